From an optimization exercise on the open Yosys and OpenROAD flow, aimed at small area; shortcuts taken in it are not production practice.
In this exercise RTL edits were held to simulation tests only and were not proved equivalent to the original.
Order is by start time. A run may have started before the one above it ended, and the first run may already hold edits.
The series may have gaps, and a smaller design here may also do less where the tests do not look.

==> design.v <==
module rfile #(
    parameter REG_W = -1,
    parameter REG_S = -1,
    parameter DATA_W = -1
)(
    input wire  clk,
    input wire [REG_W-1:0] a1,a2,a3,
    output wire [DATA_W-1:0] rd1,rd2,
    input wire [DATA_W-1:0] wd,
    input wire              we
);
    reg [DATA_W-1:0] rf [0:REG_S-1];
    wire [DATA_W-1:0] x1;
    assign x1 = rf[1];
    assign rd1 = (a1 == 0) ? {DATA_W{1'b0}} : rf[a1];
    assign rd2 = (a2 == 0) ? {DATA_W{1'b0}} : rf[a2];
    always @(posedge clk) begin
        if (we && (a3 != 0)) begin
            rf[a3] <= wd;
        end
    end
endmodule
module alu #(
    parameter DATA_W =32,
    parameter SHAMT_W = 5,
    parameter OP =3
)(
    input wire [DATA_W-1:0] a,
    input wire [DATA_W-1:0] b,
    input wire [OP-1:0]     s,
    input wire              ext,
    output reg [DATA_W-1:0] y
);
    wire [SHAMT_W-1:0] shamt = b[SHAMT_W-1:0];  
    always @(*) begin
        case (s)
        3'b000: y= ext ? (a-b) : (a+b);  
        3'b111: y= a & b;                
        3'b110: y= a | b;                
        3'b100: y= a ^ b;                
        3'b001: y= a << shamt;           
        3'b101:  begin
            if (ext)
                y = $signed(a) >>> shamt;  
            else
                y = a >> shamt;          
        end
        default: y=0;
     endcase
    end
endmodule
module rv32i #(
    parameter   MEMORY_S    =   2**8,
    parameter   OPCODE_W    =   7,
    parameter   SHAMT_W     =   5,
    parameter   OP          =   3,
    parameter   PC_W        =   8,
    parameter   REG_W       =   5,
    parameter   DATA_W      =   32,
    parameter   REG_S       =   32,
    parameter   FUNCT3      =   3,
    parameter   FUNCT7      =   7,
    parameter   IMM         =   32,
    parameter   BYTE        =   8,
    parameter   HALF        =   2*BYTE,
    parameter   WORD        =   4*BYTE,
    parameter   STORE_M     =   2
)(
    input wire                  clk,
    input wire                  n_rst,
    input wire  [DATA_W-1:0]    instruction,
    output wire [PC_W-1:0]      pc,
    input wire  [DATA_W-1:0]    d_in,
    output wire                 wr_en,
    output wire [STORE_M-1:0]   mode,
    output wire [PC_W-1:0]      wr_addr,
    output wire [PC_W-1:0]      rd_addr,
    output wire [DATA_W-1:0]    d_out
);
    reg [PC_W - 1:0]        pc_reg;     
    reg [DATA_W - 1:0]      inst;       
    wire                    r_we;       
    wire [PC_W-1:0]         pc_next;    
    assign pc    = pc_reg;
    always @(posedge clk or negedge n_rst) begin
        if (!n_rst) begin
            pc_reg <= 0;
        end else begin
            pc_reg <= pc_next;   
        end
    end
    always @(posedge clk or negedge n_rst) begin
        if (!n_rst) begin
            inst <= 0;
        end else begin
            inst <= instruction;
        end
    end
    wire    [REG_W-1:0]     rs1,rs2,rd;
    wire    [DATA_W-1:0]    rdata1,rdata2;
    wire                    aluop;
    wire    [OPCODE_W-1:0]  opcode;
    wire    [FUNCT3-1:0]    funct3;
    wire    [FUNCT7-1:0]    funct7;
    wire    [DATA_W-1:0]    imm_i, imm_s, imm_b, imm_j, imm_u;
    wire    [DATA_W-1:0]    imm_sel;
    reg     [REG_W-1:0]     rd_E;
    reg     [DATA_W-1:0]    rdata_E1,rdata_E2;
    reg                     aluop_E;
    reg     [OP-1:0]        funct3_E;
    reg     [IMM-1:0]       imm_E;
    reg     [OPCODE_W-1:0]  opcode_E;
    reg     [PC_W-1:0]      pc_E;
    assign funct7   = inst[31:25];
    assign rs2      = inst[24:20];
    assign rs1      = inst[19:15];
    assign funct3   = inst[14:12];
    assign rd       = inst[11:7];
    assign opcode   = inst[6:0];
    assign aluop    = inst[30];
    assign imm_i = {{20{inst[31]}}, inst[31:20]};
    assign imm_s = {{20{inst[31]}}, inst[31:25], inst[11:7]};
    assign imm_b = {{19{inst[31]}}, inst[31], inst[7], inst[30:25], inst[11:8], 1'b0};
    assign imm_j = {{11{inst[31]}}, inst[31], inst[19:12], inst[20], inst[30:21], 1'b0};
    assign imm_u = {inst[31:12], 12'b0};
    assign imm_sel = (opcode == 7'b0000011   || opcode == 7'b0010011   || opcode == 7'b1100111) ? imm_i :
                     (opcode == 7'b0100011)   ? imm_s :
                     (opcode == 7'b1100011)  ? imm_b :
                     (opcode == 7'b1101111)     ? imm_j :
                     (opcode == 7'b0110111 || opcode == 7'b0010111) ? imm_u :
                     imm_i;
    wire                    is_jal_D;        
    wire                    is_jalr_D;       
    wire    [PC_W-1:0]      jal_target_D;    
    wire    [PC_W-1:0]      jalr_target_D;   
    wire    [DATA_W-1:0]    jal_sum_D;       
    wire    [DATA_W-1:0]    jalr_sum_D;      
    assign is_jal_D       = (opcode == 7'b1101111);
    assign is_jalr_D      = (opcode == 7'b1100111);
    assign jal_sum_D      = pc_reg + imm_sel;
    assign jalr_sum_D     = rdata1 + imm_sel;
    assign jal_target_D   = jal_sum_D[PC_W-1:0];
    assign jalr_target_D  = jalr_sum_D[PC_W-1:0];
    rfile #(
        .REG_W(REG_W),
        .DATA_W(DATA_W),
        .REG_S(REG_S)
    )rfile(
        .clk(clk),
        .a1(rs1),        
        .a2(rs2),        
        .a3(rd_W),       
        .rd1(rdata1),    
        .rd2(rdata2),    
        .wd(wd),         
        .we(r_we)        
    );
    always @(posedge clk) begin
        rdata_E1    <= rdata1;
        rdata_E2    <= rdata2;
        rd_E        <= rd;
        funct3_E    <= funct3;
        aluop_E     <= aluop;
        opcode_E    <= opcode;
        imm_E       <= imm_sel;
        pc_E        <= pc_reg;
    end
    reg     [DATA_W-1:0]    alu_res_M;
    reg     [REG_W-1:0]     rd_M;
    reg     [FUNCT3-1:0]    funct3_M;
    reg     [DATA_W-1:0]    rdata_M1,rdata_M2;
    reg     [OPCODE_W-1:0]  opcode_M;
    reg     [PC_W-1:0]      pc_M;
    wire    [DATA_W-1:0]    alu_res;
    wire    [DATA_W-1:0]    in_a, in_b;
    wire    [FUNCT3-1:0]    s;
    wire                    branch_taken_E;
    wire    [PC_W-1:0]      pc_plus4;
    wire    [PC_W-1:0]      branch_target;
    wire    [PC_W-1:0]      jal_target;
    wire    [PC_W-1:0]      jalr_target;
    wire                    use_imm_E;
    reg     [PC_W-1:0]      pc_next_r;
    wire    [DATA_W-1:0]    branch_sum;
    wire    [DATA_W-1:0]    jal_sum;
    wire    [DATA_W-1:0]    jalr_sum;
    assign s        = (opcode_E == 7'b0110011 || opcode_E == 7'b0010011) ? funct3_E : 0;
    assign use_imm_E= (opcode_E == 7'b0000011)  || (opcode_E == 7'b0100011) ||
                      (opcode_E == 7'b0010011)   || (opcode_E == 7'b1101111)   ||
                      (opcode_E == 7'b1100111)  || (opcode_E == 7'b0110111)   ||
                      (opcode_E == 7'b0010111);
    assign in_a     = (opcode_E == 7'b0010111) ? pc_E : (opcode_E == 7'b0110111 ? {DATA_W{1'b0}} : rdata_E1);
    assign in_b     = use_imm_E ? imm_E : rdata_E2;
    assign branch_taken_E = (opcode_E == 7'b1100011) && (funct3_E == 3'b000) && (rdata_E1 == rdata_E2);
    assign pc_plus4       = pc_reg + 8'd4;       
    assign branch_sum     = pc_E + imm_E;        
    assign branch_target  = branch_sum[7:0];     
    always @(*) begin
        pc_next_r = pc_plus4;                    
        if (branch_taken_E)  pc_next_r = branch_target;   
        if (is_jal_D)        pc_next_r = jal_target_D;    
        if (is_jalr_D)       pc_next_r = jalr_target_D;   
    end
    assign pc_next = pc_next_r;
    alu #(
        .DATA_W(DATA_W),
        .SHAMT_W(SHAMT_W),
        .OP(OP)
    )alu(
        .a(in_a),
        .b(in_b),
        .s(s),  
        .ext(aluop_E),
        .y(alu_res)
    );
    always @(posedge clk)begin
        alu_res_M   <= alu_res;
        rd_M        <= rd_E;
        funct3_M    <= funct3_E;
        opcode_M    <= opcode_E;
        rdata_M1    <= rdata_E1;
        rdata_M2    <= rdata_E2;
        pc_M        <= pc_E;
    end
    wire    [DATA_W-1:0]    rd_data;
    reg     [OPCODE_W-1:0]  opcode_W;
    reg     [DATA_W-1:0]    rd_data_W;
    reg     [DATA_W-1:0]    alu_res_W;
    reg     [REG_W-1:0]     rd_W;
    reg     [PC_W-1:0]      pc_W;
    assign rd_addr  = alu_res_M;
    assign rd_data  = rd_data_sel(funct3_M,d_in);
    function [DATA_W-1:0] rd_data_sel(
        input [FUNCT3-1:0] funct,
        input [DATA_W-1:0] data
    );
        case(funct)
            3'b000 : rd_data_sel = (data[7]) ? {24'hFFFFFF,data[7:0]}:{24'h0,data[7:0]};
            3'b001 : rd_data_sel = (data[15]) ? {16'hFFFF,data[15:0]}:{16'h0,data[15:0]};
            3'b010 : rd_data_sel = data;
            3'b100 : rd_data_sel = {24'h0,data[7:0]};
            3'b101 : rd_data_sel = {16'h0,data[15:0]};
            default: rd_data_sel = 32'h0;
        endcase
    endfunction
    always @(posedge clk) begin
        opcode_W    <= opcode_M;
        rd_data_W   <= rd_data;
        rd_W        <= rd_M;
        alu_res_W   <= alu_res_M;
        pc_W        <= pc_M;
    end
    wire [DATA_W-1:0]   wd;
    wire [DATA_W-1:0]   jal_link;
    assign jal_link  = pc_W + 32'd4;   
    assign wd        = (opcode_W == 7'b0000011)                         ? rd_data_W :
                       (opcode_W == 7'b0110011   || opcode_W == 7'b0010011 ||
                        opcode_W == 7'b0010111 || opcode_W == 7'b0110111) ? alu_res_W :
                       (opcode_W == 7'b1101111  || opcode_W == 7'b1100111) ? jal_link :
                       rd_data_W;
    assign r_we     = (opcode_W == 7'b0000011)  || (opcode_W == 7'b0110011)   ||
                      (opcode_W == 7'b0010011)   || (opcode_W == 7'b1101111)  ||
                      (opcode_W == 7'b1100111)  || (opcode_W == 7'b0110111)  ||
                      (opcode_W == 7'b0010111);
    assign wr_en    = (opcode_M == 7'b0100011);
    assign mode     = funct3_M[1:0];
    assign wr_addr  = alu_res_M;
    assign d_out    = rdata_M2;
endmodule
==> run.sh <==
#!/bin/bash
# synth_recipe.tcl (not shown) runs the flow's synth.tcl, then flattens the netlist and writes it again
# the make line also repeats each setting of config.mk as NAME=value (left out here)
make -C /OpenROAD-flow-scripts/flow DESIGN_CONFIG=/design/flow/config.mk WORK_HOME=/design/flow/orfs CLKGATE_MAP_FILE= SYNTH_SCRIPT=/design/flow/synth_recipe.tcl finish
==> config.mk <==
export PLATFORM = sky130hd
export DESIGN_NAME = rv32i
export DESIGN_NICKNAME = rv32i
export VERILOG_FILES = /design/flow/design.v
export SDC_FILE = /design/flow/constraint.sdc
export NUM_CORES = 4
export LEC_CHECK = 0
export CAP_MARGIN = 20
export CORE_MARGIN = 2
export CORE_UTILIZATION = 40
export SLEW_MARGIN = 20
==> constraint.sdc <==
create_clock -name core_clock -period 7.0 [get_ports {clk}]
set_input_delay 1.4000 -clock core_clock [delete_from_list [all_inputs] [get_ports {clk}]]
set_output_delay 1.4000 -clock core_clock [all_outputs]
set_load 0.01 [all_outputs]
==> results of run 1 <==
==> per-stage QoR <==
stage                     hold WS (ns)  instances  cell area (um^2)
after global placement          0.3107       6375             70120
after CTS                       0.3120       6642             74960
after global routing            0.3250       6643             74980
after detailed placement        0.3121       6378             70200
after floorplan                 0.3096       4240             66190
final                           0.3145       6645             74990
==> worst reg2reg max path, cell delays in order (launching register included) <==
cell	delay, ns
dfxtp_1	0.38
and4bb_4	0.27
o2bb2ai_1	0.31
o21ai_0	0.32
nand4_1	0.37
a2111oi_4	0.48
a21oi_1	0.15
xnor2_1	0.19
ha_1	0.53
nand4_1	0.26
nor4_1	0.23
o21ai_0	0.46
or3b_1	0.35
nand4_1	0.16
o31ai_1	0.54
a41oi_1	0.22
xor2_1	0.17
o2111ai_1	0.21
==> path summary, 6_finish.rpt <==
path / endpoint / slack (ns) / cells after the start
max: alu_res_M[29]$_DFF_P_ / 1.29 / 17
min: rd_M[4]$_DFF_P_ / 0.31 / 0
max reg2reg: alu_res_M[29]$_DFF_P_ / 1.29 / 17
min reg2reg: rd_M[4]$_DFF_P_ / 0.31 / 0
min in group asynchronous: inst[16]$_DFF_PN0_ / 0.73 / 2
max in group asynchronous: inst[23]$_DFF_PN0_ / 5.71 / 2
==> synth_stat cells (11+ instances only) <==
cell / count / area (um^2)
o21ai_1: 11 / 55.05
nor4_1: 17 / 106.4
nor2b_1: 20 / 125.1
nand2b_1: 17 / 106.4
dfxtp_1: 291 / 5826
a21oi_1: 200 / 1001
mux2i_1: 140 / 1401
clkbuf_1: 155 / 581.8
o211ai_1: 44 / 330.3
edfxtp_1: 1024 / 30750
buf_1: 55 / 206.5
xnor2_1: 79 / 691.9
ha_1: 120 / 1501
nand3_1: 68 / 340.3
a31oi_1: 23 / 143.9
and3_1: 14 / 87.58
nand4_1: 18 / 112.6
buf_6: 12 / 135.1
inv_1: 92 / 345.3
o22ai_1: 32 / 200.2
buf_4: 23 / 172.7
nand2_1: 185 / 694.4
o21ai_0: 128 / 640.6
mux4_2: 647 / 14570
a22o_1: 26 / 227.7
nor3_1: 56 / 280.3
a211oi_1: 41 / 307.8
nor2_1: 231 / 867.1
or3_1: 12 / 75.07
dfrtp_1: 40 / 1001
a221oi_1: 11 / 96.34
buf_2: 62 / 310.3
xor2_1: 38 / 332.8
and2_1: 16 / 100.1
or4_1: 12 / 90.09
a21o_1: 41 / 307.8
==> metal layers <==
layer	track usage	vias up	part of all wire
li1	-	17251	-
met1	0.3631	22328	0.38
met2	0.4603	2242	0.48
met3	0.04387	500	0.075
met4	0.1472	2	0.060
met5	0	-	0.000071
==> cell families after synthesis <==
| logic type | count (synthesis) |
|---|---|
| simple gates | 714 |
| mux | 797 |
| flops | 1355 |
| compound gates | 696 |
| buf+inv | 405 |
| other cells | 1 |
| fa+ha+maj | 124 |
| xor+xnor | 117 |
==> final cells by class <==
| cell class | instances | area [um^2] | area share |
|---|---|---|---|
| inverters | 98 | 372.9 | 0.004972 |
| clock buffers | 200 | 4028 | 0.05371 |
| clock inverters | 64 | 735.7 | 0.009811 |
| flip-flops and latches | 1355 | 37620 | 0.5016 |
| repair buffers | 256 | 2362 | 0.03150 |
| diodes | 3 | 7.507 | 0.0001001 |
| multi-input cells | 2480 | 27130 | 0.3617 |
| well taps | 2189 | 2739 | 0.03652 |
==> out/summary.txt, run 1 <==
Most flops, register -> rfile.rf
GPL Wtd Cong -> 1.042
port bufs -> 124
simple logic cell fraction of the synthesized area -> 0.05183
worst clock skew -> 0.03845 ns
# IOs -> 125
crit path time final -> 5.714 ns
Worst EP arrival -> 6.40 ns
CTS hold repair buffers -> 0
mux cell area share after synthesis -> 0.2434
CP required -> 7.68 ns
Place WS -> 1.459 ns
CP Launch Point -> opcode_E[2]$_DFF_P_
cell count after synthesis -> 4209
die area -> 168400 um^2
Post-synth EDFFs -> 1024
area of the core -> 164400 um^2
final core occ -> 0.4560
cell area after synthesis -> 66070 um^2
most common cell after layout, fill and taps aside -> edfxtp_1
post-synthesis sequential element count -> 1355
Setup Buffers After CTS -> 0
Compound-Gate Fraction of Synth Area -> 0.06959
average wire per standard cell -> 35.85 um
achievable clock frequency -> 0.1750 GHz
first-pass GRT wire length -> 332.0 mm
CP max FO -> 8
WL final -> 238.2 mm
number of global-route vias before repair -> 41993
unrepaired setup endpoints after global routing -> no
Slew @ Worst Pin -> 1.284 ns
Final Setup Violations -> 0
Worst path slowest cell -> o31ai_1
P&R area growth vs syn -> 13.49%
number of H-tree levels -> 4
clock sink count -> 1355
clk slew on worst S/H paths -> 0.06 ns
CTS Buffer Depth -> 3
ys async rst share -> 0.02952
aggregate global routing overflow -> 0
drt initial violations -> 5492
cts bufs inserted -> 144
Syn Area/Cell -> 15.70 um^2
final worst slack -> 1.286 ns
XOR/XNOR share of the synthesized area -> 0.01551
CP Class -> reg -> reg
Die W -> 410.4 um
DRC Markers -> 0
Max Slew Vio Count -> 0
DRT Pass-1 Iters -> 6
most frequent cells in the layout -> edfxtp_1 (1024), mux4_2 (647), dfxtp_1 (289)
MaxCap Viol Count -> 0
vias -> 42323
Final TNS setup -> 0 ns
Critical Path Source Type -> register
CP peak stage delay -> 0.54 ns
Initial Utilization -> 0.4018
Buf/Inv on CP -> 0
CTS-repair resized insts -> 0
Setup crit end kind -> register
Die Y-Extent -> 410.4 um
Post-Synth Adder-Cell Area -> 0.02394
Slew HR -> 0.1439
Clock Root Buffer -> clkbuf_16
Fillers -> 14287
main combinational cell family by area after synthesis -> multiplexers
status -> timing/DRC/antenna clean
fin crit share -> 0.8163
Worst R2R Start -> opcode_E[2]$_DFF_P_
estimated wirelength of the detail-placed design -> 159.3 mm
CP top delay family -> compound AO/OA/AOI/OAI gates
hold_sp -> rd_E[4]$_DFF_P_
Yosys cell types -> 102
final net count -> 4525
layout cells sized above 1 -> 0.2520
cells along the critical path -> and4bb_4 > o2bb2ai_1 > o21ai_0 > nand4_1 > a2111oi_4 > a21oi_1 > xnor2_1 > ha_1 > nand4_1 > nor4_1 > o21ai_0 > or3b_1 > nand4_1 > o31ai_1 > a41oi_1 > xor2_1 > o2111ai_1
Fin. Hold Viols -> 0
most frequent CP cell -> nand4_1
Site Rows -> 149
Largest register FFs -> 1024
Min-Delay Path Class -> reg -> reg
aggregate global-route resource usage -> 0.2816
TritonCTS clock tree -> done
Main synth FF type -> edfxtp_1
Avg Vias per Cell -> 6.369
largest net degree at the start of global routing -> 94
synth warn -> 3
clk latency of the worst-skew pair -> 0.80 ns
post-synthesis sequential area ratio -> 0.5687
antenna violations before repair -> 8
Final ANT Viol Nets -> 0
Power of run 1 is not shown: the default activity estimate is doubtful for this run.
==> run 2: changes to the inputs <==
==> design.v (replaced) <==
module dec31 (
    input  wire [4:0]  a,
    output wire [31:1] y
);
    genvar i;
    generate
        for (i = 1; i < 32; i = i + 1) begin : g_d
            assign y[i] = (a == i);
        end
    endgenerate
endmodule
module wdec31 (
    input  wire [4:0]  a,
    output wire [31:1] we,
    output wire [31:1] nwe
);
    genvar i;
    generate
        for (i = 1; i < 32; i = i + 1) begin : g_d
            assign we[i]  = (a == i);
            assign nwe[i] = (a != i);
        end
    endgenerate
endmodule
module rnext (
    input  wire [31:0] q,
    input  wire [31:0] wd,
    input  wire        we,
    input  wire        nwe,
    output wire [31:0] y
);
    assign y = (q & {32{nwe}}) | (wd & {32{we}});
endmodule
module aoi222 (
    input  wire a1, a2, b1, b2, c1, c2,
    output wire y
);
    assign y = ~((a1 & a2) | (b1 & b2) | (c1 & c2));
endmodule
module rmux (
    input  wire [31:1]       s,
    input  wire [32*31-1:0]  q,
    output wire [31:0]       y
);
    genvar i, j;
    generate
        for (j = 0; j < 32; j = j + 1) begin : g_b
            wire [10:0] t;
            for (i = 0; i < 10; i = i + 1) begin : g_t
                aoi222 u (
                    .a1(s[3*i+1]), .a2(q[32*(3*i)+j]),
                    .b1(s[3*i+2]), .b2(q[32*(3*i+1)+j]),
                    .c1(s[3*i+3]), .c2(q[32*(3*i+2)+j]),
                    .y(t[i]));
            end
            assign t[10] = ~(s[31] & q[32*30+j]);
            assign y[j] = ~&t;
        end
    endgenerate
endmodule
module alu (
    input  wire [31:0] a,
    input  wire [31:0] b,
    input  wire [2:0]  s,
    input  wire        ext,
    output reg  [31:0] y,
    output wire        eq
);
    wire [31:0] x   = a ^ b;
    wire [31:0] sum = a + (b ^ {32{ext}}) + {31'b0, ext};
    assign eq = ~|x;
    wire        left = ~s[2];
    wire [31:0] ar;
    genvar i;
    generate
        for (i = 0; i < 32; i = i + 1) begin : g_rev
            assign ar[i] = a[31-i];
        end
    endgenerate
    wire [31:0] sin  = left ? ar : a;
    wire        fill = ext & a[31] & ~left;
    wire [31:0] sr   = $signed({fill, sin}) >>> b[4:0];
    wire [31:0] srr;
    generate
        for (i = 0; i < 32; i = i + 1) begin : g_rev2
            assign srr[i] = sr[31-i];
        end
    endgenerate
    always @(*) begin
        case (s)
        3'b000: y = sum;
        3'b111: y = a & b;
        3'b110: y = a | b;
        3'b100: y = x;
        3'b001: y = srr;
        3'b101: y = sr;
        default: y = 32'b0;
        endcase
    end
endmodule
module rv32i (
    input  wire        clk,
    input  wire        n_rst,
    input  wire [31:0] instruction,
    output wire [7:0]  pc,
    input  wire [31:0] d_in,
    output wire        wr_en,
    output wire [1:0]  mode,
    output wire [7:0]  wr_addr,
    output wire [7:0]  rd_addr,
    output wire [31:0] d_out
);
    reg  [7:0]  pc_reg;
    reg  [31:0] inst;
    wire [7:0]  pc_next;
    assign pc = pc_reg;
    always @(posedge clk or negedge n_rst)
        if (!n_rst) pc_reg <= 8'd0;
        else        pc_reg <= pc_next;
    always @(posedge clk or negedge n_rst)
        if (!n_rst) inst[0] <= 1'b0;
        else        inst[0] <= instruction[0];
    always @(posedge clk)
        inst[31:1] <= instruction[31:1];
    wire [6:0] op = inst[6:0];
    wire [2:0] f3 = inst[14:12];
    wire is_load  = (op == 7'b0000011);
    wire is_store = (op == 7'b0100011);
    wire is_br    = (op == 7'b1100011);
    wire is_imm   = (op == 7'b0010011);
    wire is_op    = (op == 7'b0110011);
    wire is_jal   = (op == 7'b1101111);
    wire is_jalr  = (op == 7'b1100111);
    wire is_lui   = (op == 7'b0110111);
    wire is_auipc = (op == 7'b0010111);
    wire writes   = is_load | is_op | is_imm | is_jal | is_jalr | is_lui | is_auipc;
    wire [31:0] r1, r2;
    wire [4:0]  rd_W;
    reg  [31:0] wd_W;
    wire [32*31-1:0] rq;
    wire [31:1]      s1, s2, we, nwe;
    genvar gi;
    generate
        for (gi = 1; gi < 32; gi = gi + 1) begin : g_rf
            reg  [31:0] r;
            wire [31:0] rn;
            rnext u_n (.q(r), .wd(wd_W), .we(we[gi]), .nwe(nwe[gi]), .y(rn));
            always @(posedge clk)
                r <= rn;
            assign rq[32*(gi-1) +: 32] = r;
        end
    endgenerate
    wdec31 u_wdec (.a(rd_W), .we(we), .nwe(nwe));
    dec31  u_dec1 (.a(inst[19:15]), .y(s1));
    dec31  u_dec2 (.a(inst[24:20]), .y(s2));
    rmux   u_rd1  (.s(s1), .q(rq), .y(r1));
    rmux   u_rd2  (.s(s2), .q(rq), .y(r2));
    wire [8:0] link = {1'b0, pc_reg} + 9'd4;
    wire [7:0] imm_p = {inst[27:25], inst[3] ? inst[24:21] : inst[11:8], 1'b0};
    wire [7:0] add_p = pc_reg + imm_p;
    wire       st_fmt = inst[5] & ~inst[6];
    wire       sub_a  = inst[30] & ~inst[6];
    wire [7:0] imm_a  = st_fmt ? {inst[27:25], inst[11:7]} : inst[27:20];
    wire [7:0] add_a  = r1[7:0] + (imm_a ^ {8{sub_a}}) + {7'b0, sub_a};
    wire        a_r1 = is_op | is_imm | is_br;
    wire        a_j  = is_jal | is_jalr;
    wire [31:0] in_a = a_r1     ? r1 :
                       is_auipc ? {24'b0, pc_reg} :
                       a_j      ? {23'b0, link} : 32'b0;
    wire        b_r2 = is_op | is_br | is_store;
    wire        b_u  = is_lui | is_auipc;
    wire [31:0] in_b = b_r2   ? r2 :
                       is_imm ? {{20{inst[31]}}, inst[31:20]} :
                       b_u    ? {inst[31:12], 12'b0} : 32'b0;
    reg [31:0] a_E, b_E;
    reg [7:0]  t_E;
    reg        alu_E, ext_E, beq_E;
    reg [4:0]  rd_E;
    reg [2:0]  f3_E;
    reg        ld_E, st_E;
    always @(posedge clk) begin
        a_E   <= in_a;
        b_E   <= in_b;
        t_E   <= inst[6] ? add_p : add_a;
        alu_E <= is_op | is_imm;
        ext_E <= inst[30] & (is_op | is_imm | b_u);
        beq_E <= is_br & (f3 == 3'b000);
        rd_E  <= writes ? inst[11:7] : 5'd0;
        f3_E  <= f3;
        ld_E  <= is_load;
        st_E  <= is_store;
    end
    wire [31:0] y;
    wire        eq;
    alu alu (.a(a_E), .b(b_E), .s(alu_E ? f3_E : 3'b000), .ext(ext_E), .y(y), .eq(eq));
    wire taken_E = beq_E & eq;
    assign pc_next = is_jalr ? add_a :
                     is_jal  ? add_p :
                     taken_E ? t_E   : link[7:0];
    reg [31:0] x_M;
    reg [7:0]  a_M;
    reg [4:0]  rd_M;
    reg [2:0]  f3_M;
    reg        ld_M, st_M;
    always @(posedge clk) begin
        x_M  <= y;
        a_M  <= t_E;
        rd_M <= rd_E;
        f3_M <= f3_E;
        ld_M <= ld_E;
        st_M <= st_E;
    end
    assign wr_en   = st_M;
    assign mode    = f3_M[1:0];
    assign wr_addr = a_M;
    assign rd_addr = a_M;
    assign d_out   = x_M;
    function [31:0] rd_data_sel(input [2:0] funct, input [31:0] data);
        case (funct)
            3'b000 : rd_data_sel = {{24{data[7]}}, data[7:0]};
            3'b001 : rd_data_sel = {{16{data[15]}}, data[15:0]};
            3'b010 : rd_data_sel = data;
            3'b100 : rd_data_sel = {24'h0, data[7:0]};
            3'b101 : rd_data_sel = {16'h0, data[15:0]};
            default: rd_data_sel = 32'h0;
        endcase
    endfunction
    reg [4:0] rd_Wr;
    assign rd_W = rd_Wr;
    always @(posedge clk) begin
        wd_W  <= ld_M ? rd_data_sel(f3_M, d_in) : x_M;
        rd_Wr <= rd_M;
    end
endmodule
--- a/config.mk
+++ b/config.mk
@@ -8,4 +8,9 @@
 export CAP_MARGIN = 20
 export CORE_MARGIN = 2
 export CORE_UTILIZATION = 40
+export CTS_BUF_LIST = sky130_fd_sc_hd__clkbuf_16
+export CTS_CLUSTER_DIAMETER = 100
+export CTS_CLUSTER_SIZE = 20
 export SLEW_MARGIN = 20
+export SYNTH_HIERARCHICAL = 1
+export SYNTH_MINIMUM_KEEP_SIZE = 0
==> out/summary.txt, run 2 <==
status -> timing/DRC/antenna clean
Main synth FF type -> dfxtp_1
CP max FO -> 19 (+11)
Hold Path End -> rd_Wr[4]$_DFF_P_
DRC Markers -> 0 (unchanged)
aggregate global routing overflow -> 0 (unchanged)
synth warn -> 8 (+5)
post-synthesis sequential area ratio -> 0.4485 (-0.1202)
WL final -> 235.6 mm (-1.1%)
Setup crit end kind -> register
DRT Pass-1 Iters -> 14 (+8)
cts bufs inserted -> 73 (-49%)
Die W -> 370.9 um (-9.6%)
Worst EP arrival -> 5.49 ns (-0.91 ns)
Syn Area/Cell -> 11.09 um^2 (-29%)
Final ANT Viol Nets -> 0 (unchanged)
achievable clock frequency -> 0.2040 GHz (+17%)
cell area after synthesis -> 53850 um^2 (-19%)
clk slew on worst S/H paths -> 0.09 ns (+0.03 ns)
Slew HR -> 0.1382 (-0.005680)
most frequent cells in the layout -> dfxtp_1 (1192), a22o_1 (948), a222oi_1 (643)
P&R area growth vs syn -> 8.746%
largest net degree at the start of global routing -> 52 (-45%)
Worst R2R Start -> inst[18]$_DFF_P_
antenna violations before repair -> 11 (+3)
# IOs -> 125 (unchanged)
Min-Delay Path Class -> reg -> reg
final non-filler cell area -> 58550 um^2 (-22%)
top post-synthesis cells by area -> dfxtp_1 (44%), a22o_1 (15%), a222oi_1 (12%)
number of diodes -> 0 (-3)
CP required -> 7.59 ns (-0.09 ns)
average wire per standard cell -> 35.30 um (-1.5%)
Initial Utilization -> 0.4035 (+0.001631)
area of the core -> 133500 um^2 (-19%)
final net count -> 5077 (+12%)
Placement Cell Area -> 56340 um^2 (-20%)
port bufs -> 124 (unchanged)
Largest register FFs -> 992 (-3.1%)
drt initial violations -> 11010 (+100%)
Most flops, register -> g_rf.r
ys async rst share -> 0.007475 (-0.02205)
Post-synth EDFFs -> 0 (-100%)
clk latency of the worst-skew pair -> 0.71 ns (-0.09 ns)
first-pass GRT wire length -> 331.0 mm (-0.29%)
layout cells sized above 1 -> 0.1005 (-0.1515)
estimated wirelength of the detail-placed design -> 148.0 mm (-7.1%)
reg2reg path depth -> 12 (-5)
clock sink count -> 1204 (-11%)
Final Setup Violations -> 0 (unchanged)
r2r setup slk -> 2.10 ns (+0.81 ns)
CTS Buffer Depth -> 3 (unchanged)
number of H-tree levels -> 3 (-1)
Die Y-Extent -> 370.9 um (-9.6%)
GPL Wtd Cong -> 1.032 (-0.95%)
Critical Path Source Type -> register
vias -> 48994 (+16%)
most common cell after layout, fill and taps aside -> dfxtp_1
Synth top area share -> 0.4443 (-0.02109)
Final TNS setup -> 0 ns (unchanged)
number of global-route vias before repair -> 44502 (+6.0%)
CTS-repair resized insts -> 0 (unchanged)
worst hold path depth -> 0 (unchanged)
CP Class -> reg -> reg
MaxCap Viol Count -> 0 (unchanged)
fin crit share -> 0.7002 (-0.1162)
Site Rows -> 134 (-10%)
CTS hold repair buffers -> 0 (unchanged)
top cells by count, synth -> dfxtp_1 (1195), a22o_1 (948), a222oi_1 (643)
worst clock skew -> 0.04700 ns (+0.008554 ns)
Slew @ Worst Pin -> 1.293 ns (+0.008521 ns)
Setup Buffers After CTS -> 0 (unchanged)
aggregate global-route resource usage -> 0.3263 (+0.04471)
die area -> 137600 um^2 (-18%)
cell count after synthesis -> 4857 (+15%)
TritonCTS clock tree -> done
hold_sp -> rd_M[4]$_DFF_P_
Fin. Hold Viols -> 0 (unchanged)
top-count cell post-synth -> dfxtp_1
post-synthesis sequential element count -> 1204 (-11%)
Crit Reg-Reg Endpoint -> pc_reg[7]$_DFF_PN0_
Clock Root Buffer -> clkbuf_16
unrepaired setup endpoints after global routing -> no
Avg Vias per Cell -> 7.340 (+15%)
Max Slew Vio Count -> 0 (unchanged)
Yosys cell types -> 88 (-14%)
area leader, netlist -> dfxtp_1
crit path time final -> 4.901 ns (-0.8131 ns)
run 2: modules after synthesis (local to each module, per instance):
module / flip-flops and latches / cells inside
alu: 0 / 950
aoi222: 0 / 1
dec31: 0 / 46
rmux: 0 / 131
rnext: 0 / 38
rv32i: 1204 / 1640
wdec31: 0 / 95
run 2: how the worst max path moves through the flow:
| stage | start | endpoint | slack, ns | cells past startpoint |
|---|---|---|---|---|
| after floorplan | b_E[2]$_DFF_P_ | x_M[30]$_DFF_P_ | 3.10 | 16 |
| after global placement | inst[18]$_DFF_P_ | pc_reg[6]$_DFF_PN0_ | 2.39 | 13 |
| after detailed placement | inst[18]$_DFF_P_ | pc_reg[6]$_DFF_PN0_ | 2.30 | 13 |
| after CTS | inst[18]$_DFF_P_ | pc_reg[6]$_DFF_PN0_ | 2.28 | 13 |
| after global routing | inst[18]$_DFF_P_ | pc_reg[6]$_DFF_PN0_ | 2.01 | 13 |
| final | inst[18]$_DFF_P_ | pc_reg[7]$_DFF_PN0_ | 2.10 | 12 |
run 2: kinds of logic (layout without fill, tap and decap cells):
family | after synthesis | count (layout) | synth area share
fa+ha+maj | 118 | 118 | 0.02784
buf+inv | 443 | 493 | 0.05990
simple gates | 744 | 744 | 0.06825
xor+xnor | 78 | 78 | 0.01283
compound gates | 2166 | 2166 | 0.3518
flops | 1204 | 1204 | 0.4485
mux | 104 | 104 | 0.03088
run 2: metal layers:
layer  global-route usage  share of wire  vias up
met1               0.4362           0.39    24225
met5                    0        0.00041        -
met3               0.1013           0.14      578
met4               0.1619          0.056       12
met2               0.4732           0.42     3666
li1                     -              -    20513
run 2: critical path, cell delays in order, from the launching register on:
cell      delay [ns]
dfxtp_1         0.42
nand2b_1        0.74
nor2_4          0.29
buf_16          0.27
a222oi_1        0.38
nand4_1         0.65
a2111o_1        0.65
ha_1            0.31
a21oi_1         0.21
o22ai_1         0.13
a211oi_2        0.33
nor2_1          0.08
a311o_1         0.27
run 2: metrics by stage:
step	hold WS [ns]	worst slack, ns	util	std cells
after global routing	0.3324	2.006	0.4388	6675
after detailed placement	0.3132	2.304	0.4221	6580
after global placement	0.3106	2.388	0.4216	6577
after CTS	0.3223	2.278	0.4376	6669
after floorplan	0.3096	3.098	-	4857
final	0.3174	2.099	0.4388	6675
run 2: layout make-up:
cell class	instances	area, um^2
clock buffers	76	1902
clock inverters	13	155.1
fillers	12673	74900
inverters	130	488.0
multi-input cells	3210	27110
flip-flops and latches	1204	24150
well taps	1768	2212
repair buffers	274	2532
Power of run 2 is not shown: the default activity estimate is doubtful for this run.
==> run 3: changes to the inputs <==
--- a/design.v
+++ b/design.v
@@ -58,45 +58,170 @@
         end
     endgenerate
 endmodule
+module c_xor2 (input wire a, b, output wire y);
+    assign y = a ^ b;
+endmodule
+module c_ha (input wire a, b, output wire s, c);
+    assign s = a ^ b;
+    assign c = a & b;
+endmodule
+module c_and2 (input wire a, b, output wire y);
+    assign y = a & b;
+endmodule
+module c_ao21 (input wire a1, a2, b1, output wire y);
+    assign y = (a1 & a2) | b1;
+endmodule
+module c_mx2i (input wire a0, a1, s, output wire y);
+    assign y = ~(s ? a1 : a0);
+endmodule
+module c_aoi22 (input wire a1, a2, b1, b2, output wire y);
+    assign y = ~((a1 & a2) | (b1 & b2));
+endmodule
+module c_nand2 (input wire a, b, output wire y);
+    assign y = ~(a & b);
+endmodule
 module alu (
     input  wire [31:0] a,
     input  wire [31:0] b,
     input  wire [2:0]  s,
     input  wire        ext,
-    output reg  [31:0] y,
+    output wire [31:0] y,
     output wire        eq
 );
-    wire [31:0] x   = a ^ b;
-    wire [31:0] sum = a + (b ^ {32{ext}}) + {31'b0, ext};
-    assign eq = ~|x;
+    genvar i;
+    wire [31:0] bx, p, g;
+    generate
+        for (i = 0; i < 32; i = i + 1) begin : g_pg
+            c_xor2 u_bx (.a(b[i]), .b(ext), .y(bx[i]));
+            c_ha   u_pg (.a(a[i]), .b(bx[i]), .s(p[i]), .c(g[i]));
+        end
+    endgenerate
+    assign eq = ~|p;
+    wire [31:0] G0, P0;
+    c_ao21 u_g00 (.a1(p[0]), .a2(ext), .b1(g[0]), .y(G0[0]));
+    assign P0[0] = 1'b0;
+    assign G0[31:1] = g[31:1];
+    assign P0[31:1] = p[31:1];
+    wire [31:0] G1, P1, G2, P2, G3, P3, G4, P4, H;
+    generate
+        for (i = 0; i < 32; i = i + 1) begin : g_l1
+            if (i % 2 == 1) begin : g_m
+                c_ao21 u_g (.a1(P0[i]), .a2(G0[i-1]), .b1(G0[i]), .y(G1[i]));
+                if (i > 1) begin : g_p
+                    c_and2 u_p (.a(P0[i]), .b(P0[i-1]), .y(P1[i]));
+                end else begin : g_z
+                    assign P1[i] = 1'b0;
+                end
+            end else begin : g_t
+                assign G1[i] = G0[i];
+                assign P1[i] = P0[i];
+            end
+        end
+        for (i = 0; i < 32; i = i + 1) begin : g_l2
+            if (i % 4 == 3) begin : g_m
+                c_ao21 u_g (.a1(P1[i]), .a2(G1[i-2]), .b1(G1[i]), .y(G2[i]));
+                if (i > 3) begin : g_p
+                    c_and2 u_p (.a(P1[i]), .b(P1[i-2]), .y(P2[i]));
+                end else begin : g_z
+                    assign P2[i] = 1'b0;
+                end
+            end else begin : g_t
+                assign G2[i] = G1[i];
+                assign P2[i] = P1[i];
+            end
+        end
+        for (i = 0; i < 32; i = i + 1) begin : g_l3
+            if (i % 8 == 7) begin : g_m
+                c_ao21 u_g (.a1(P2[i]), .a2(G2[i-4]), .b1(G2[i]), .y(G3[i]));
+                if (i > 7) begin : g_p
+                    c_and2 u_p (.a(P2[i]), .b(P2[i-4]), .y(P3[i]));
+                end else begin : g_z
+                    assign P3[i] = 1'b0;
+                end
+            end else begin : g_t
+                assign G3[i] = G2[i];
+                assign P3[i] = P2[i];
+            end
+        end
+        for (i = 0; i < 32; i = i + 1) begin : g_l4
+            if (i % 16 == 15) begin : g_m
+                c_ao21 u_g (.a1(P3[i]), .a2(G3[i-8]), .b1(G3[i]), .y(G4[i]));
+                assign P4[i] = 1'b0;
+            end else begin : g_t
+                assign G4[i] = G3[i];
+                assign P4[i] = P3[i];
+            end
+        end
+        for (i = 0; i < 31; i = i + 1) begin : g_h
+            if (i == 15 || i == 7 || i == 3 || i == 1 || i == 0) begin : g_d
+                assign H[i] = (i == 15) ? G4[i] : (i == 7) ? G3[i] : (i == 3) ? G2[i] :
+                              (i == 1) ? G1[i] : G0[i];
+            end else if (i == 23) begin : g_23
+                c_ao21 u_h (.a1(P3[i]), .a2(H[15]), .b1(G3[i]), .y(H[i]));
+            end else if (i % 8 == 3 || i % 8 == 7) begin : g_4
+                c_ao21 u_h (.a1(P2[i]), .a2(H[i-4]), .b1(G2[i]), .y(H[i]));
+            end else if (i % 2 == 1) begin : g_2
+                c_ao21 u_h (.a1(P1[i]), .a2(H[i-2]), .b1(G1[i]), .y(H[i]));
+            end else begin : g_1
+                c_ao21 u_h (.a1(P0[i]), .a2(H[i-1]), .b1(G0[i]), .y(H[i]));
+            end
+        end
+    endgenerate
+    wire [31:0] c = {H[30:0], ext};
+    wire [31:0] sum;
+    generate
+        for (i = 0; i < 32; i = i + 1) begin : g_sum
+            c_xor2 u_s (.a(p[i]), .b(c[i]), .y(sum[i]));
+        end
+    endgenerate
     wire        left = ~s[2];
-    wire [31:0] ar;
-    genvar i;
-    generate
-        for (i = 0; i < 32; i = i + 1) begin : g_rev
-            assign ar[i] = a[31-i];
-        end
-    endgenerate
-    wire [31:0] sin  = left ? ar : a;
-    wire        fill = ext & a[31] & ~left;
-    wire [31:0] sr   = $signed({fill, sin}) >>> b[4:0];
-    wire [31:0] srr;
-    generate
-        for (i = 0; i < 32; i = i + 1) begin : g_rev2
-            assign srr[i] = sr[31-i];
-        end
-    endgenerate
-    always @(*) begin
-        case (s)
-        3'b000: y = sum;
-        3'b111: y = a & b;
-        3'b110: y = a | b;
-        3'b100: y = x;
-        3'b001: y = srr;
-        3'b101: y = sr;
-        default: y = 32'b0;
-        endcase
-    end
+    wire        fill = ext & a[31];
+    wire [31:0] st0, st1, st2, st3, st4, st5;
+    generate
+        for (i = 0; i < 32; i = i + 1) begin : g_sh
+            c_mx2i u0 (.a0(a[i]), .a1(a[31-i]), .s(left), .y(st0[i]));    
+            if (i + 1 < 32) begin : g1a
+                c_mx2i u1 (.a0(st0[i]), .a1(st0[i+1]), .s(b[0]), .y(st1[i]));
+            end else begin : g1b
+                c_mx2i u1 (.a0(st0[i]), .a1(~fill), .s(b[0]), .y(st1[i]));
+            end
+            if (i + 2 < 32) begin : g2a
+                c_mx2i u2 (.a0(st1[i]), .a1(st1[i+2]), .s(b[1]), .y(st2[i]));  
+            end else begin : g2b
+                c_mx2i u2 (.a0(st1[i]), .a1(fill), .s(b[1]), .y(st2[i]));
+            end
+            if (i + 4 < 32) begin : g3a
+                c_mx2i u3 (.a0(st2[i]), .a1(st2[i+4]), .s(b[2]), .y(st3[i]));
+            end else begin : g3b
+                c_mx2i u3 (.a0(st2[i]), .a1(~fill), .s(b[2]), .y(st3[i]));
+            end
+            if (i + 8 < 32) begin : g4a
+                c_mx2i u4 (.a0(st3[i]), .a1(st3[i+8]), .s(b[3]), .y(st4[i]));  
+            end else begin : g4b
+                c_mx2i u4 (.a0(st3[i]), .a1(fill), .s(b[3]), .y(st4[i]));
+            end
+            if (i + 16 < 32) begin : g5a
+                c_mx2i u5 (.a0(st4[i]), .a1(st4[i+16]), .s(b[4]), .y(st5[i]));
+            end else begin : g5b
+                c_mx2i u5 (.a0(st4[i]), .a1(~fill), .s(b[4]), .y(st5[i]));
+            end
+        end
+    endgenerate
+    wire [31:0] sr = st5;
+    wire s_sum = (s == 3'b000);
+    wire s_sll = (s == 3'b001);
+    wire s_srl = (s == 3'b101);
+    wire s_p   = (s == 3'b100) | (s == 3'b110);
+    wire s_g   = (s == 3'b111) | (s == 3'b110);
+    generate
+        for (i = 0; i < 32; i = i + 1) begin : g_out
+            wire t0, t1, t2;
+            c_aoi22 u0 (.a1(s_sum), .a2(sum[i]), .b1(s_sll), .b2(sr[31-i]), .y(t0));
+            c_aoi22 u1 (.a1(s_srl), .a2(sr[i]),  .b1(s_p),   .b2(p[i]),     .y(t1));
+            c_nand2 u2 (.a(s_g), .b(g[i]), .y(t2));
+            assign y[i] = ~(t0 & t1 & t2);
+        end
+    endgenerate
 endmodule
 module rv32i (
     input  wire        clk,
@@ -183,7 +308,8 @@
         b_E   <= in_b;
         t_E   <= inst[6] ? add_p : add_a;
         alu_E <= is_op | is_imm;
-        ext_E <= inst[30] & (is_op | is_imm | b_u);
+        ext_E <= inst[30] & (((is_op | is_imm) & (f3 == 3'b000)) |
+                             ((is_op | is_imm) & (f3 == 3'b101)) | b_u);
         beq_E <= is_br & (f3 == 3'b000);
         rd_E  <= writes ? inst[11:7] : 5'd0;
         f3_E  <= f3;
==> out/summary.txt, run 3 <==
die area -> 131700 um^2 (-4.3%)
Slew HR -> 0.1041 (-0.03413)
Placed Cells -> 6093 (-7.4%)
clock sink count -> 1204 (unchanged)
Crit. path cell count -> 13 (+1)
Main synth FF type -> dfxtp_1
MaxCap Viol Count -> 0 (unchanged)
reg2reg path depth -> 13 (+1)
CTS Buffer Depth -> 3 (unchanged)
Buf/Inv on CP -> 1 (unchanged)
unrepaired setup endpoints after global routing -> no
Max Slew Vio Count -> 0 (unchanged)
status -> timing/DRC/antenna clean
final non-filler cell area -> 56320 um^2 (-3.8%)
top layer reached by signal wires -> met5
aggregate global-route resource usage -> 0.3237 (-0.002584)
Yosys cell types -> 64 (-27%)
Die Y-Extent -> 362.9 um (-2.2%)
CP required -> 7.59 ns (about the same)
Worst path slowest cell -> nand2b_1
Fillers -> 11872 (-6.3%)
number of H-tree levels -> 3 (unchanged)
post-synthesis sequential area ratio -> 0.4687 (+0.02022)
CP max FO -> 17 (-2)
met3 WL post-DR -> 30.45 mm (-5.0%)
achievable clock frequency -> 0.1975 GHz (-3.2%)
CP Class -> reg -> reg
area leader, netlist -> dfxtp_1
Slew @ Worst Pin -> 1.341 ns (+0.04801 ns)
cts bufs inserted -> 72 (-1.4%)
layout cells sized above 1 -> 0.1109 (+0.01045)
Setup crit end kind -> register
P&R area growth vs syn -> 9.316%
vias -> 46543 (-5.0%)
synth warn -> 7 (-1)
number of global-route vias before repair -> 42639 (-4.2%)
Avg Vias per Cell -> 7.519 (+2.4%)
Setup Buffers After CTS -> 0 (unchanged)
WL final -> 224.3 mm (-4.8%)
post-synthesis sequential element count -> 1204 (unchanged)
CTS-repair resized insts -> 0 (unchanged)
Final ANT Viol Nets -> 0 (unchanged)
DRC Markers -> 0 (unchanged)
Most flops, register -> g_rf.r
cells along the critical path -> nand2b_1 > nor2_4 > buf_4 > a222oi_1 > nand4_1 > a2111o_1 > ha_1 > and2_1 > and3_1 > and2_1 > a211oi_1 > nand3_1 > o211ai_1
Min-Delay Path Class -> reg -> reg
Fin. Hold Viols -> 0 (unchanged)
Worst EP arrival -> 5.65 ns (+0.16 ns)
WL met1 -> 85.85 mm (-6.9%)
most common cell after layout, fill and taps aside -> dfxtp_1
Critical Path Source Type -> register
Post-synth EDFFs -> 0 (unchanged)
Clock Root Buffer -> clkbuf_16
top cells by count, synth -> dfxtp_1 (1195), a22o_1 (943), a222oi_1 (641)
Placement Cell Area -> 54160 um^2 (-3.9%)
DRT Pass-1 Iters -> 14 (unchanged)
final net count -> 4626 (-8.9%)
top post-synthesis cells by area -> dfxtp_1 (46%), a22o_1 (16%), a222oi_1 (12%)
CTS hold repair buffers -> 0 (unchanged)
port bufs -> 124 (unchanged)
Post-Layout Cell Count -> 6190 (-7.3%)
cell count after synthesis -> 4409 (-9.2%)
worst hold path depth -> 0 (unchanged)
area of the core -> 127700 um^2 (-4.3%)
first-pass GRT wire length -> 315.2 mm (-4.8%)
crit path time final -> 5.063 ns (+0.1614 ns)
Final Setup Violations -> 0 (unchanged)
GPL Wtd Cong -> 0.9609 (-6.9%)
most frequent cells in the layout -> dfxtp_1 (1189), a22o_1 (943), a222oi_1 (641)
CP peak stage delay -> 0.73 ns (about the same)
CP top delay family -> simple AND/OR/NAND/NOR gates
Site Rows -> 131 (-2.2%)
worst clock skew -> 0.05012 ns (+0.003114 ns)
cell area after synthesis -> 51520 um^2 (-4.3%)
Initial Utilization -> 0.4035 (about the same)
Routed met2 length -> 93.91 mm (-4.1%)
Synth top area share -> 0.4643 (+0.02004)
# IOs -> 125 (unchanged)
top-count cell post-synth -> dfxtp_1
fin crit share -> 0.7232 (+0.02305)
Fin Hold WS -> 0.3256 ns (+0.008151 ns)
largest net degree at the start of global routing -> 35 (-33%)
estimated wirelength of the detail-placed design -> 139.9 mm (-5.5%)
Die W -> 362.9 um (-2.2%)
TritonCTS clock tree -> done
clk slew on worst S/H paths -> 0.09 ns (about the same)
clk latency of the worst-skew pair -> 0.70 ns (about the same)
Syn Area/Cell -> 11.69 um^2 (+5.4%)
Final TNS setup -> 0 ns (unchanged)
ys async rst share -> 0.007475 (unchanged)
antenna violations before repair -> 17 (+6)
aggregate global routing overflow -> 0 (unchanged)
average wire per standard cell -> 36.23 um (+2.7%)
drt initial violations -> 10385 (-5.7%)
most frequent CP cell -> and2_1
Largest register FFs -> 992 (unchanged)
==> run 3: changes by cell type after synthesis, sizes merged, moves of 35 or more <==
cell	previous run	this run
mux2i	42	199
inv	130	42
o21ai	111	25
nor2	202	117
a21oi	129	46
ha	115	46
nand2	225	169
clkbuf	79	25
a22oi	16	65
mux4	46	0
a21o	23	58
==> run 3: kinds of logic after synthesis <==
group / after synthesis / share of synthesized area
AOI/OAI and AO/OA: 1977 / 0.3535
DFF: 1204 / 0.4687
muxes: 209 / 0.04092
and+or+nand+nor: 597 / 0.05984
adders and majority gates: 48 / 0.01195
xor gates and xnor gates: 86 / 0.01477
buffers and inverters: 288 / 0.05037
==> run 3: final timing paths <==
check	startpoint	to	slack [ns]
worst max-delay path	inst[19]$_DFF_P_	pc_reg[7]$_DFF_PN0_	1.94
worst min-delay path	rd_E[0]$_SDFF_PN0_	rd_M[0]$_DFF_P_	0.33
worst max register to register	inst[19]$_DFF_P_	pc_reg[7]$_DFF_PN0_	1.94
worst min register to register	rd_E[0]$_SDFF_PN0_	rd_M[0]$_DFF_P_	0.33
max in group asynchronous	n_rst	pc_reg[7]$_DFF_PN0_	5.59
min in group asynchronous	n_rst	pc_reg[4]$_DFF_PN0_	1.05
==> run 3: cell type report <==
class                      instances  area [um^2]  area share
multi-input combinational       2917        25440      0.4517
clock inverter                    13        113.9    0.002022
inverter                          42        157.7    0.002799
tap                             1662         2079     0.03692
antenna                            2        5.005  0.00008886
clock buffer                      75         1877     0.03332
timing repair buffer             275         2495     0.04430
sequential                      1204        24160      0.4289
==> run 3: modules after synthesis (local to each module, per instance), excerpt <==
module   cells inside  flops+latches  area [um^2]
aoi222              1              0        10.01
c_ao21              1              0        7.507
c_and2              1              0        6.256
dec31              46              0        217.7
rmux              131              0        914.6
c_aoi22             1              0        12.51
wdec31             95              0        452.9
c_ha                1              0        12.51
c_xor2              1              0        8.758
c_nand2             1              0        3.754
alu                52              0        274.0
==> run 3: metrics by stage <==
step | worst slack (ns) | util
floorplan | 2.915 | -
global placement | 2.356 | 0.4240
detailed placement | 2.295 | 0.4241
CTS | 2.229 | 0.4397
global route | 1.917 | 0.4411
finish | 1.937 | 0.4411
==> run 3: routing by layer <==
metal | global-route usage | up-vias
met4 | 0.1617 | 8
met1 | 0.4234 | 22973
met5 | 0.007029 | -
met3 | 0.09744 | 777
met2 | 0.4815 | 3647
li1 | - | 19138
Power of run 3 is not shown: the default activity estimate is doubtful for this run.
==> run 4: changes to the inputs <==
--- a/design.v
+++ b/design.v
@@ -74,11 +74,8 @@
 module c_mx2i (input wire a0, a1, s, output wire y);
     assign y = ~(s ? a1 : a0);
 endmodule
-module c_aoi22 (input wire a1, a2, b1, b2, output wire y);
-    assign y = ~((a1 & a2) | (b1 & b2));
-endmodule
-module c_nand2 (input wire a, b, output wire y);
-    assign y = ~(a & b);
+module c_sel5 (input wire s0, v0, s1, v1, s2, v2, s3, v3, s4, v4, output wire y);
+    assign y = (s0 & v0) | (s1 & v1) | (s2 & v2) | (s3 & v3) | (s4 & v4);
 endmodule
 module alu (
     input  wire [31:0] a,
@@ -215,11 +212,9 @@
     wire s_g   = (s == 3'b111) | (s == 3'b110);
     generate
         for (i = 0; i < 32; i = i + 1) begin : g_out
-            wire t0, t1, t2;
-            c_aoi22 u0 (.a1(s_sum), .a2(sum[i]), .b1(s_sll), .b2(sr[31-i]), .y(t0));
-            c_aoi22 u1 (.a1(s_srl), .a2(sr[i]),  .b1(s_p),   .b2(p[i]),     .y(t1));
-            c_nand2 u2 (.a(s_g), .b(g[i]), .y(t2));
-            assign y[i] = ~(t0 & t1 & t2);
+            c_sel5 u (.s0(s_sum), .v0(sum[i]), .s1(s_sll), .v1(sr[31-i]),
+                      .s2(s_srl), .v2(sr[i]),  .s3(s_p),   .v3(p[i]),
+                      .s4(s_g),   .v4(g[i]),   .y(y[i]));
         end
     endgenerate
 endmodule
==> flow/run.sh (new file) <==
#!/bin/bash
# The standard layout (standard.sh: standard synthesis, floorplan, place,
# CTS, route), with the port buffers made from the smallest buffer cell.
# ORFS writes each step's log under orfs/logs; make's own output goes to
# make_finish.log here.
set -euo pipefail
bash standard.sh "BUFFER_PORTS_ARGS=-buffer_cell sky130_fd_sc_hd__buf_1" finish > make_finish.log 2>&1
==> standard.sh (new file) <==
#!/bin/bash
# synth_recipe.tcl (not shown) runs the flow's synth.tcl, then flattens the netlist and writes it again
# the make line also repeats each setting of config.mk as NAME=value (left out here)
make -C /OpenROAD-flow-scripts/flow DESIGN_CONFIG=/design/flow/config.mk WORK_HOME=/design/flow/orfs CLKGATE_MAP_FILE= SYNTH_SCRIPT=/design/flow/synth_recipe.tcl "${@:-finish}"
--- a/config.mk
+++ b/config.mk
@@ -7,10 +7,10 @@
 export LEC_CHECK = 0
 export CAP_MARGIN = 20
 export CORE_MARGIN = 2
-export CORE_UTILIZATION = 40
+export CORE_UTILIZATION = 60
 export CTS_BUF_LIST = sky130_fd_sc_hd__clkbuf_16
 export CTS_CLUSTER_DIAMETER = 100
-export CTS_CLUSTER_SIZE = 20
+export CTS_CLUSTER_SIZE = 22
 export SLEW_MARGIN = 20
 export SYNTH_HIERARCHICAL = 1
 export SYNTH_MINIMUM_KEEP_SIZE = 0
removed: run.sh
==> out/summary.txt, run 4 <==
Min-Delay Path Class -> reg -> reg
hold_sp -> rd_E[2]$_SDFF_PN0_
CP max FO -> 20 (+3)
Setup crit end kind -> register
achievable clock frequency -> 0.2026 GHz (+2.6%)
CTS-repair resized insts -> 0 (unchanged)
Avg Vias per Cell -> 8.329 (+11%)
Post-Layout Cell Count -> 5625 (-9.1%)
final non-filler cell area -> 54020 um^2 (-4.1%)
TritonCTS clock tree -> done
area leader, netlist -> dfxtp_1
Slew @ Worst Pin -> 1.265 ns (-0.07539 ns)
DRT Pass-1 Iters -> 12 (-2)
Fin. Hold Viols -> 0 (unchanged)
cts bufs inserted -> 60 (-17%)
Main synth FF type -> dfxtp_1
antenna violations before repair -> 33 (+16)
unrepaired setup endpoints after global routing -> no
post-synthesis sequential element count -> 1204 (unchanged)
Post-synth EDFFs -> 0 (unchanged)
top-count cell post-synth -> dfxtp_1
Initial Utilization -> 0.6032 (+0.1997)
Synth top area share -> 0.4680 (+0.003637)
most frequent cells in the layout -> dfxtp_1 (1189), a22o_1 (943), a222oi_1 (673)
first-pass GRT wire length -> 304.0 mm (-3.5%)
Max Slew Vio Count -> 0 (unchanged)
Largest register FFs -> 992 (unchanged)
top cells by count, synth -> dfxtp_1 (1195), a22o_1 (943), a222oi_1 (673)
clock sink count -> 1204 (unchanged)
top post-synthesis cells by area -> dfxtp_1 (47%), a22o_1 (16%), a222oi_1 (13%)
cell area after synthesis -> 51120 um^2 (-0.78%)
Final Setup Violations -> 0 (unchanged)
Worst EP arrival -> 5.51 ns (-0.14 ns)
aggregate global routing overflow -> 0 (unchanged)
crit path time final -> 4.936 ns (-0.1268 ns)
most common cell after layout, fill and taps aside -> dfxtp_1
number of global-route vias before repair -> 41171 (-3.4%)
DRC Markers -> 0 (unchanged)
clk slew on worst S/H paths -> 0.09 ns (about the same)
Setup Buffers After CTS -> 0 (unchanged)
fin crit share -> 0.7051 (-0.01811)
Final TNS setup -> 0 ns (unchanged)
Most flops, register -> g_rf.r
final net count -> 4568 (-1.3%)
Final ANT Viol Nets -> 0 (unchanged)
largest net degree at the start of global routing -> 36 (+2.9%)
MaxCap Viol Count -> 0 (unchanged)
aggregate global-route resource usage -> 0.4770 (+0.1532)
average wire per standard cell -> 38.78 um (+7.0%)
WL final -> 218.2 mm (-2.7%)
drt initial violations -> 10939 (+5.3%)
post-synthesis sequential area ratio -> 0.4724 (+0.003671)
port bufs -> 124 (unchanged)
GPL Wtd Cong -> 1.041 (+8.3%)
CP Class -> reg -> reg
Worst R2R Start -> inst[18]$_DFF_P_
area of the core -> 84750 um^2 (-34%)
Site Rows -> 107 (-18%)
CP required -> 7.57 ns (-0.02 ns)
CP Launch Point -> inst[18]$_DFF_P_
Die Y-Extent -> 295.9 um (-18%)
ys async rst share -> 0.007475 (unchanged)
Placed Cells -> 5528 (-9.3%)
estimated wirelength of the detail-placed design -> 133.4 mm (-4.7%)
Placement Cell Area -> 52190 um^2 (-3.6%)
CTS hold repair buffers -> 0 (unchanged)
Syn Area/Cell -> 11.68 um^2 (about the same)
Clock Root Buffer -> clkbuf_16
die area -> 87550 um^2 (-34%)
Slew HR -> 0.1544 (+0.05038)
status -> timing/DRC/antenna clean
number of H-tree levels -> 2 (-1)
# IOs -> 125 (unchanged)
clk latency of the worst-skew pair -> 0.70 ns (about the same)
Critical Path Source Type -> register
layout cells sized above 1 -> 0.09060 (-0.02031)
P&R area growth vs syn -> 5.671%
vias -> 46849 (+0.66%)
Die W -> 295.9 um (-18%)
worst clock skew -> 0.04050 ns (-0.009619 ns)
cell count after synthesis -> 4377 (-0.73%)
Yosys cell types -> 63 (-1.6%)
synth warn -> 7 (unchanged)
CTS Buffer Depth -> 3 (unchanged)
[run 4: final timing paths]
| check | depth (start not counted) | slack [ns] | to |
|---|---|---|---|
| setup / recovery | 12 | 2.06 | pc_reg[6]$_DFF_PN0_ |
| hold / removal | 0 | 0.33 | rd_M[2]$_DFF_P_ |
| setup reg to reg | 12 | 2.06 | pc_reg[6]$_DFF_PN0_ |
| hold reg to reg | 0 | 0.33 | rd_M[2]$_DFF_P_ |
| max in group asynchronous | 1 | 5.90 | inst[0]$_DFF_PN0_ |
| min in group asynchronous | 1 | 0.69 | pc_reg[4]$_DFF_PN0_ |
[run 4: layer usage]
| metal | wire, um | vias to the layer above | share of wire | GRT usage |
|---|---|---|---|---|
| li1 | - | 19028 | - | - |
| met1 | 80180 | 22863 | 0.37 | 0.6279 |
| met2 | 84790 | 4078 | 0.39 | 0.6419 |
| met3 | 36370 | 858 | 0.17 | 0.2046 |
| met4 | 16580 | 22 | 0.076 | 0.2827 |
| met5 | 229 | - | 0.0010 | 0.01330 |
[run 4: cells by family (layout without fill, tap and decap cells)]
logic type      after synthesis  count (layout)  synth area share
mux                         209             209           0.04124
other cells                   0              22                 0
compound gates             1977            1977            0.3515
buf+inv                     288             370           0.05076
xor+xnor                     86              86           0.01488
flops                      1204            1204            0.4724
simple gates                565             565           0.05717
fa+ha+maj                    48              48           0.01204
[run 4: cell type report]
| cell class | instances | area [um^2] |
|---|---|---|
| flip-flops and latches | 1204 | 24160 |
| diodes | 22 | 55.05 |
| repair buffers | 261 | 1617 |
| clock buffers | 61 | 1526 |
| multi-input cells | 2885 | 25040 |
| well taps | 1144 | 1431 |
| fillers | 6903 | 30720 |
| clock inverters | 6 | 42.54 |
| inverters | 42 | 157.7 |
[run 4: worst max-delay path: stages, from the launching register on]
cell and delay [ns]:
dfxtp_1 0.39, nand2b_1 0.74, nor2_4 0.28, buf_4 0.34, a222oi_1 0.30, nand4_1 0.43
a2111o_1 0.67, fa_1 0.52, a21o_1 0.20, a221o_1 0.30, a21oi_1 0.18, xnor2_1 0.11
a221o_1 0.32
[run 4: Yosys stat by module (local to each module, per instance)]
module  times used  cell area, um^2  flops+latches  cells inside
rv32i            1            26920           1204          1631
wdec31           1            452.9              0            95
alu              1            113.9              0            20
c_xor2          64            8.758              0             1
c_sel5          32            21.27              0             3
c_ao21          53            7.507              0             1
rmux             2            914.6              0           131
c_and2          22            6.256              0             1
rnext           31            350.3              0            38
dec31            2            217.7              0            46
c_ha            32            12.51              0             1
c_mx2i         192            10.01              0             1
aoi222         640            10.01              0             1
[run 4: metrics by stage]
step	setup slack, ns	hold WS, ns	util
after floorplan	2.833	0.3096	-
after global placement	2.279	0.3111	0.6159
after detailed placement	2.255	0.3121	0.6159
after CTS	2.223	0.3322	0.6344
after global routing	1.981	0.3353	0.6369
final	2.064	0.3331	0.6374
Power of run 4 is not shown: the default activity estimate is doubtful for this run.
==> run 5: changes to the inputs <==
--- a/design.v
+++ b/design.v
@@ -292,29 +292,26 @@
     wire [31:0] in_b = b_r2   ? r2 :
                        is_imm ? {{20{inst[31]}}, inst[31:20]} :
                        b_u    ? {inst[31:12], 12'b0} : 32'b0;
-    reg [31:0] a_E, b_E;
+    wire [2:0]  s_alu = (is_op | is_imm) ? f3 : 3'b000;
+    wire        ext   = inst[30] & (((is_op | is_imm) & ((f3 == 3'b000) | (f3 == 3'b101))) | b_u);
+    wire [31:0] y;
+    wire        eq;
+    alu alu (.a(in_a), .b(in_b), .s(s_alu), .ext(ext), .y(y), .eq(eq));
+    reg [31:0] x_E;
     reg [7:0]  t_E;
-    reg        alu_E, ext_E, beq_E;
+    reg        taken_E;
     reg [4:0]  rd_E;
     reg [2:0]  f3_E;
     reg        ld_E, st_E;
     always @(posedge clk) begin
-        a_E   <= in_a;
-        b_E   <= in_b;
-        t_E   <= inst[6] ? add_p : add_a;
-        alu_E <= is_op | is_imm;
-        ext_E <= inst[30] & (((is_op | is_imm) & (f3 == 3'b000)) |
-                             ((is_op | is_imm) & (f3 == 3'b101)) | b_u);
-        beq_E <= is_br & (f3 == 3'b000);
-        rd_E  <= writes ? inst[11:7] : 5'd0;
-        f3_E  <= f3;
-        ld_E  <= is_load;
-        st_E  <= is_store;
+        x_E     <= y;
+        t_E     <= inst[6] ? add_p : add_a;
+        taken_E <= is_br & (f3 == 3'b000) & eq;
+        rd_E    <= writes ? inst[11:7] : 5'd0;
+        f3_E    <= f3;
+        ld_E    <= is_load;
+        st_E    <= is_store;
     end
-    wire [31:0] y;
-    wire        eq;
-    alu alu (.a(a_E), .b(b_E), .s(alu_E ? f3_E : 3'b000), .ext(ext_E), .y(y), .eq(eq));
-    wire taken_E = beq_E & eq;
     assign pc_next = is_jalr ? add_a :
                      is_jal  ? add_p :
                      taken_E ? t_E   : link[7:0];
@@ -324,7 +321,7 @@
     reg [2:0]  f3_M;
     reg        ld_M, st_M;
     always @(posedge clk) begin
-        x_M  <= y;
+        x_M  <= x_E;
         a_M  <= t_E;
         rd_M <= rd_E;
         f3_M <= f3_E;
==> out/summary.txt, run 5 <==
most common cell after layout, fill and taps aside -> dfxtp_1
Site Rows -> 106 (-0.93%)
post-synthesis sequential element count -> 1170 (-2.8%)
Buf/Inv on CP -> 1 (unchanged)
top cells by count, synth -> dfxtp_1 (1161), a22o_1 (943), a222oi_1 (673)
Syn Area/Cell -> 11.59 um^2 (-0.80%)
aggregate global-route resource usage -> 0.4793 (+0.002386)
Yosys cell types -> 68 (+7.9%)
worst clock skew -> 0.04183 ns (+0.001335 ns)
CTS-repair resized insts -> 0 (unchanged)
die area -> 86350 um^2 (-1.4%)
Final Setup Violations -> 0 (unchanged)
Final ANT Viol Nets -> 0 (unchanged)
cts bufs inserted -> 59 (-1.7%)
Worst path slowest cell -> a222oi_1
grt met3 use -> 0.1732 (-0.03141)
Avg Vias per Cell -> 8.470 (+1.7%)
layout cells sized above 1 -> 0.1030 (+0.01237)
number of H-tree levels -> 2 (unchanged)
port bufs -> 124 (unchanged)
final net count -> 4585 (+0.37%)
P&R area growth vs syn -> 6.123%
largest net degree at the start of global routing -> 35 (-2.8%)
area leader, netlist -> dfxtp_1
antenna violations before repair -> 14 (-58%)
achievable clock frequency -> 0.1498 GHz (-26%)
CP Class -> reg -> reg
most frequent CP cell -> a21o_1
GRT Max-Usage Layer -> met2
most frequent cells in the layout -> dfxtp_1 (1160), a22o_1 (938), a222oi_1 (673)
aggregate global routing overflow -> 0 (unchanged)
GRT met2 Usage -> 0.6543 (+0.01237)
vias -> 47138 (+0.62%)
# IOs -> 125 (unchanged)
drt initial violations -> 11279 (+3.1%)
first-pass GRT wire length -> 305.9 mm (+0.62%)
ys async rst share -> 0.007692 (+0.0002172)
CP top delay family -> compound AO/OA/AOI/OAI gates
Die W -> 293.9 um (-0.69%)
cells along the critical path -> nand2b_1 > nor2_4 > a222oi_1 > nand4_1 > a2111o_1 > a222oi_1 > inv_1 > ha_1 > and2_1 > a21o_1 > a21o_1 > a21o_1 > a21o_1 > a21o_1 > a21o_1 > xor2_1 > a222oi_1 > nand2_1
top post-synthesis cells by area -> dfxtp_1 (46%), a22o_1 (16%), a222oi_1 (13%)
area of the core -> 83420 um^2 (-1.6%)
GPL Wtd Cong -> 1.045 (+0.42%)
post-synthesis sequential area ratio -> 0.4655 (-0.006831)
unrepaired setup endpoints after global routing -> no
CP peak stage delay -> 0.69 ns (-0.05 ns)
CP required -> 7.52 ns (-0.05 ns)
Setup crit end kind -> register
Initial Utilization -> 0.6043 (+0.001029)
Max Slew Vio Count -> 0 (unchanged)
TritonCTS clock tree -> done
Slew @ Worst Pin -> 1.228 ns (-0.03761 ns)
Setup Buffers After CTS -> 0 (unchanged)
Final TNS setup -> 0 ns (unchanged)
met1 usage -> 0.6340 (+0.006117)
Post-Layout Cell Count -> 5565 (-1.1%)
CTS Buffer Depth -> 3 (unchanged)
Most flops, register -> g_rf.r
status -> timing/DRC/antenna clean
CP max FO -> 32 (+60%)
estimated wirelength of the detail-placed design -> 141.8 mm (+6.3%)
CTS hold repair buffers -> 0 (unchanged)
fin crit share -> 0.9536 (+0.2485)
WL final -> 217.0 mm (-0.51%)
synth warn -> 7 (unchanged)
Clock Root Buffer -> clkbuf_16
Fillers -> 6760 (-2.1%)
clk slew on worst S/H paths -> 0.09 ns (about the same)
Main synth FF type -> dfxtp_1
Slew HR -> 0.1796 (+0.02513)
MaxCap Viol Count -> 0 (unchanged)
number of global-route vias before repair -> 42179 (+2.4%)
Synth top area share -> 0.4611 (-0.006893)
Worst EP arrival -> 7.20 ns (+1.69 ns)
Fin. Hold Viols -> 0 (unchanged)
cell count after synthesis -> 4351 (-0.59%)
Post-synth EDFFs -> 0 (unchanged)
Placed Cells -> 5484 (-0.80%)
Die Y-Extent -> 293.9 um (-0.69%)
clk latency of the worst-skew pair -> 0.70 ns (about the same)
Min-Delay Path Class -> reg -> reg
Fin Hold WS -> 0.3314 ns (-0.001685 ns)
DRC Markers -> 0 (unchanged)
clock sink count -> 1170 (-2.8%)
Critical Path Source Type -> register
top-count cell post-synth -> dfxtp_1
average wire per standard cell -> 39.00 um (+0.57%)
DRT Pass-1 Iters -> 21 (+9)
Largest register FFs -> 992 (unchanged)
cell area after synthesis -> 50410 um^2 (-1.4%)
crit path time final -> 6.675 ns (+1.740 ns)
[run 5: cell types whose count changed after synthesis, moves of 9 or more]
cell / delta
dfxtp_1: -34
nand2_1: +9
a221o_2: +19
a221o_1: -20
o21ai_0: +9
[run 5: final cells by class]
cell class	count	area, um^2	share of cell area
multi-input combinational	2892	25010	0.4674
clock buffer	59	1476	0.02760
clock inverter	8	62.56	0.001169
sequential	1170	23470	0.4387
timing repair buffer	304	1947	0.03639
tap	1080	1351	0.02526
inverter	44	165.2	0.003087
antenna	8	20.02	0.0003742
[run 5: Yosys stat by module (local to each module, per instance)]
module  flip-flops and latches  times used  area [um^2]
c_xor2                       0          64        8.758
c_mx2i                       0         192        10.01
aoi222                       0         640        10.01
dec31                        0           2        217.7
c_ha                         0          32        12.51
alu                          0           1        113.9
c_ao21                       0          53        7.507
rv32i                     1170           1        26210
rnext                        0          31        350.3
rmux                         0           2        914.6
c_and2                       0          22        6.256
wdec31                       0           1        452.9
c_sel5                       0          32        21.27
[run 5: layer usage]
| metal | part of all wire | wire length [um] |
|---|---|---|
| met5 | 0.00041 | 90 |
| met4 | 0.085 | 18520 |
| met3 | 0.16 | 34410 |
| met2 | 0.39 | 84490 |
| met1 | 0.37 | 79540 |
[run 5: cells by family (layout without fill, tap and decap cells)]
| group | Yosys count | in the layout | share of synthesized area |
|---|---|---|---|
| muxes | 201 | 201 | 0.04011 |
| adders and majority gates | 48 | 48 | 0.01221 |
| AOI/OAI and AO/OA | 1984 | 1984 | 0.3578 |
| DFF | 1170 | 1170 | 0.4655 |
| buffers and inverters | 289 | 415 | 0.05153 |
| and+or+nand+nor | 576 | 576 | 0.05840 |
| other | 0 | 8 | 0 |
| xor gates and xnor gates | 83 | 83 | 0.01442 |
[run 5: worst reg2reg max path, cell delays in order, from the launching register on]
cell      delay [ns]
dfxtp_1         0.52
nand2b_1        0.50
nor2_4          0.33
a222oi_1        0.45
nand4_1         0.36
a2111o_1        0.61
a222oi_1        0.69
inv_1           0.21
ha_1            0.42
and2_1          0.18
a21o_1          0.26
a21o_1          0.27
a21o_1          0.27
a21o_1          0.22
a21o_1          0.19
a21o_1          0.17
xor2_1          0.16
a222oi_1        0.61
nand2_1         0.11
[run 5: metrics by stage]
step | worst slack (ns) | instance area [um^2] | util
after floorplan | 0.5540 | 50410 | -
after global placement | 0.8513 | 51740 | 0.6202
after detailed placement | 0.8257 | 51780 | 0.6208
after CTS | 0.7660 | 53320 | 0.6392
after global routing | 0.3585 | 53480 | 0.6410
final | 0.3245 | 53500 | 0.6413
[run 5: path summary, 6_finish.rpt]
kind | start | end | slack (ns) | depth (start not counted)
hold / removal | x_E[22]$_DFF_P_ | x_M[22]$_DFF_P_ | 0.33 | 0
setup reg to reg | inst[19]$_DFF_P_ | x_E[23]$_DFF_P_ | 0.32 | 18
min in group asynchronous | n_rst | inst[0]$_DFF_PN0_ | 0.67 | 1
hold reg to reg | x_E[22]$_DFF_P_ | x_M[22]$_DFF_P_ | 0.33 | 0
setup / recovery | inst[19]$_DFF_P_ | x_E[23]$_DFF_P_ | 0.32 | 18
max in group asynchronous | n_rst | pc_reg[5]$_DFF_PN0_ | 5.97 | 1
Power of run 5 is not shown: the default activity estimate is doubtful for this run.
==> run 6: changes to the inputs <==
--- a/design.v
+++ b/design.v
@@ -292,26 +292,29 @@
     wire [31:0] in_b = b_r2   ? r2 :
                        is_imm ? {{20{inst[31]}}, inst[31:20]} :
                        b_u    ? {inst[31:12], 12'b0} : 32'b0;
-    wire [2:0]  s_alu = (is_op | is_imm) ? f3 : 3'b000;
-    wire        ext   = inst[30] & (((is_op | is_imm) & ((f3 == 3'b000) | (f3 == 3'b101))) | b_u);
-    wire [31:0] y;
-    wire        eq;
-    alu alu (.a(in_a), .b(in_b), .s(s_alu), .ext(ext), .y(y), .eq(eq));
-    reg [31:0] x_E;
+    reg [31:0] a_E, b_E;
     reg [7:0]  t_E;
-    reg        taken_E;
+    reg        alu_E, ext_E, beq_E;
     reg [4:0]  rd_E;
     reg [2:0]  f3_E;
     reg        ld_E, st_E;
     always @(posedge clk) begin
-        x_E     <= y;
-        t_E     <= inst[6] ? add_p : add_a;
-        taken_E <= is_br & (f3 == 3'b000) & eq;
-        rd_E    <= writes ? inst[11:7] : 5'd0;
-        f3_E    <= f3;
-        ld_E    <= is_load;
-        st_E    <= is_store;
+        a_E   <= in_a;
+        b_E   <= in_b;
+        t_E   <= inst[6] ? add_p : add_a;
+        alu_E <= is_op | is_imm;
+        ext_E <= inst[30] & (((is_op | is_imm) & (f3 == 3'b000)) |
+                             ((is_op | is_imm) & (f3 == 3'b101)) | b_u);
+        beq_E <= is_br & (f3 == 3'b000);
+        rd_E  <= writes ? inst[11:7] : 5'd0;
+        f3_E  <= f3;
+        ld_E  <= is_load;
+        st_E  <= is_store;
     end
+    wire [31:0] y;
+    wire        eq;
+    alu alu (.a(a_E), .b(b_E), .s(alu_E ? f3_E : 3'b000), .ext(ext_E), .y(y), .eq(eq));
+    wire taken_E = beq_E & eq;
     assign pc_next = is_jalr ? add_a :
                      is_jal  ? add_p :
                      taken_E ? t_E   : link[7:0];
@@ -321,7 +324,7 @@
     reg [2:0]  f3_M;
     reg        ld_M, st_M;
     always @(posedge clk) begin
-        x_M  <= x_E;
+        x_M  <= y;
         a_M  <= t_E;
         rd_M <= rd_E;
         f3_M <= f3_E;
==> flow/run.sh (replaced) <==
#!/bin/bash
# The standard layout (standard.sh: standard synthesis, floorplan, place,
# CTS, route), with the port buffers made from the smallest buffer cell and
# ORFS's power recovery (downsizing gates off the critical paths) enabled
# after global routing. ORFS writes each step's log under orfs/logs; make's
# own output goes to make_finish.log here.
set -euo pipefail
bash standard.sh "BUFFER_PORTS_ARGS=-buffer_cell sky130_fd_sc_hd__buf_1" RECOVER_POWER=100 finish > make_finish.log 2>&1
==> out/summary.txt, run 6 <==
Min-Delay Path Class -> reg -> reg
ys async rst share -> 0.007475 (-0.0002172)
Final TNS setup -> 0 ns (unchanged)
final net count -> 4568 (-0.37%)
DRT Pass-1 Iters -> 19 (-9.5%)
Setup Buffers After CTS -> 0 (unchanged)
achievable clock frequency -> 0.1686 GHz (+13%)
Synth top area share -> 0.4680 (+0.006893)
Worst EP arrival -> 6.51 ns (-0.69 ns)
Final Setup Violations -> 0 (unchanged)
Slew HR -> -1.421 (-1.600)
average wire per standard cell -> 38.81 um (-0.50%)
synth warn -> 7 (unchanged)
GPL Wtd Cong -> 1.041 (-0.42%)
Fin. Hold Viols -> 0 (unchanged)
aggregate global routing overflow -> 0 (unchanged)
Die W -> 295.9 um (+0.69%)
top-count cell post-synth -> dfxtp_1
P&R area growth vs syn -> 4.990%
post-synthesis sequential element count -> 1204 (+2.9%)
aggregate global-route resource usage -> 0.4770 (-0.002386)
Largest register FFs -> 992 (unchanged)
Worst path slowest cell -> nor2_1
status -> failed layout checks
Main synth FF type -> dfxtp_1
# IOs -> 125 (unchanged)
post-synthesis sequential area ratio -> 0.4724 (+0.006831)
Initial Utilization -> 0.6032 (-0.001029)
area of the core -> 84750 um^2 (+1.6%)
most frequent cells in the layout -> dfxtp_1 (1190), a22o_1 (943), a222oi_1 (673)
CP required -> 7.57 ns (+0.05 ns)
Critical Path Source Type -> register
Post-synth EDFFs -> 0 (unchanged)
cell area after synthesis -> 51120 um^2 (+1.4%)
CTS-repair resized insts -> 0 (unchanged)
number of H-tree levels -> 2 (unchanged)
cts bufs inserted -> 60 (+1.7%)
Final ANT Viol Nets -> 0 (unchanged)
Die Y-Extent -> 295.9 um (+0.69%)
DRC Markers -> 0 (unchanged)
most common cell after layout, fill and taps aside -> dfxtp_1
r2r setup slk -> 1.07 ns (+0.74 ns)
CP max FO -> 32 (unchanged)
vias -> 46702 (-0.92%)
CP Class -> reg -> reg
Slew @ Worst Pin -> 3.618 ns (+2.390 ns)
top cells by count, synth -> dfxtp_1 (1195), a22o_1 (943), a222oi_1 (673)
first-pass GRT wire length -> 304.0 mm (-0.62%)
Fail Reasons -> max-capacitance violations, max-slew violations
Setup crit end kind -> register
CTS hold repair buffers -> 0 (unchanged)
Placed Cells -> 5528 (+0.80%)
WL final -> 218.3 mm (+0.55%)
MaxCap Viol Count -> 33 (+33)
CTS Buffer Depth -> 3 (unchanged)
drt initial violations -> 10959 (-2.8%)
Fillers -> 6951 (+2.8%)
layout cells sized above 1 -> 0.08029 (-0.02268)
CP peak stage delay -> 2.62 ns (+1.93 ns)
cell count after synthesis -> 4377 (+0.60%)
die area -> 87550 um^2 (+1.4%)
FF+latch area -> 24150 um^2 (+2.9%)
unrepaired setup endpoints after global routing -> no
Syn Area/Cell -> 11.68 um^2 (+0.81%)
estimated wirelength of the detail-placed design -> 133.4 mm (-5.9%)
Clock Root Buffer -> clkbuf_16
Most flops, register -> g_rf.r
Max Slew Vio Count -> 1019 (+1019)
number of global-route vias before repair -> 41171 (-2.4%)
TritonCTS clock tree -> done
port bufs -> 124 (unchanged)
top post-synthesis cells by area -> dfxtp_1 (47%), a22o_1 (16%), a222oi_1 (13%)
fin crit share -> 0.8474 (-0.1062)
clk latency of the worst-skew pair -> 0.70 ns (about the same)
worst clock skew -> 0.04389 ns (+0.002057 ns)
area occupied by multi-input gates -> 24840 um^2 (-0.66%)
antenna violations before repair -> 33 (+19)
clk slew on worst S/H paths -> 0.09 ns (about the same)
clock sink count -> 1204 (+2.9%)
crit path time final -> 5.932 ns (-0.7436 ns)
cells along the critical path -> nand3b_1 > nor2_1 > a222oi_1 > nand4_1 > a2111o_1 > a221o_1
Post-Layout Cell Count -> 5624 (+1.1%)
area leader, netlist -> dfxtp_1
Avg Vias per Cell -> 8.304 (-2.0%)
Site Rows -> 107 (+0.94%)
Yosys cell types -> 63 (-7.4%)
largest net degree at the start of global routing -> 36 (+2.9%)
==> run 6: cell types whose count changed in the layout (fill, tap and decap cells not counted), moves of 9 or more <==
| cell | previous run | this run |
|---|---|---|
| a221o_1 | 4 | 24 |
| a221o_2 | 19 | 0 |
| and2_0 | 0 | 18 |
| and2_1 | 58 | 38 |
| buf_4 | 171 | 117 |
| clkbuf_1 | 0 | 23 |
| dfxtp_1 | 1160 | 1190 |
| diode_2 | 8 | 21 |
| nor2_1 | 23 | 46 |
| nor2_4 | 73 | 49 |
| o21ai_0 | 34 | 25 |
==> run 6: metrics by stage <==
stage	instance area [um^2]	util	hold slack (ns)	setup WS, ns
after detailed placement	52190	0.6159	0.3121	2.255
after CTS	53760	0.6344	0.3322	2.223
after floorplan	51120	-	0.3096	2.833
final	53670	0.6333	0.3337	1.068
after global routing	53630	0.6329	0.3353	1.062
after global placement	52190	0.6159	0.3111	2.279
==> run 6: cells by family after synthesis <==
logic type                 count (synthesis)  share of synthesized area
DFF                                     1204                     0.4724
xor gates and xnor gates                  86                    0.01488
adders and majority gates                 48                    0.01204
buffers and inverters                    288                    0.05076
muxes                                    209                    0.04124
and+or+nand+nor                          565                    0.05717
AOI/OAI and AO/OA                       1977                     0.3515
==> run 6: area by class of cell <==
| cell class | count | area share |
|---|---|---|
| tap | 1144 | 0.02667 |
| clock inverter | 6 | 0.0007926 |
| multi-input combinational | 2885 | 0.4628 |
| clock buffer | 61 | 0.02844 |
| timing repair buffer | 261 | 0.02734 |
| inverter | 42 | 0.002937 |
| sequential | 1204 | 0.4500 |
| antenna | 21 | 0.0009791 |
==> run 6: worst paths after layout <==
check / cells past startpoint / startpoint / to
max: 6 / inst[20]$_DFF_P_ / b_E[24]$_DFF_P_
min: 0 / rd_E[1]$_SDFF_PN0_ / rd_M[1]$_DFF_P_
max reg2reg: 6 / inst[20]$_DFF_P_ / b_E[24]$_DFF_P_
min reg2reg: 0 / rd_E[1]$_SDFF_PN0_ / rd_M[1]$_DFF_P_
max in group asynchronous: 1 / n_rst / pc_reg[5]$_DFF_PN0_
min in group asynchronous: 1 / n_rst / pc_reg[0]$_DFFE_PN0P_
==> run 6: metal layers <==
| layer | GRT usage | part of all wire | up-vias | wire length, um |
|---|---|---|---|---|
| met5 | 0.01330 | 0.0011 | - | 233 |
| li1 | - | - | 19018 | - |
| met1 | 0.6279 | 0.37 | 22751 | 80320 |
| met2 | 0.6419 | 0.39 | 4029 | 84330 |
| met4 | 0.2827 | 0.077 | 28 | 16870 |
| met3 | 0.2046 | 0.17 | 876 | 36500 |
==> run 6: per-module statistics from Yosys, one instance, submodules excluded <==
| module | area [um^2] | cells inside | flops+latches |
|---|---|---|---|
| aoi222 | 10.01 | 1 | 0 |
| rv32i | 26920 | 1631 | 1204 |
| rnext | 350.3 | 38 | 0 |
| alu | 113.9 | 20 | 0 |
| c_xor2 | 8.758 | 1 | 0 |
| wdec31 | 452.9 | 95 | 0 |
| c_mx2i | 10.01 | 1 | 0 |
| c_sel5 | 21.27 | 3 | 0 |
| c_ha | 12.51 | 1 | 0 |
| c_ao21 | 7.507 | 1 | 0 |
| c_and2 | 6.256 | 1 | 0 |
| rmux | 914.6 | 131 | 0 |
| dec31 | 217.7 | 46 | 0 |
==> run 6: critical path: cells and delay by family, from the launching register on <==
kind             cells  cell delay (ns)
flip-flops           1             0.87
AO/OA/AOI/OAI        3             1.30
AND/OR/NAND/NOR      3             3.57
Power of run 6 is not shown: the default activity estimate is doubtful for this run.
==> run 7: changes to the inputs <==
==> flow/run.sh (replaced) <==
#!/bin/bash
# The standard layout (standard.sh: standard synthesis, floorplan, place,
# CTS, route), with the port buffers made from the smallest buffer cell.
# ORFS writes each step's log under orfs/logs; make's own output goes to
# make_finish.log here.
set -euo pipefail
bash standard.sh "BUFFER_PORTS_ARGS=-buffer_cell sky130_fd_sc_hd__buf_1" finish > make_finish.log 2>&1
--- a/config.mk
+++ b/config.mk
@@ -7,10 +7,10 @@
 export LEC_CHECK = 0
 export CAP_MARGIN = 20
 export CORE_MARGIN = 2
-export CORE_UTILIZATION = 60
+export CORE_UTILIZATION = 70
 export CTS_BUF_LIST = sky130_fd_sc_hd__clkbuf_16
-export CTS_CLUSTER_DIAMETER = 100
-export CTS_CLUSTER_SIZE = 22
+export CTS_CLUSTER_DIAMETER = 120
+export CTS_CLUSTER_SIZE = 24
 export SLEW_MARGIN = 20
 export SYNTH_HIERARCHICAL = 1
 export SYNTH_MINIMUM_KEEP_SIZE = 0
==> out/summary.txt, run 7 <==
Post-Layout Cell Count -> 5422 (-3.6%)
CTS-repair resized insts -> 0 (unchanged)
Site Rows -> 99 (-7.5%)
most frequent cells in the layout -> dfxtp_1 (1188), a22o_1 (943), a222oi_1 (673)
Setup Buffers After CTS -> 0 (unchanged)
antenna violations before repair -> 36 (+9.1%)
Final Setup Violations -> 0 (unchanged)
layout cells sized above 1 -> 0.08673 (+0.006444)
Worst EP arrival -> 5.51 ns (-1.00 ns)
port bufs -> 124 (unchanged)
Initial Utilization -> 0.7043 (+0.1010)
Min-Delay Path Class -> reg -> reg
CP Class -> reg -> reg
post-synthesis sequential area ratio -> 0.4724 (unchanged)
final net count -> 4547 (-0.46%)
fin crit share -> 0.6997 (-0.1477)
most frequent CP cell -> a221o_1
Buf/Inv on CP -> 1 (+1)
P&R area growth vs syn -> 4.971% (about the same)
GPL Wtd Cong -> 1.109 (+6.5%)
CP max FO -> 32 (unchanged)
Most flops, register -> g_rf.r
post-synthesis sequential element count -> 1204 (unchanged)
Critical Path Source Type -> register
estimated wirelength of the detail-placed design -> 128.6 mm (-3.6%)
unrepaired setup endpoints after global routing -> no
Placed Cells -> 5324 (-3.7%)
Max Slew Vio Count -> 0 (-100%)
cts bufs inserted -> 56 (-6.7%)
Slew @ Worst Pin -> 1.356 ns (-2.262 ns)
clk slew on worst S/H paths -> 0.10 ns (about the same)
aggregate global-route resource usage -> 0.5448 (+0.06784)
synth warn -> 7 (unchanged)
DRC Markers -> 0 (unchanged)
Syn Area/Cell -> 11.68 um^2 (unchanged)
Die Y-Extent -> 274.2 um (-7.3%)
final core occ -> 0.7393 (+0.1059)
cell count after synthesis -> 4377 (unchanged)
Fin. Hold Viols -> 0 (unchanged)
Main synth FF type -> dfxtp_1
cell area after synthesis -> 51120 um^2 (unchanged)
Worst path slowest cell -> nand2b_1
most common cell after layout, fill and taps aside -> dfxtp_1
top post-synthesis cells by area -> dfxtp_1 (47%), a22o_1 (16%), a222oi_1 (13%)
clk latency of the worst-skew pair -> 0.72 ns (+0.02 ns)
CP top delay family -> compound AO/OA/AOI/OAI gates
clock sink count -> 1204 (unchanged)
number of H-tree levels -> 2 (unchanged)
worst clock skew -> 0.03956 ns (-0.004327 ns)
Largest register FFs -> 992 (unchanged)
largest net degree at the start of global routing -> 36 (unchanged)
# IOs -> 125 (unchanged)
first-pass GRT wire length -> 301.3 mm (-0.90%)
average wire per standard cell -> 39.52 um (+1.8%)
Die W -> 274.2 um (-7.3%)
Clock Root Buffer -> clkbuf_16
WL final -> 214.3 mm (-1.8%)
achievable clock frequency -> 0.2042 GHz (+21%)
area leader, netlist -> dfxtp_1
CP required -> 7.61 ns (+0.04 ns)
ys async rst share -> 0.007475 (unchanged)
die area -> 75210 um^2 (-14%)
aggregate global routing overflow -> 0 (unchanged)
crit path time final -> 4.898 ns (-1.034 ns)
Synth top area share -> 0.4680 (unchanged)
r2r setup slk -> 2.10 ns (+1.03 ns)
Avg Vias per Cell -> 8.897 (+7.1%)
Final ANT Viol Nets -> 0 (unchanged)
vias -> 48242 (+3.3%)
MaxCap Viol Count -> 0 (-100%)
TritonCTS clock tree -> done
CTS hold repair buffers -> 0 (unchanged)
status -> timing/DRC/antenna clean
Post-synth EDFFs -> 0 (unchanged)
number of global-route vias before repair -> 42679 (+3.7%)
Slew HR -> 0.09400 (+1.515)
DRT Pass-1 Iters -> 19 (unchanged)
CP peak stage delay -> 0.74 ns (-1.88 ns)
Final TNS setup -> 0 ns (unchanged)
top cells by count, synth -> dfxtp_1 (1195), a22o_1 (943), a222oi_1 (673)
Yosys cell types -> 63 (unchanged)
area of the core -> 72590 um^2 (-14%)
CTS Buffer Depth -> 3 (unchanged)
drt initial violations -> 13990 (+28%)
top-count cell post-synth -> dfxtp_1
Setup crit end kind -> register
cells along the critical path -> nand2b_1 > nor2_4 > a222oi_1 > nand4_1 > a2111o_1 > inv_1 > o22ai_2 > fa_1 > a21o_1 > a221o_1 > a21oi_1 > xnor2_1 > a221o_1
run 7: cell counts after synthesis:
Identical to the previous run, type by type.
run 7: layout make-up:
type / instances / area, um^2
sequential: 1204 / 24160
clock inverter: 6 / 52.55
antenna: 24 / 60.06
multi-input combinational: 2885 / 25020
timing repair buffer: 244 / 1564
inverter: 42 / 157.7
tap: 959 / 1200
fill: 5167 / 18920
clock buffer: 58 / 1451
run 7: kinds of logic (layout without fill, tap and decap cells):
family | Yosys count | in the layout | synth area share
fa+ha+maj | 48 | 48 | 0.01204
flops | 1204 | 1204 | 0.4724
mux | 209 | 209 | 0.04124
xor+xnor | 86 | 86 | 0.01488
compound gates | 1977 | 1977 | 0.3515
other cells | 0 | 24 | 0
buf+inv | 288 | 350 | 0.05076
simple gates | 565 | 565 | 0.05717
run 7: through the flow:
step	setup slack [ns]	instance area (um^2)	hold slack (ns)
2_1_floorplan	2.833	51120	0.3096
3_3_place_gp	2.326	51800	0.3109
3_5_place_dp	2.330	51840	0.3121
4_1_cts	2.311	53350	0.3330
5_1_grt	2.080	53620	0.3329
6_report	2.102	53660	0.3310
run 7: final timing paths:
kind / startpoint / endpoint / cells past startpoint
worst max register to register: inst[19]$_DFF_P_ / pc_reg[6]$_DFF_PN0_ / 13
worst min register to register: ld_E$_DFF_P_ / ld_M$_DFF_P_ / 0
max in group asynchronous: n_rst / pc_reg[0]$_DFFE_PN0P_ / 1
worst min-delay path: ld_E$_DFF_P_ / ld_M$_DFF_P_ / 0
worst max-delay path: inst[19]$_DFF_P_ / pc_reg[6]$_DFF_PN0_ / 13
min in group asynchronous: n_rst / pc_reg[3]$_DFF_PN0_ / 1
run 7: modules after synthesis (local to each module, per instance), excerpt:
module | cell area [um^2] | cells inside | flops+latches
alu | 113.9 | 20 | 0
c_ao21 | 7.507 | 1 | 0
aoi222 | 10.01 | 1 | 0
c_ha | 12.51 | 1 | 0
c_xor2 | 8.758 | 1 | 0
c_sel5 | 21.27 | 3 | 0
rv32i | 26920 | 1631 | 1204
c_and2 | 6.256 | 1 | 0
c_mx2i | 10.01 | 1 | 0
run 7: worst register-to-register path, stage by stage, from the launching register on:
cell and delay, ns:
dfxtp_1 0.41, nand2b_1 0.74, nor2_4 0.40, a222oi_1 0.66
nand4_1 0.22, a2111o_1 0.52, inv_1 0.19, o22ai_2 0.13
fa_1 0.46, a21o_1 0.19, a221o_1 0.29, a21oi_1 0.19
xnor2_1 0.10, a221o_1 0.32
run 7: metal layers:
| layer | vias up | share of wire | wire [um] | global-route usage |
|---|---|---|---|---|
| li1 | 19001 | - | - | - |
| met1 | 22943 | 0.34 | 72040 | 0.6790 |
| met2 | 4868 | 0.38 | 80970 | 0.7372 |
| met3 | 1402 | 0.19 | 39820 | 0.2700 |
| met4 | 28 | 0.097 | 20850 | 0.3493 |
| met5 | - | 0.0027 | 584 | 0.04814 |
Power of run 7 is not shown: the default activity estimate is doubtful for this run.
==> run 8: changes to the inputs <==
--- a/design.v
+++ b/design.v
@@ -292,29 +292,26 @@
     wire [31:0] in_b = b_r2   ? r2 :
                        is_imm ? {{20{inst[31]}}, inst[31:20]} :
                        b_u    ? {inst[31:12], 12'b0} : 32'b0;
-    reg [31:0] a_E, b_E;
+    wire [2:0]  s_alu = (is_op | is_imm) ? f3 : 3'b000;
+    wire        ext   = inst[30] & (((is_op | is_imm) & ((f3 == 3'b000) | (f3 == 3'b101))) | b_u);
+    wire [31:0] y;
+    wire        eq;
+    alu alu (.a(in_a), .b(in_b), .s(s_alu), .ext(ext), .y(y), .eq(eq));
+    reg [31:0] x_E;
     reg [7:0]  t_E;
-    reg        alu_E, ext_E, beq_E;
+    reg        taken_E;
     reg [4:0]  rd_E;
     reg [2:0]  f3_E;
     reg        ld_E, st_E;
     always @(posedge clk) begin
-        a_E   <= in_a;
-        b_E   <= in_b;
-        t_E   <= inst[6] ? add_p : add_a;
-        alu_E <= is_op | is_imm;
-        ext_E <= inst[30] & (((is_op | is_imm) & (f3 == 3'b000)) |
-                             ((is_op | is_imm) & (f3 == 3'b101)) | b_u);
-        beq_E <= is_br & (f3 == 3'b000);
-        rd_E  <= writes ? inst[11:7] : 5'd0;
-        f3_E  <= f3;
-        ld_E  <= is_load;
-        st_E  <= is_store;
+        x_E     <= y;
+        t_E     <= inst[6] ? add_p : add_a;
+        taken_E <= is_br & (f3 == 3'b000) & eq;
+        rd_E    <= writes ? inst[11:7] : 5'd0;
+        f3_E    <= f3;
+        ld_E    <= is_load;
+        st_E    <= is_store;
     end
-    wire [31:0] y;
-    wire        eq;
-    alu alu (.a(a_E), .b(b_E), .s(alu_E ? f3_E : 3'b000), .ext(ext_E), .y(y), .eq(eq));
-    wire taken_E = beq_E & eq;
     assign pc_next = is_jalr ? add_a :
                      is_jal  ? add_p :
                      taken_E ? t_E   : link[7:0];
@@ -324,7 +321,7 @@
     reg [2:0]  f3_M;
     reg        ld_M, st_M;
     always @(posedge clk) begin
-        x_M  <= y;
+        x_M  <= x_E;
         a_M  <= t_E;
         rd_M <= rd_E;
         f3_M <= f3_E;
==> out/summary.txt, run 8 <==
Setup crit end kind -> register
cell count after synthesis -> 4351 (-0.59%)
Clock Root Buffer -> clkbuf_16
CTS-repair resized insts -> 0 (unchanged)
top cells by count, synth -> dfxtp_1 (1161), a22o_1 (943), a222oi_1 (673)
Final ANT Viol Nets -> 0 (unchanged)
clk slew on worst S/H paths -> 0.10 ns (about the same)
TritonCTS clock tree -> done
Slew @ Worst Pin -> 1.333 ns (-0.02281 ns)
most common cell after layout, fill and taps aside -> dfxtp_1
CTS hold repair buffers -> 0 (unchanged)
Max Slew Vio Count -> 0 (unchanged)
Fail Reasons -> negative setup slack
vias -> 48184 (-0.12%)
number of global-route vias before repair -> 43552 (+2.0%)
Most flops, register -> g_rf.r
Setup Buffers After CTS -> 0 (unchanged)
CP peak stage delay -> 1.05 ns (+0.31 ns)
most frequent cells in the layout -> dfxtp_1 (1157), a22o_1 (938), a222oi_1 (673)
CP required -> 7.57 ns (-0.04 ns)
FF+latch area -> 23470 um^2 (-2.8%)
die area -> 74180 um^2 (-1.4%)
Avg Vias per Cell -> 8.911 (+0.16%)
fin crit share -> 1.002 (+0.3027)
Worst path slowest cell -> nand4_1
r2r setup slk -> -0.02 ns (-2.12 ns)
port bufs -> 124 (unchanged)
reg2reg path depth -> 20 (+7)
Critical Path Source Type -> register
Final Setup Violations -> 1 (+1)
crit path time final -> 7.017 ns (+2.119 ns)
antenna violations before repair -> 31 (-14%)
area leader, netlist -> dfxtp_1
ys async rst share -> 0.007692 (+0.0002172)
aggregate global routing overflow -> 0 (unchanged)
cells along the critical path -> or3_1 > nor2_4 > buf_4 > a222oi_1 > nand4_1 > a2111o_1 > a221o_2 > xor2_1 > ha_1 > and2_1 > and2_1 > and2_1 > a21o_1 > a21o_1 > a21o_1 > a21o_1 > a21o_1 > xor2_1 > a222oi_1 > nand2_1
estimated wirelength of the detail-placed design -> 131.4 mm (+2.1%)
aggregate global-route resource usage -> 0.5433 (-0.001456)
final worst slack -> -0.01731 ns (-2.119 ns)
# IOs -> 125 (unchanged)
Post-synth EDFFs -> 0 (unchanged)
clock sink count -> 1170 (-2.8%)
clk latency of the worst-skew pair -> 0.73 ns (about the same)
Die Y-Extent -> 272.4 um (-0.69%)
worst hold path depth -> 0 (unchanged)
Fin Hold WS -> 0.3309 ns (-0.00008800 ns)
cell area after synthesis -> 50410 um^2 (-1.4%)
Worst EP arrival -> 7.58 ns (+2.07 ns)
CTS Buffer Depth -> 3 (unchanged)
Yosys cell types -> 68 (+7.9%)
Synth top area share -> 0.4611 (-0.006893)
cts bufs inserted -> 54 (-3.6%)
Fin. Hold Viols -> 0 (unchanged)
synth warn -> 7 (unchanged)
first-pass GRT wire length -> 300.3 mm (-0.34%)
Die W -> 272.4 um (-0.69%)
GPL Wtd Cong -> 1.059 (-4.5%)
Syn Area/Cell -> 11.59 um^2 (-0.80%)
largest net degree at the start of global routing -> 35 (-2.8%)
Initial Utilization -> 0.7064 (+0.002100)
top-count cell post-synth -> dfxtp_1
drt initial violations -> 13139 (-6.1%)
number of H-tree levels -> 2 (unchanged)
Min-Delay Path Class -> reg -> reg
Slew HR -> 0.1104 (+0.01640)
Worst R2R Start -> inst[21]$_DFF_P_
CP Class -> reg -> reg
achievable clock frequency -> 0.1425 GHz (-30%)
post-synthesis sequential area ratio -> 0.4655 (-0.006831)
CP max FO -> 17 (-47%)
hold_sp -> rd_E[0]$_SDFF_PN0_
top post-synthesis cells by area -> dfxtp_1 (46%), a22o_1 (16%), a222oi_1 (13%)
Crit Reg-Reg Endpoint -> x_E[31]$_DFF_P_
DRC Markers -> 0 (unchanged)
post-synthesis sequential element count -> 1170 (-2.8%)
P&R area growth vs syn -> 5.053% (about the same)
Hold Path End -> rd_M[0]$_DFF_P_
Largest register FFs -> 992 (unchanged)
Main synth FF type -> dfxtp_1
MaxCap Viol Count -> 0 (unchanged)
area occupied by multi-input gates -> 24970 um^2 (-0.21%)
layout cells sized above 1 -> 0.09766 (+0.01093)
status -> failed layout checks
area of the core -> 71360 um^2 (-1.7%)
unrepaired setup endpoints after global routing -> no
Fillers -> 5171 (+0.077%)
Site Rows -> 98 (-1.0%)
average wire per standard cell -> 39.09 um (-1.1%)
worst clock skew -> 0.06037 ns (+0.02080 ns)
final net count -> 4554 (+0.15%)
WL final -> 211.4 mm (-1.4%)
most frequent CP cell -> a21o_1
DRT Pass-1 Iters -> 17 (-2)
-- run 8: cell count changes after synthesis, sizes merged, moves of 5 or more --
cell    change
a211oi      -5
buf         -5
dfxtp      -34
mux2        -5
nand2       +9
nor2b       -5
o21ai       +9
-- run 8: kinds of logic (layout without fill, tap and decap cells) --
logic type | Yosys count | in the layout | share of synthesized area
AO/OA/AOI/OAI | 1984 | 1984 | 0.3578
flip-flops | 1170 | 1170 | 0.4655
AND/OR/NAND/NOR | 576 | 576 | 0.05840
buffers and inverters | 289 | 382 | 0.05153
multiplexers | 201 | 201 | 0.04011
XOR/XNOR | 83 | 83 | 0.01442
adder cells (fa/ha/maj) | 48 | 48 | 0.01221
other | 0 | 13 | 0
-- run 8: how the worst max path moves through the flow --
stage,startpoint,endpoint
global placement,inst[18]$_DFF_P_,x_E[31]$_DFF_P_
detailed placement,inst[18]$_DFF_P_,x_E[31]$_DFF_P_
floorplan,inst[20]$_DFF_P_,x_E[31]$_DFF_P_
finish,inst[21]$_DFF_P_,x_E[31]$_DFF_P_
CTS,inst[18]$_DFF_P_,x_E[31]$_DFF_P_
global route,inst[21]$_DFF_P_,x_E[31]$_DFF_P_
-- run 8: per-stage QoR --
stage                     cell area [um^2]  instances   TNS, ns    util  setup slack (ns)
after global placement               51380       5329         0  0.7199            0.8727
after CTS                            52800       5389         0  0.7399            0.8449
after detailed placement             51380       5329         0  0.7199            0.8916
after floorplan                      50410       4351         0       -            0.5540
after global routing                 52930       5397         0  0.7417           0.04188
final                                52960       5407  -0.01731  0.7421          -0.01731
-- run 8: layout make-up --
class	instances	share of cell area
Antenna cell	13	0.0006143
Clock buffer	55	0.02599
Clock inverter	5	0.0009214
Inverter	44	0.003119
Multi-Input combinational cell	2892	0.4715
Sequential cell	1170	0.4432
Tap cell	950	0.02245
Timing Repair Buffer	278	0.03218
-- run 8: per-layer routing --
layer	global-route usage	vias to the layer above	wire [um]
met5	0.03594	-	379
met4	0.3557	42	19570
met3	0.2755	1317	40070
met2	0.7253	4881	80150
met1	0.6800	22958	71190
li1	-	18986	-
-- run 8: modules after synthesis, one instance, submodules excluded, excerpt --
module / copies in the design / flops+latches / cell area, um^2 / cells
c_ao21: 53 / 0 / 7.507 / 1
rnext: 31 / 0 / 350.3 / 38
rmux: 2 / 0 / 914.6 / 131
wdec31: 1 / 0 / 452.9 / 95
c_ha: 32 / 0 / 12.51 / 1
dec31: 2 / 0 / 217.7 / 46
c_and2: 22 / 0 / 6.256 / 1
-- run 8: worst max-delay path, delay by kind of cell (launching register included) --
kind | cells | cell delay (ns)
and+or+nand+nor | 7 | 2.24
DFF | 1 | 0.78
AOI/OAI and AO/OA | 9 | 2.90
buffers and inverters | 1 | 0.26
adders and majority gates | 1 | 0.37
xor gates and xnor gates | 2 | 0.31
Power of run 8 is not shown: the default activity estimate is doubtful for this run.

-- static timing again, ports no longer ideal --
No port has a modelled driver above. Below, the same layouts with a new extraction and two added sets of constraints.
Step 1, drivers: a clkbuf_16 drives clk and a buf_2 each remaining input, both assumed.
Step 2 adds t to the input delays and takes it off the output delays; t is the mean of the earliest and latest rising clock arrival at the registers after step 1. Input paths then give back, and output paths get back, about the clock's delay inside the block.
Three values: ideal ports, drivers, drivers and shift; two values: the first two.
run	t (ns)	setup slack, ns	worst hold slack (ns)	worst setup path after step 2
run 1	0.865	1.286 / 1.286 / 1.286	0.315 / 0.315 / 0.315	register to register
run 2	0.772	2.099 / 2.099 / 2.099	0.317 / 0.317 / 0.317	register to register
run 3	0.756	1.937 / 1.937 / 1.937	0.326 / 0.326 / 0.326	register to register
run 4	0.750	2.064 / 2.064 / 2.064	0.333 / 0.333 / 0.333	register to register
run 5	0.750	0.325 / 0.325 / 0.325	0.331 / 0.331 / 0.331	register to register
run 6	0.750	1.068 / 1.068 / 1.068	0.334 / 0.334 / 0.334	register to register
run 7	0.773	2.102 / 2.102 / 2.102	0.331 / 0.331 / 0.331	register to register
run 8	0.771	-0.017 / -0.017 / -0.017	0.331 / 0.331 / 0.331	register to register
